What follows belongs to an exercise in optimizing a design on an open flow for small area; a production flow would make more cautious choices.
In this exercise RTL edits were held to simulation tests only and were not proved equivalent to the original.
Order is by start time. A run may have started before the one above it ended, and the first run may already hold edits.
The series may have gaps, and a smaller design here may also do less where the tests do not look.
Power is estimated from default activity; no workload was simulated.

**design.v**
```verilog
module alu (
    input wire [31:0] input1,     
    input wire [31:0] input2,     
    input wire [4:0] alu_op,      
    input wire add_en,
    input wire addi_en,
    input wire sub_en,
    input wire xor_en,
    input wire xori_en,
    input wire or_en,
    input wire ori_en,
    input wire and_en,
    input wire andi_en,
    input wire sll_en,
    input wire slli_en,
    input wire srl_en,
    input wire srli_en,
    input wire sra_en,
    input wire srai_en,
    input wire slt_en,
    input wire slti_en,
    input wire sltu_en,
    input wire sltiu_en,
    output reg [31:0] alu_result  
);
    wire [31:0]  add_result, sub_result, xor_result, or_result, and_result;
    wire [31:0] sll_result, srl_result, sra_result, slt_result, sltu_result;
    wire [31:0] addi_result, xori_result, ori_result, andi_result;
    wire [31:0] slli_result, srli_result, srai_result, slti_result, sltiu_result;
    alu_addi addi_op (
        .rs1(input1),
        .imm(input2),
        .addi_result(addi_result)
    );
    alu_xori xori_op (
        .rs1(input1),
        .imm(input2),
        .xori_result(xori_result)
    );
    alu_ori ori_op (
        .rs1(input1),
        .imm(input2),
        .ori_result(ori_result)
    );
    alu_andi andi_op (
        .rs1(input1),
        .imm(input2),
        .andi_result(andi_result)
    );
    alu_slli slli_op (
        .rs1(input1),
        .imm(input2),
        .slli_result(slli_result)
    );
    alu_srli srli_op (
        .rs1(input1),
        .imm(input2),
        .srli_result(srli_result)
    );
    alu_srai srai_op (
        .rs1(input1),
        .imm(input2),
        .srai_result(srai_result)
    );
    alu_slti slti_op (
        .rs1(input1),
        .imm(input2),
        .slti_result(slti_result)
    );
    alu_sltiu sltiu_op (
        .rs1(input1),
        .imm(input2),
        .sltiu_result(sltiu_result)
    );
    alu_add add_op (
        .op1(input1),
        .op2(input2),
        .add_result(add_result)
    );
    alu_sub sub_op (
        .op1(input1),
        .op2(input2),
        .sub_result(sub_result)
    );
    alu_xor xor_op (
        .op1(input1),
        .op2(input2),
        .xor_result(xor_result)
    );
    alu_or or_op (
        .op1(input1),
        .op2(input2),
        .or_result(or_result)
    );
    alu_and and_op (
        .op1(input1),
        .op2(input2),
        .and_result(and_result)
    );
    alu_sll sll_op (
        .op1(input1),
        .op2(input2),
        .sll_result(sll_result)
    );
    alu_srl srl_op (
        .op1(input1),
        .op2(input2),
        .srl_result(srl_result)
    );
    alu_sra sra_op (
        .op1(input1),
        .op2(input2),
        .sra_result(sra_result)
    );
    alu_slt slt_op (
        .op1(input1),
        .op2(input2),
        .slt_result(slt_result)
    );
    alu_sltu sltu_op (
        .op1(input1),
        .op2(input2),
        .sltu_result(sltu_result)
    );
    always @(*) begin
        alu_result = 32'b0;
        case(alu_op)
            5'b00000: if (add_en)   alu_result = add_result;    
            5'b00001: if (addi_en)  alu_result = addi_result;   
            5'b00010: if (sub_en)   alu_result = sub_result;    
            5'b00011: if (xor_en)   alu_result = xor_result;    
            5'b00100: if (xori_en)  alu_result = xori_result;   
            5'b00101: if (or_en)    alu_result = or_result;     
            5'b00110: if (ori_en)   alu_result = ori_result;    
            5'b00111: if (and_en)   alu_result = and_result;    
            5'b01000: if (andi_en)  alu_result = andi_result;   
            5'b01001: if (sll_en)   alu_result = sll_result;    
            5'b01010: if (slli_en)  alu_result = slli_result;   
            5'b01011: if (srl_en)   alu_result = srl_result;    
            5'b01100: if (srli_en)  alu_result = srli_result;   
            5'b01101: if (sra_en)   alu_result = sra_result;    
            5'b01110: if (srai_en)  alu_result = srai_result;   
            5'b01111: if (slt_en)   alu_result = slt_result;    
            5'b10000: if (slti_en)  alu_result = slti_result;   
            5'b10001: if (sltu_en)  alu_result = sltu_result;   
            5'b10010: if (sltiu_en) alu_result = sltiu_result;  
            default: alu_result = 32'b0;   
        endcase
    end
endmodule
module alu_add #(parameter PRECISION = 32)
(
    input  wire [PRECISION-1:0] op1,
    input  wire [PRECISION-1:0] op2,
    output wire [PRECISION-1:0] add_result
);
    localparam num_steps = $clog2(PRECISION);
    wire [PRECISION-1:0] generates  [num_steps:0];
    wire [PRECISION-1:0] propagates [num_steps:0];
    genvar k, idx;
    generate
        for (idx = 0; idx < PRECISION; idx = idx + 1) begin : init_step
            assign generates[0][idx]  = op1[idx] & op2[idx];
            assign propagates[0][idx] = op1[idx] ^ op2[idx];
        end
        for (k = 1; k <= num_steps; k = k + 1) begin : steps
            for (idx = 0; idx < PRECISION; idx = idx + 1) begin : stage
                if (idx < (1 << (k-1))) begin
                    assign generates[k][idx] = generates[k-1][idx];
                    assign propagates[k][idx] = propagates[k-1][idx];
                end else begin
                    assign generates[k][idx] = generates[k-1][idx] | 
                                             (propagates[k-1][idx] & generates[k-1][idx-(1<<(k-1))]);
                    assign propagates[k][idx] = propagates[k-1][idx] & 
                                              propagates[k-1][idx-(1<<(k-1))];
                end
            end
        end
        assign add_result[0] = propagates[0][0];
        for (idx = 1; idx < PRECISION; idx = idx + 1) begin : sum
            assign add_result[idx] = propagates[0][idx] ^ generates[num_steps][idx-1];
        end
    endgenerate
endmodule
module alu_addi #(parameter PRECISION = 32)
(
    input  wire [PRECISION-1:0] rs1,
    input  wire [PRECISION-1:0] imm,
    output wire [PRECISION-1:0] addi_result
);
    localparam num_steps = $clog2(PRECISION);
    wire [PRECISION-1:0] generates  [num_steps:0];
    wire [PRECISION-1:0] propagates [num_steps:0];
    genvar k, idx;
    generate
        for (idx = 0; idx < PRECISION; idx = idx + 1) begin : init_step
            assign generates[0][idx]  = rs1[idx] & imm[idx];
            assign propagates[0][idx] = rs1[idx] ^ imm[idx];
        end
        for (k = 1; k <= num_steps; k = k + 1) begin : steps
            for (idx = 0; idx < PRECISION; idx = idx + 1) begin : stage
                if (idx < (1 << (k-1))) begin
                    assign generates[k][idx] = generates[k-1][idx];
                    assign propagates[k][idx] = propagates[k-1][idx];
                end else begin
                    assign generates[k][idx] = generates[k-1][idx] | 
                                             (propagates[k-1][idx] & generates[k-1][idx-(1<<(k-1))]);
                    assign propagates[k][idx] = propagates[k-1][idx] & 
                                              propagates[k-1][idx-(1<<(k-1))];
                end
            end
        end
        assign addi_result[0] = propagates[0][0];
        for (idx = 1; idx < PRECISION; idx = idx + 1) begin : sum
            assign addi_result[idx] = propagates[0][idx] ^ generates[num_steps][idx-1];
        end
    endgenerate
endmodule
module alu_and (
    input wire [31:0] op1,
    input wire [31:0] op2,
    output wire [31:0] and_result
);
    assign and_result = op1 & op2;   
endmodule
module alu_andi (
    input wire [31:0] rs1,
    input wire [31:0] imm,
    output wire [31:0] andi_result
);
    assign andi_result = rs1 & imm;   
endmodule
module alu_or (
    input wire [31:0] op1,
    input wire [31:0] op2,
    output wire [31:0] or_result
);
    assign or_result = op1 | op2;   
endmodule
module alu_ori (
    input wire [31:0] rs1,
    input wire [31:0] imm,
    output wire [31:0] ori_result
);
    assign ori_result = rs1 | imm;   
endmodule
module alu_sll (
    input wire [31:0] op1,
    input wire [31:0] op2,
    output wire [31:0] sll_result
);
    assign sll_result = op1 << op2[4:0];   
endmodule
module alu_slli (
    input wire [31:0] rs1,
    input wire [31:0] imm,
    output wire [31:0] slli_result
);
    assign slli_result = rs1 << imm[4:0];   
endmodule
module alu_slt (
    input wire [31:0] op1,
    input wire [31:0] op2,
    output wire [31:0] slt_result
);
    assign slt_result = ($signed(op1) < $signed(op2)) ? 32'b1 : 32'b0;   
endmodule
module alu_slti (
    input wire [31:0] rs1,
    input wire [31:0] imm,
    output wire [31:0] slti_result
);
    assign slti_result = ($signed(rs1) < $signed(imm)) ? 32'b1 : 32'b0;   
endmodule
module alu_sltiu (
    input wire [31:0] rs1,
    input wire [31:0] imm,
    output wire [31:0] sltiu_result
);
    assign sltiu_result = (rs1 < imm) ? 32'b1 : 32'b0;   
endmodule
module alu_sltu (
    input wire [31:0] op1,
    input wire [31:0] op2,
    output wire [31:0] sltu_result
);
    assign sltu_result = (op1 < op2) ? 32'b1 : 32'b0;   
endmodule
module alu_sra (
    input wire [31:0] op1,
    input wire [31:0] op2,
    output wire [31:0] sra_result
);
    assign sra_result = $signed(op1) >>> op2[4:0];   
endmodule
module alu_srai (
    input wire [31:0] rs1,
    input wire [31:0] imm,
    output wire [31:0] srai_result
);
    assign srai_result = $signed(rs1) >>> imm[4:0];   
endmodule
module alu_srl (
    input wire [31:0] op1,
    input wire [31:0] op2,
    output wire [31:0] srl_result
);
    assign srl_result = op1 >> op2[4:0];   
endmodule
module alu_srli (
    input wire [31:0] rs1,
    input wire [31:0] imm,
    output wire [31:0] srli_result
);
    assign srli_result = rs1 >> imm[4:0];   
endmodule
module alu_sub #(parameter PRECISION = 32)
(
    input  wire [PRECISION-1:0] op1,
    input  wire [PRECISION-1:0] op2,
    output wire [PRECISION-1:0] sub_result
);
    localparam num_steps = $clog2(PRECISION);
    wire [PRECISION-1:0] generates  [num_steps:0];
    wire [PRECISION-1:0] propagates [num_steps:0];
    wire [PRECISION-1:0] op2_complement = ~op2 + 1;
    genvar k, idx;
    generate
        for (idx = 0; idx < PRECISION; idx = idx + 1) begin : init_step
            assign generates[0][idx]  = op1[idx] & op2_complement[idx];
            assign propagates[0][idx] = op1[idx] ^ op2_complement[idx];
        end
        for (k = 1; k <= num_steps; k = k + 1) begin : steps
            for (idx = 0; idx < PRECISION; idx = idx + 1) begin : stage
                if (idx < (1 << (k-1))) begin
                    assign generates[k][idx] = generates[k-1][idx];
                    assign propagates[k][idx] = propagates[k-1][idx];
                end else begin
                    assign generates[k][idx] = generates[k-1][idx] | 
                                             (propagates[k-1][idx] & generates[k-1][idx-(1<<(k-1))]);
                    assign propagates[k][idx] = propagates[k-1][idx] & 
                                              propagates[k-1][idx-(1<<(k-1))];
                end
            end
        end
        assign sub_result[0] = propagates[0][0];
        for (idx = 1; idx < PRECISION; idx = idx + 1) begin : subtract
            assign sub_result[idx] = propagates[0][idx] ^ generates[num_steps][idx-1];
        end
    endgenerate
endmodule
module alu_xor (
    input wire [31:0] op1,
    input wire [31:0] op2,
    output wire [31:0] xor_result
);
    assign xor_result = op1 ^ op2;   
endmodule
module alu_xori (
    input wire [31:0] rs1,
    input wire [31:0] imm,
    output wire [31:0] xori_result
);
    assign xori_result = rs1 ^ imm;   
endmodule
module gpr(
    input [4:0] rs1,
    input [4:0] rs2,
    input [4:0] rd,
    input [31:0] write_data,
    output reg [31:0] read_data1,
    output reg [31:0] read_data2,
    input reg_write,
    input reg_read,
    input clock,
    input reset
);
    reg [31:0] reg_memory [31:0];
    integer i;
    always @(posedge clock or posedge reset) begin
        if (reset) begin
            for (i = 0; i < 32; i = i + 1) begin
                reg_memory[i] <= i;  
            end
        end
        else if (reg_write && rd != 5'b0) begin
            reg_memory[rd] <= write_data;
        end
    end
    always @(*) begin
        if (reg_read) begin
            read_data1 = reg_memory[rs1];
            read_data2 = reg_memory[rs2];
        end else begin
            read_data1 = 32'h0;
            read_data2 = 32'h0;
        end
    end
endmodule
module decoder(
    input wire [31:0] instruction,   
    output reg [4:0] alu_op,         
    output reg reg_write,            
    output reg reg_read,             
    output reg [4:0] rs1,            
    output reg [4:0] rs2,            
    output reg [4:0] rd,             
    output reg [31:0] imm,           
    output reg alu_src,              
    output reg add_en,
    output reg addi_en,
    output reg sub_en,
    output reg xor_en,
    output reg xori_en,
    output reg or_en,
    output reg ori_en,
    output reg and_en,
    output reg andi_en,
    output reg sll_en,
    output reg slli_en,
    output reg srl_en,
    output reg srli_en,
    output reg sra_en,
    output reg srai_en,
    output reg sltu_en,
    output reg slt_en,
    output reg slti_en,
    output reg sltiu_en
);
    wire [6:0] opcode = instruction[6:0];
    wire [2:0] funct3 = instruction[14:12];
    wire [6:0] funct7 = instruction[31:25];
    localparam R_TYPE = 7'b0110011;
    localparam I_TYPE = 7'b0010011;
    always @(*) begin
        rs1 = instruction[19:15];
        rs2 = instruction[24:20];
        rd = instruction[11:7];
        imm = 32'b0;
        reg_write = 1'b0;
        reg_read = 1'b0;   
        alu_src = 1'b0;
        alu_op = 5'b00000;
        add_en = 1'b0;
        addi_en = 1'b0;
        sub_en = 1'b0;
        xor_en = 1'b0;
        xori_en = 1'b0;
        or_en = 1'b0;
        ori_en = 1'b0;
        and_en = 1'b0;
        andi_en = 1'b0;
        sll_en = 1'b0;
        slli_en = 1'b0;
        srl_en = 1'b0;
        srli_en = 1'b0;
        sra_en = 1'b0;
        srai_en = 1'b0;
        slt_en = 1'b0;
        slti_en = 1'b0;
        sltu_en = 1'b0;
        sltiu_en = 1'b0;
        case (opcode)
            R_TYPE: begin
                reg_write = 1'b1;
                reg_read = 1'b1;   
                alu_src = 1'b0;
                if (funct7 == 7'b0000000 && funct3 == 3'b000) begin
                    add_en = 1'b1;
                    alu_op = 5'b00000;   
                end
                else if (funct7 == 7'b0100000 && funct3 == 3'b000) begin
                    sub_en = 1'b1;
                    alu_op = 5'b00010;   
                end
                else if (funct7 == 7'b0000000 && funct3 == 3'b100) begin
                    xor_en = 1'b1;
                    alu_op = 5'b00011;   
                end
                else if (funct7 == 7'b0000000 && funct3 == 3'b110) begin
                    or_en = 1'b1;
                    alu_op = 5'b00101;   
                end
                else if (funct7 == 7'b0000000 && funct3 == 3'b111) begin
                    and_en = 1'b1;
                    alu_op = 5'b00111;   
                end
                else if (funct7 == 7'b0000000 && funct3 == 3'b001) begin
                    sll_en = 1'b1;
                    alu_op = 5'b01001;   
                end
                else if (funct7 == 7'b0000000 && funct3 == 3'b101) begin
                    srl_en = 1'b1;
                    alu_op = 5'b01011;   
                end
                else if (funct7 == 7'b0100000 && funct3 == 3'b101) begin
                    sra_en = 1'b1;
                    alu_op = 5'b01101;   
                end
                else if (funct7 == 7'b0000000 && funct3 == 3'b011) begin
                    sltu_en = 1'b1;
                    alu_op = 5'b10001;   
                end
                else if (funct7 == 7'b0000000 && funct3 == 3'b010) begin
                    slt_en = 1'b1;
                    alu_op = 5'b01111;   
                end
                else begin
                    reg_write = 1'b0;
                    alu_op = 5'b00000;
                end
            end
            I_TYPE: begin
                reg_write = 1'b1;
                reg_read = 1'b1;   
                alu_src = 1'b1;
                rs2 = 5'b0;   
                case (funct3)
                    3'b000: begin   
                        addi_en = 1'b1;
                        alu_op = 5'b00001;   
                        imm = {{20{instruction[31]}}, instruction[31:20]};
                    end
                    3'b010: begin   
                        slti_en = 1'b1;
                        alu_op = 5'b10000;   
                        imm = {{20{instruction[31]}}, instruction[31:20]};
                    end
                    3'b011: begin   
                        sltiu_en = 1'b1;
                        alu_op = 5'b10010;   
                        imm = {{20{instruction[31]}}, instruction[31:20]};
                    end
                    3'b100: begin   
                        xori_en = 1'b1;
                        alu_op = 5'b00100;   
                        imm = {{20{instruction[31]}}, instruction[31:20]};
                    end
                    3'b110: begin   
                        ori_en = 1'b1;
                        alu_op = 5'b00110;   
                        imm = {{20{instruction[31]}}, instruction[31:20]};
                    end
                    3'b111: begin   
                        andi_en = 1'b1;
                        alu_op = 5'b01000;   
                        imm = {{20{instruction[31]}}, instruction[31:20]};
                    end
                    3'b001: begin   
                        slli_en = 1'b1;
                        alu_op = 5'b01010;   
                        imm = {27'b0, instruction[24:20]};   
                    end
                    3'b101: begin   
                        imm = {27'b0, instruction[24:20]};   
                        if (funct7[5]) begin
                            srai_en = 1'b1;
                            alu_op = 5'b01110;   
                        end else begin
                            srli_en = 1'b1;
                            alu_op = 5'b01100;   
                        end
                    end
                    default: begin
                        alu_op = 5'b00000;
                        reg_write = 1'b0;
                        reg_read = 1'b0;   
                    end
                endcase
            end
            default: begin
                alu_op = 5'b00000;
                reg_write = 1'b0;
                reg_read = 1'b0;
                alu_src = 1'b0;
                rs1 = 5'b0;
                rs2 = 5'b0;
                rd = 5'b0;
                imm = 32'b0;
            end
        endcase
    end
endmodule
module riscv_top (
    input wire clk,
    input wire reset,
    input wire [31:0] instruction,
    output wire [31:0] alu_result,
    output wire reg_write,
    output wire reg_read
);
    wire [4:0] alu_op;
    wire [4:0] rs1;
    wire [4:0] rs2;
    wire [4:0] rd;
    wire [31:0] imm;
    wire alu_src;
    wire add_en, addi_en, sub_en, xor_en, xori_en;
    wire or_en, ori_en, and_en, andi_en;
    wire sll_en, slli_en, srl_en, srli_en;
    wire sra_en, srai_en, sltu_en;
    wire slt_en, slti_en, sltiu_en;
    wire [31:0] read_data1;
    wire [31:0] read_data2;
    wire [31:0] alu_input2;
    decoder u_decoder (
        .instruction(instruction),
        .alu_op(alu_op),
        .reg_write(reg_write),
        .reg_read(reg_read),
        .rs1(rs1),
        .rs2(rs2),
        .rd(rd),
        .imm(imm),
        .alu_src(alu_src),
        .add_en(add_en),
        .addi_en(addi_en),
        .sub_en(sub_en),
        .xor_en(xor_en),
        .xori_en(xori_en),
        .or_en(or_en),
        .ori_en(ori_en),
        .and_en(and_en),
        .andi_en(andi_en),
        .sll_en(sll_en),
        .slli_en(slli_en),
        .srl_en(srl_en),
        .srli_en(srli_en),
        .sra_en(sra_en),
        .srai_en(srai_en),
        .sltu_en(sltu_en),
        .slt_en(slt_en),
        .slti_en(slti_en),
        .sltiu_en(sltiu_en)
    );
    gpr u_gpr (
        .clock(clk),
        .reset(reset),
        .reg_write(reg_write),
        .reg_read(reg_read),
        .rs1(rs1),
        .rs2(rs2),
        .rd(rd),
        .write_data(alu_result),
        .read_data1(read_data1),
        .read_data2(read_data2)
    );
    assign alu_input2 = alu_src ? imm : read_data2;
    alu u_alu (
        .input1(read_data1),
        .input2(alu_input2),
        .alu_op(alu_op),
        .add_en(add_en),
        .addi_en(addi_en),
        .sub_en(sub_en),
        .xor_en(xor_en),
        .xori_en(xori_en),
        .or_en(or_en),
        .ori_en(ori_en),
        .and_en(and_en),
        .andi_en(andi_en),
        .sll_en(sll_en),
        .slli_en(slli_en),
        .srl_en(srl_en),
        .srli_en(srli_en),
        .sra_en(sra_en),
        .srai_en(srai_en),
        .slt_en(slt_en),
        .slti_en(slti_en),
        .sltu_en(sltu_en),
        .sltiu_en(sltiu_en),
        .alu_result(alu_result)
    );
endmodule
```
**run.sh**
```bash
#!/bin/bash
# synth_recipe.tcl (not shown) runs the flow's synth.tcl, then flattens the netlist and writes it again
# the make line also repeats each setting of config.mk as NAME=value (left out here)
make -C /OpenROAD-flow-scripts/flow DESIGN_CONFIG=/design/flow/config.mk WORK_HOME=/design/flow/orfs CLKGATE_MAP_FILE= SYNTH_SCRIPT=/design/flow/synth_recipe.tcl finish
```
**config.mk**
```make
export PLATFORM = sky130hd
export DESIGN_NAME = riscv_top
export DESIGN_NICKNAME = riscv_top
export VERILOG_FILES = /design/flow/design.v
export SDC_FILE = /design/flow/constraint.sdc
export NUM_CORES = 4
export LEC_CHECK = 0
export CAP_MARGIN = 20
export CORE_MARGIN = 2
export CORE_UTILIZATION = 30
export SETUP_SLACK_MARGIN = 0.5
export SLEW_MARGIN = 20
```
**constraint.sdc**
```tcl
create_clock -name core_clock -period 18.0 [get_ports {clk}]
set_input_delay 3.6000 -clock core_clock [delete_from_list [all_inputs] [get_ports {clk}]]
set_output_delay 3.6000 -clock core_clock [all_outputs]
set_load 0.01 [all_outputs]
```
==> impl_metrics.toml, run 1 <==
[yosys]
synth_edf_count = 0
async_flop_share = 1.00
yosysSeqAreaShare = 0.393
synthTopCellsByArea = "dfrtp_1, a21oi_1, nor2_1"
synth_top_area_share = 0.361
ys_seq_elements = 1024
synth_common_cells = "dfrtp_1, nor2_1, a21oi_1, nand2_1, o21ai_0"
synth.avg_cell_area_um2 = 8.55
yosysWarnings = 7
netlist_instances = 7650
synth_top_area_cell = "dfrtp_1"
synthFlopType = "dfrtp_1"
netlist_area_um2 = 65400
post_synth_num_cell_types = 115
yosysMostFrequentCell = "dfrtp_1"

[timing]
drv_slew = 0
relSlewSlack = 0.118
min_period_ps = 17630
worst_slack_ps = 374
period_share = 0.979
finalSetupViolCount = 0
fin_tns_setup_ps = 0
finalClockSkew_ps = 71.9
final-hold-violation-count = 0
rsz0062_at_grt = "no"
whs_ps = 405
tightest_slew_ps = 1320
fmax_mhz = 56.7

[power_and_ir_drop]
irDropWorstVdd_mv = 0.0770
p_leak_nw = 31.3
pwr_density_cell_nw_per_um2 = 72.7

[clock_tree]
path_clk_slew_ps = 60
cts_hold_buf = 0
cts_sinks = 1024
cts_setup_buffers = 0
clock_latency_ps = 830
cts.htree.levels = 3
cts_buffers = 116
tritoncts = "done"
cts_root_buf = "clkbuf_16"
cts_buffer_depth = 3
post_cts_resized = 0

[layout]
layout.nets = 7793
regMostFlops = "u_gpr.reg_memory"
drive_above_1_share = 0.163
synthToLayoutAreaGrowth_pct = 16.6
largest_reg_flops = 1024
top_regs = "u_gpr.reg_memory (1024)"

[route]
initialDrtViolationCount = 14200
vias_per_cell = 7.29
wl_um = 582000
drc = 0
vias = 78100
wl_per_cell_um = 54.3
drtAntennaViolNets = 0
drt_first_pass_iters = 10

[worst_setup_path]
critPathMaxStageDelay_ps = 1020
r2r_slack_ps = 9540
cp-end-kind = "primary output"
crit_slowest_cell = "nand3_2"
crit_arrival_ps = 14030
required_ps = 14400
crit_path_frequent_cell = "buf_4"
critPathLaunchType = "input port"
crit_type = "input port to primary output"
critPathMaxFanout = 16

[place]
place_ws_ps = 1020
dp_hpwl_um = 414000
numPortBuffers = 67
finalWeightedCongestion = 1.14

[global_routing]
grt_max_degree = 154
grt_pass1_wl_um = 740000
track_usage = 0.508
grt_pass1_vias = 69700
antenna_found_initial = 96
grt_overflow = 0

[floorplanning]
die_h_um = 471
coreArea_um2 = 217000
start_util = 0.301
rows = 171
die_x_um = 471
die_area_um2 = 222000
top_level_ports = 68

[min_path]
hold_path_class = "flop to flop"

[outcome]
outcome = "complete, no violations"

[job]
maxCapViolations = 0
final timing paths:
path | cells after the start | start | end
setup / recovery | 31 | instruction[4] | alu_result[30]
hold / removal | 0 | u_gpr.reg_memory[0][25] | u_gpr.reg_memory[0][25]
setup reg to reg | 26 | u_gpr.reg_memory[16][1] | u_gpr.reg_memory[24][30]
hold reg to reg | 0 | u_gpr.reg_memory[0][25] | u_gpr.reg_memory[0][25]
max in group asynchronous | 5 | reset | u_gpr.reg_memory[17][1]
min in group asynchronous | 2 | reset | u_gpr.reg_memory[14][12]
critical path, delay by kind of cell:
| kind | cells | cell delay [ps] |
|---|---|---|
| compound gates | 10 | 2770 |
| xor+xnor | 1 | 160 |
| fa+ha+maj | 1 | 470 |
| buf+inv | 10 | 3130 |
| simple gates | 9 | 3740 |
where the power goes:
part / switching [W] / internal [W] / total (W)
logic: 0.000475 / 0.000101 / 0.000576
registers: 0.0000299 / 0.00232 / 0.00235
clock network: 0.00114 / 0.00148 / 0.00262
placed cells by master, fill, tap and decap left out, types with 94 or more instances in the layout:
master,count
o21ai_0,537
nor3_1,139
mux2i_1,322
mux2_2,158
a21oi_1,800
buf_4,506
nor2_1,821
a22oi_1,293
dfrtp_1,944
o22ai_1,94
clkbuf_16,119
nand3_1,146
ha_1,124
nand2_1,681
inv_1,128
diode_2,127
layout make-up:
| cell class | instances | area [um^2] |
|---|---|---|
| fill | 22600 | 141000 |
| multi-input combinational | 5757 | 37200 |
| sequential | 1024 | 25700 |
| timing repair buffer | 593 | 4890 |
| tap | 2854 | 3570 |
| clock buffer | 158 | 3280 |
| clock inverter | 53 | 747 |
| inverter | 142 | 541 |
| antenna | 127 | 318 |
cells by family after synthesis:
family                     Yosys count  synth area share
AOI/OAI and AO/OA                 2611             0.259
and+or+nand+nor                   2461             0.178
xor gates and xnor gates            67           0.00918
DFF                               1024             0.393
adders and majority gates          125            0.0240
buffers and inverters              869            0.0565
muxes                              493            0.0796
per-stage QoR:
step	cells	cell area [um^2]	utilization	total power, W
6_report	10700	76200	0.351	0.00554
5_1_grt	10600	76000	0.350	0.00558
3_3_place_gp	10400	71700	0.330	0.00290
3_5_place_dp	10400	71800	0.331	0.00290
2_1_floorplan	7650	65400	-	0.00259
4_1_cts	10600	75800	0.349	0.00548
routing by layer:
layer	global-route usage	vias up	wire [um]
li1	-	28400	-
met1	0.575	38900	206000
met2	0.684	7960	226000
met3	0.263	2784	81900
met4	0.462	45	66300
met5	0.0203	-	960
==> inputs of run 2 (changes only) <==
==> design.v (replaced) <==
module alu (
    input wire [31:0] a,
    input wire [31:0] b,
    input wire sub,
    input wire sgn,
    input wire fill_en,
    input wire sh_left,
    input wire s_sum,
    input wire s_sr,
    input wire s_sl,
    input wire s_xo,
    input wire s_ao,
    input wire s_lt,
    output wire [31:0] result
);
    genvar j;
    wire [32:0] c;
    wire [31:0] sum;
    alu_cla u_cla (.a(a[23:0]), .b(b[23:0]), .cin(sub), .c8(c[8]), .c16(c[16]), .c24(c[24]));
    assign c[0] = sub;
    generate
        for (j = 0; j < 32; j = j + 1) begin : add
            wire co;
            c_fa u (.a(a[j]), .b(b[j]), .ci(c[j]), .s(sum[j]), .co(co));
            if (j % 8 != 7 || j == 31) begin : chain
                assign c[j + 1] = co;
            end
        end
    endgenerate
    wire lt;
    alu_lt u_lt (.a31(a[31]), .b31(b[31]), .c32(c[32]), .sgn(sgn), .lt(lt));
    wire fill = fill_en & a[31] & ~sh_left;
    wire fill_n = ~fill;
    wire [31:0] a_rev, st0, st1, st2, st3, st4, st5, st5_rev;
    generate
        for (j = 0; j < 32; j = j + 1) begin : rev
            assign a_rev[j] = a[31 - j];
            assign st5_rev[j] = st5[31 - j];
        end
    endgenerate
    c_mux2i_v #(32) u_sr (.s({32{sh_left}}), .a0(a), .a1(a_rev), .y(st0));    
    c_mux2i_v #(32) u_s1 (.s({32{b[0]}}), .a0(st0), .a1({fill_n, st0[31:1]}), .y(st1));
    c_mux2i_v #(32) u_s2 (.s({32{b[1]}}), .a0(st1), .a1({{2{fill}}, st1[31:2]}), .y(st2));
    c_mux2i_v #(32) u_s4 (.s({32{b[2]}}), .a0(st2), .a1({{4{fill_n}}, st2[31:4]}), .y(st3));
    c_mux2i_v #(32) u_s8 (.s({32{b[3]}}), .a0(st3), .a1({{8{fill}}, st3[31:8]}), .y(st4));
    c_mux2i_v #(32) u_s16 (.s({32{b[4]}}), .a0(st4), .a1({{16{fill_n}}, st4[31:16]}), .y(st5));
    wire [31:0] yn, xab, xn, an;
    c_aoi222_v #(32) u_y (.a1({32{s_sum}}), .a2(sum), .b1({32{s_sr}}), .b2(st5),
                          .c1({32{s_sl}}), .c2(st5_rev), .y(yn));
    c_xor2_v #(32) u_xab (.a(a), .b(b), .y(xab));
    c_nand2_v #(32) u_xn (.a({32{s_xo}}), .b(xab), .y(xn));        
    c_nand3_v #(32) u_an (.a({32{s_ao}}), .b(a), .c(b), .y(an));   
    wire ltn;
    c_nand2_v #(1) u_ltn (.a(s_lt), .b(lt), .y(ltn));
    c_nand4_v #(1) u_o0 (.a(yn[0]), .b(xn[0]), .c(an[0]), .d(ltn), .y(result[0]));
    c_nand3_v #(31) u_o (.a(yn[31:1]), .b(xn[31:1]), .c(an[31:1]), .y(result[31:1]));
endmodule
module alu_cla (
    input wire [23:0] a,
    input wire [23:0] b,
    input wire cin,
    output wire c8,
    output wire c16,
    output wire c24
);
    wire [23:0] g = a & b;
    wire [23:0] p = a | b;
    reg [2:0] bg, bp;
    integer k, m;
    always @(*) begin
        for (k = 0; k < 3; k = k + 1) begin
            bg[k] = 1'b0;
            bp[k] = 1'b1;
            for (m = 0; m < 8; m = m + 1) begin
                bg[k] = g[8*k + m] | (p[8*k + m] & bg[k]);
                bp[k] = bp[k] & p[8*k + m];
            end
        end
    end
    assign c8 = bg[0] | (bp[0] & cin);
    assign c16 = bg[1] | (bp[1] & bg[0]) | (bp[1] & bp[0] & cin);
    assign c24 = bg[2] | (bp[2] & bg[1]) | (bp[2] & bp[1] & bg[0]) | (bp[2] & bp[1] & bp[0] & cin);
endmodule
module alu_lt (
    input wire a31,
    input wire b31,
    input wire c32,
    input wire sgn,
    output wire lt
);
    assign lt = (a31 ^ b31) ? ~c32 : (sgn ? a31 : ~b31);
endmodule
module c_fa (input wire a, input wire b, input wire ci, output wire s, output wire co);
    assign s = a ^ b ^ ci;
    assign co = (a & b) | (ci & (a ^ b));
endmodule
module c_oai22_v #(parameter W = 1) (
    input wire [W-1:0] a1,
    input wire [W-1:0] a2,
    input wire [W-1:0] b1,
    input wire [W-1:0] b2,
    output wire [W-1:0] y
);
    assign y = ~((a1 | a2) & (b1 | b2));
endmodule
module c_aoi222_v #(parameter W = 1) (
    input wire [W-1:0] a1,
    input wire [W-1:0] a2,
    input wire [W-1:0] b1,
    input wire [W-1:0] b2,
    input wire [W-1:0] c1,
    input wire [W-1:0] c2,
    output wire [W-1:0] y
);
    assign y = ~((a1 & a2) | (b1 & b2) | (c1 & c2));
endmodule
module c_aoi22_v #(parameter W = 1) (
    input wire [W-1:0] a1,
    input wire [W-1:0] a2,
    input wire [W-1:0] b1,
    input wire [W-1:0] b2,
    output wire [W-1:0] y
);
    assign y = ~((a1 & a2) | (b1 & b2));
endmodule
module c_or3_v #(parameter W = 1) (
    input wire [W-1:0] a,
    input wire [W-1:0] b,
    input wire [W-1:0] c,
    output wire [W-1:0] y
);
    assign y = a | b | c;
endmodule
module c_a2bb2oi_v #(parameter W = 1) (
    input wire [W-1:0] a1_n,
    input wire [W-1:0] a2_n,
    input wire [W-1:0] b1,
    input wire [W-1:0] b2,
    output wire [W-1:0] y
);
    assign y = ~((~a1_n & ~a2_n) | (b1 & b2));
endmodule
module c_mux2i_v #(parameter W = 1) (
    input wire [W-1:0] s,
    input wire [W-1:0] a0,
    input wire [W-1:0] a1,
    output wire [W-1:0] y
);
    assign y = ~((s & a1) | (~s & a0));
endmodule
module c_nand2_v #(parameter W = 1) (
    input wire [W-1:0] a,
    input wire [W-1:0] b,
    output wire [W-1:0] y
);
    assign y = ~(a & b);
endmodule
module c_nand3_v #(parameter W = 1) (
    input wire [W-1:0] a,
    input wire [W-1:0] b,
    input wire [W-1:0] c,
    output wire [W-1:0] y
);
    assign y = ~(a & b & c);
endmodule
module c_nand4_v #(parameter W = 1) (
    input wire [W-1:0] a,
    input wire [W-1:0] b,
    input wire [W-1:0] c,
    input wire [W-1:0] d,
    output wire [W-1:0] y
);
    assign y = ~(a & b & c & d);
endmodule
module c_nor3_v #(parameter W = 1) (
    input wire [W-1:0] a,
    input wire [W-1:0] b,
    input wire [W-1:0] c,
    output wire [W-1:0] y
);
    assign y = ~(a | b | c);
endmodule
module c_xor2_v #(parameter W = 1) (
    input wire [W-1:0] a,
    input wire [W-1:0] b,
    output wire [W-1:0] y
);
    assign y = a ^ b;
endmodule
module c_xnor2_v #(parameter W = 1) (
    input wire [W-1:0] a,
    input wire [W-1:0] b,
    output wire [W-1:0] y
);
    assign y = ~(a ^ b);
endmodule
module gpr (
    input wire clock,
    input wire reset,
    input wire reg_write,
    input wire is_r,
    input wire is_i,
    input wire sub,
    input wire [4:0] rs1,
    input wire [4:0] rs2,
    input wire [4:0] rd,
    input wire [31:0] imm,
    input wire [31:0] write_data,
    output wire [31:0] read_a,    
    output wire [31:0] read_b     
);
    reg phase;
    always @(posedge clock or posedge reset)
        if (reset)
            phase <= 1'b0;
        else
            phase <= ~phase;
    wire [31:1] en, en_n;
    gpr_wdec u_wdec (.reg_write(reg_write), .rd(rd), .en(en), .en_n(en_n));
    wire [31:0] wenc;
    c_xor2_v #(32) u_wenc (.a(write_data), .b({32{phase}}), .y(wenc));
    wire [32*33-1:0] slot_a, slot_b;
    assign slot_a[31:0] = {27'b0, rs1};
    assign slot_b[31:0] = {27'b0, rs2};
    assign slot_a[32*32 +: 32] = 32'b0;
    assign slot_b[32*32 +: 32] = imm;
    reg [31*32-1:0] r;
    wire [31*32-1:0] d, en_bits, en_n_bits;
    genvar i;
    generate
        for (i = 1; i < 32; i = i + 1) begin : regs
            assign en_bits[32*(i-1) +: 32] = {32{en[i]}};
            assign en_n_bits[32*(i-1) +: 32] = {32{en_n[i]}};
        end
    endgenerate
    c_oai22_v #(31*32) u_hold (.a1(en_bits), .a2(r), .b1(en_n_bits), .b2({31{wenc}}), .y(d));
    always @(posedge clock)
        r <= d;
    assign slot_a[32 +: 31*32] = r;
    assign slot_b[32 +: 31*32] = r;
    reg [31:1] written;
    always @(posedge clock or posedge reset)
        if (reset)
            written <= 31'b0;
        else
            written <= written | en;
    wire [32:0] sa, sb;
    wire ta, tb;
    gpr_sel u_sela (.rs(rs1), .written(written), .phase(phase), .gate(1'b1), .sub(1'b0),
                    .use_imm(1'b0), .s(sa), .t(ta));
    gpr_sel u_selb (.rs(rs2), .written(written), .phase(phase), .gate(is_r), .sub(sub),
                    .use_imm(is_i), .s(sb), .t(tb));
    rd_port #(.N(32)) u_rda (.s(sa[31:0]), .d(slot_a[32*32-1:0]), .t(ta), .y(read_a));
    rd_port #(.N(33)) u_rdb (.s(sb), .d(slot_b), .t(tb), .y(read_b));
endmodule
module gpr_wdec (
    input wire reg_write,
    input wire [4:0] rd,
    output wire [31:1] en,
    output wire [31:1] en_n
);
    genvar i;
    generate
        for (i = 1; i < 32; i = i + 1) begin : g
            assign en[i] = reg_write & (rd == i);
            assign en_n[i] = ~(reg_write & (rd == i));
        end
    endgenerate
endmodule
module gpr_sel (
    input wire [4:0] rs,
    input wire [31:1] written,
    input wire phase,
    input wire gate,
    input wire sub,
    input wire use_imm,
    output wire [32:0] s,
    output wire t
);
    wire [31:0] w = {written, 1'b0};
    wire hit = w[rs];
    genvar k;
    generate
        for (k = 1; k < 32; k = k + 1) begin : g
            assign s[k] = gate & w[k] & (rs == k);
        end
    endgenerate
    assign s[0] = gate & ~hit;
    assign s[32] = use_imm;
    assign t = (gate & hit & phase) ^ sub;
endmodule
module rd_port #(parameter N = 33) (
    input wire [N-1:0] s,
    input wire [32*N-1:0] d,
    input wire t,
    output wire [31:0] y
);
    wire [32*10-1:0] tn;
    genvar g;
    generate
        for (g = 0; g < 10; g = g + 1) begin : grp
            c_aoi222_v #(32) u (.a1({32{s[3*g]}}), .a2(d[32*(3*g) +: 32]),
                                .b1({32{s[3*g+1]}}), .b2(d[32*(3*g+1) +: 32]),
                                .c1({32{s[3*g+2]}}), .c2(d[32*(3*g+2) +: 32]),
                                .y(tn[32*g +: 32]));
        end
    endgenerate
    wire [31:0] o0, o1, o2;
    c_nand4_v #(32) u_o0 (.a(tn[0 +: 32]), .b(tn[32 +: 32]), .c(tn[64 +: 32]), .d(tn[96 +: 32]), .y(o0));
    c_nand4_v #(32) u_o1 (.a(tn[128 +: 32]), .b(tn[160 +: 32]), .c(tn[192 +: 32]), .d(tn[224 +: 32]), .y(o1));
    generate
        if (N == 33) begin : last3
            wire [31:0] t10;
            c_aoi222_v #(32) u (.a1({32{s[30]}}), .a2(d[32*30 +: 32]),
                                .b1({32{s[31]}}), .b2(d[32*31 +: 32]),
                                .c1({32{s[32]}}), .c2(d[32*32 +: 32]),
                                .y(t10));
            c_nand3_v #(32) u_o2 (.a(tn[256 +: 32]), .b(tn[288 +: 32]), .c(t10), .y(o2));
        end else begin : last2
            c_nand2aoi22_v #(32) u_o2 (.a(tn[256 +: 32]), .b(tn[288 +: 32]),
                                       .a1({32{s[30]}}), .a2(d[32*30 +: 32]),
                                       .b1({32{s[31]}}), .b2(d[32*31 +: 32]), .y(o2));
        end
    endgenerate
    wire [31:0] m;
    c_or3_v #(32) u_m (.a(o0), .b(o1), .c(o2), .y(m));
    c_xor2_v #(32) u_y (.a(m), .b({32{t}}), .y(y));
endmodule
module c_nand2aoi22_v #(parameter W = 1) (
    input wire [W-1:0] a,
    input wire [W-1:0] b,
    input wire [W-1:0] a1,
    input wire [W-1:0] a2,
    input wire [W-1:0] b1,
    input wire [W-1:0] b2,
    output wire [W-1:0] y
);
    assign y = ~(a & b & ~((a1 & a2) | (b1 & b2)));
endmodule
module decoder (
    input wire [31:0] instruction,
    output wire reg_write,
    output wire reg_read,
    output wire is_r,
    output wire is_i,
    output wire sub,       
    output wire sgn,       
    output wire fill_en,   
    output wire sh_left,   
    output wire s_sum,     
    output wire s_sr,
    output wire s_sl,
    output wire s_xo,      
    output wire s_ao,      
    output wire s_lt
);
    wire [6:0] opcode = instruction[6:0];
    wire [2:0] f3 = instruction[14:12];
    wire [6:0] f7 = instruction[31:25];
    assign is_i = (opcode == 7'b0010011);
    assign is_r = (opcode == 7'b0110011);
    wire f7_zero = (f7 == 7'b0000000);
    wire f7_alt = (f7 == 7'b0100000);
    wire r_ok = f7_zero | (f7_alt & (f3 == 3'b000 || f3 == 3'b101));
    assign reg_read = is_r | is_i;
    assign reg_write = is_i | (is_r & r_ok);
    assign sub = (f3 == 3'b000) ? (is_r & instruction[30]) : (f3[2:1] == 2'b01);
    assign sgn = ~f3[0];
    assign fill_en = instruction[30];
    assign sh_left = ~f3[2];
    assign s_sum = reg_write & (f3 == 3'b000);
    assign s_sr = reg_write & (f3 == 3'b101);
    assign s_sl = reg_write & (f3 == 3'b001);
    assign s_xo = reg_write & (f3 == 3'b100 || f3 == 3'b110);
    assign s_ao = reg_write & f3[2] & f3[1];
    assign s_lt = reg_write & (f3[2:1] == 2'b01);
endmodule
module riscv_top (
    input wire clk,
    input wire reset,
    input wire [31:0] instruction,
    output wire [31:0] alu_result,
    output wire reg_write,
    output wire reg_read
);
    wire is_r, is_i, sub, sgn, fill_en, sh_left;
    wire s_sum, s_sr, s_sl, s_xo, s_ao, s_lt;
    wire [31:0] a, b;
    decoder u_decoder (
        .instruction(instruction),
        .reg_write(reg_write),
        .reg_read(reg_read),
        .is_r(is_r),
        .is_i(is_i),
        .sub(sub),
        .sgn(sgn),
        .fill_en(fill_en),
        .sh_left(sh_left),
        .s_sum(s_sum),
        .s_sr(s_sr),
        .s_sl(s_sl),
        .s_xo(s_xo),
        .s_ao(s_ao),
        .s_lt(s_lt)
    );
    gpr u_gpr (
        .clock(clk),
        .reset(reset),
        .reg_write(reg_write),
        .is_r(is_r),
        .is_i(is_i),
        .sub(sub),
        .rs1(instruction[19:15]),
        .rs2(instruction[24:20]),
        .rd(instruction[11:7]),
        .imm({{20{instruction[31]}}, instruction[31:20]}),
        .write_data(alu_result),
        .read_a(a),
        .read_b(b)
    );
    alu u_alu (
        .a(a),
        .b(b),
        .sub(sub),
        .sgn(sgn),
        .fill_en(fill_en),
        .sh_left(sh_left),
        .s_sum(s_sum),
        .s_sr(s_sr),
        .s_sl(s_sl),
        .s_xo(s_xo),
        .s_ao(s_ao),
        .s_lt(s_lt),
        .result(alu_result)
    );
endmodule
--- a/config.mk
+++ b/config.mk
@@ -7,6 +7,7 @@
 export LEC_CHECK = 0
 export CAP_MARGIN = 20
 export CORE_MARGIN = 2
-export CORE_UTILIZATION = 30
-export SETUP_SLACK_MARGIN = 0.5
+export CORE_UTILIZATION = 50
+export SETUP_SLACK_MARGIN = 0.1
 export SLEW_MARGIN = 20
+export SYNTH_HIERARCHICAL = 1
==> impl_metrics.toml, run 2 <==
[outcome]
outcome = "complete, no violations"

[global_routing]
grt_pass1_wl_um = 298000
track_usage = 0.466
antenna_found_initial = 10
grt_overflow = 0
grt_max_degree = 36
grt_pass1_vias = 40900

[job]
maxCapViolations = 0

[route]
wl_per_cell_um = 38.9
vias_per_cell = 8.38
drc = 0
wl_um = 212000
vias = 45700
drtAntennaViolNets = 0
initialDrtViolationCount = 11800
drt_first_pass_iters = 15

[place]
place_area_um2 = 46700
numPortBuffers = 67
finalWeightedCongestion = 1.05
dp_hpwl_um = 131000

[worst_setup_path]
crit_slowest_cell = "and3_2"
critPathMaxStageDelay_ps = 840
required_ps = 14400
crit_type = "input port to primary output"
critPathLaunchType = "input port"
r2r_slack_ps = 8040
crit_path_frequent_cell = "fa_1"
critPathMaxFanout = 24
crit_family = "simple AND/OR/NAND/NOR gates"
cp-end-kind = "primary output"
crit_arrival_ps = 14100
reg2regPathDepth = 28
r2r_start = "u_gpr.written[12]"
r2r_end = "u_gpr.r[415]"
path_buf_inv = 4

[timing]
final-hold-violation-count = 0
fin_tns_setup_ps = 0
drv_slew = 0
min_period_ps = 17700
fmax_mhz = 56.5
finalSetupViolCount = 0
period_share = 0.983
finalClockSkew_ps = 32.8
relSlewSlack = 0.158
rsz0062_at_grt = "no"
tightest_slew_ps = 1260

[clock_tree]
cts_setup_buffers = 0
cts_sinks = 1024
tritoncts = "done"
post_cts_resized = 0
cts_buffer_depth = 3
cts_root_buf = "clkbuf_16"
cts_buffers = 107
cts_hold_buf = 0
path_clk_slew_ps = 60
clock_latency_ps = 710
cts.htree.levels = 3

[power_and_ir_drop]
p_leak_nw = 18.3
p_seq_frac = 0.475
clockPowerShare = 0.456
pwr_density_cell_nw_per_um2 = 97.0
combPwrFrac = 0.069
p_sw_w = 0.00121
irDropWorstVdd_mv = 0.0915
swShare = 0.247
internal_power_w = 0.00369

[floorplanning]
top_level_ports = 68
coreArea_um2 = 83800
rows = 106
start_util = 0.506
die_x_um = 295
die_h_um = 295
die_area_um2 = 87200

[layout]
layout.nets = 4295
synthToLayoutAreaGrowth_pct = 19.0
drive_above_1_share = 0.108
design_area_um2 = 50500
final_core_util = 0.602
top_regs = "u_gpr.r (992), u_gpr.written (31), u_gpr.phase (1)"
regMostFlops = "u_gpr.r"
final_common_cell = "o22ai_1"
fill_cells = 7127
final_cell_mix = "o22ai_1, dfxtp_1, a222oi_1"
largest_reg_flops = 992

[yosys]
synth.avg_cell_area_um2 = 11.0
yosysWarnings = 8
netlist_area_um2 = 42400
netlist_instances = 3854

[min_path]
hold_path_startpoint = "u_gpr.r[320]"
holdPathEnd = "u_gpr.r[320]"
hold_path_class = "flop to flop"
whs_path_depth = 1
run 2: power by group through the flow:
stage | Clock [W] | Sequential [W] | Combinational [W]
global route | 0.00232 | 0.00233 | 0.000356
detailed placement | 0 | 0.00237 | 0.000322
finish | 0.00223 | 0.00233 | 0.000340
floorplan | 0 | 0.00237 | 0.000219
global placement | 0 | 0.00237 | 0.000319
CTS | 0.00223 | 0.00232 | 0.000324
run 2: layout make-up:
class / instances / area, um^2 / share of cell area
antenna: 15 / 37.5 / 0.000743
clock buffer: 154 / 3110 / 0.0615
clock inverter: 37 / 369 / 0.00731
inverter: 10 / 37.5 / 0.000743
multi-input combinational: 2854 / 22700 / 0.449
sequential: 1024 / 20700 / 0.409
tap: 1134 / 1420 / 0.0281
timing repair buffer: 232 / 2200 / 0.0436
run 2: worst max path at each step:
| stage | endpoint | depth (start not counted) | start |
|---|---|---|---|
| floorplan | alu_result[31] | 23 | instruction[3] |
| global placement | alu_result[31] | 29 | instruction[3] |
| detailed placement | alu_result[31] | 29 | instruction[3] |
| CTS | alu_result[31] | 29 | instruction[3] |
| global route | alu_result[31] | 29 | instruction[3] |
| finish | alu_result[31] | 29 | instruction[3] |
run 2: metal layers:
layer	up-vias	wire length (um)	GRT usage
met5	-	110	0.00610
met4	8	15900	0.287
met3	771	35300	0.180
met2	4221	82900	0.630
met1	22400	78200	0.621
li1	18300	-	-
run 2: per-stage QoR:
| stage | setup slack (ps) | cells | power (W) | hold WS [ps] |
|---|---|---|---|---|
| 2_1_floorplan | 473 | 3911 | 0.00258 | 455 |
| 3_3_place_gp | 1010 | 5236 | 0.00269 | 462 |
| 3_5_place_dp | 895 | 5242 | 0.00270 | 471 |
| 4_1_cts | 866 | 5433 | 0.00487 | 480 |
| 5_1_grt | 258 | 5447 | 0.00500 | 492 |
| 6_report | 303 | 5460 | 0.00490 | 482 |
run 2: worst register-to-register path, delay by kind of cell (launching register included):
kind	cells	cell delay, ps
AO/OA/AOI/OAI	9	1900
multiplexers	1	510
buffers and inverters	1	500
XOR/XNOR	2	430
flip-flops	1	510
adder cells (fa/ha/maj)	9	3720
AND/OR/NAND/NOR	6	2290
==> inputs of run 3 (changes only) <==
--- a/design.v
+++ b/design.v
@@ -123,6 +123,13 @@
 );
     assign y = ~((a1 & a2) | (b1 & b2));
 endmodule
+module c_and2_v #(parameter W = 1) (
+    input wire [W-1:0] a,
+    input wire [W-1:0] b,
+    output wire [W-1:0] y
+);
+    assign y = a & b;
+endmodule
 module c_or3_v #(parameter W = 1) (
     input wire [W-1:0] a,
     input wire [W-1:0] b,
@@ -246,12 +253,33 @@
             written <= written | en;
     wire [32:0] sa, sb;
     wire ta, tb;
-    gpr_sel u_sela (.rs(rs1), .written(written), .phase(phase), .gate(1'b1), .sub(1'b0),
-                    .use_imm(1'b0), .s(sa), .t(ta));
+    gpr_sel_a u_sela (.rs(rs1), .written(written), .phase(phase), .s(sa[31:0]), .t(ta));
+    assign sa[32] = 1'b0;
     gpr_sel u_selb (.rs(rs2), .written(written), .phase(phase), .gate(is_r), .sub(sub),
                     .use_imm(is_i), .s(sb), .t(tb));
-    rd_port #(.N(32)) u_rda (.s(sa[31:0]), .d(slot_a[32*32-1:0]), .t(ta), .y(read_a));
-    rd_port #(.N(33)) u_rdb (.s(sb), .d(slot_b), .t(tb), .y(read_b));
+    wire [5*32-1:0] slot_a_lo;
+    wire [5*33-1:0] slot_b_lo;
+    wire [27*31-1:0] slot_a_hi;
+    wire [27*32-1:0] slot_b_hi;
+    genvar k;
+    generate
+        for (k = 0; k < 33; k = k + 1) begin : split
+            if (k < 32) begin : a
+                assign slot_a_lo[5*k +: 5] = slot_a[32*k +: 5];
+            end
+            if (k >= 1 && k < 32) begin : ah
+                assign slot_a_hi[27*(k-1) +: 27] = slot_a[32*k + 5 +: 27];
+            end
+            assign slot_b_lo[5*k +: 5] = slot_b[32*k +: 5];
+            if (k >= 1) begin : bh
+                assign slot_b_hi[27*(k-1) +: 27] = slot_b[32*k + 5 +: 27];
+            end
+        end
+    endgenerate
+    rd_port #(.N(32), .W(5)) u_rda_lo (.s(sa[31:0]), .d(slot_a_lo[5*32-1:0]), .t(ta), .y(read_a[4:0]));
+    rd_port #(.N(31), .W(27)) u_rda_hi (.s(sa[31:1]), .d(slot_a_hi), .t(ta), .y(read_a[31:5]));
+    rd_port #(.N(33), .W(5)) u_rdb_lo (.s(sb), .d(slot_b_lo[5*33-1:0]), .t(tb), .y(read_b[4:0]));
+    rd_port #(.N(32), .W(27)) u_rdb_hi (.s(sb[32:1]), .d(slot_b_hi), .t(tb), .y(read_b[31:5]));
 endmodule
 module gpr_wdec (
     input wire reg_write,
@@ -259,11 +287,33 @@
     output wire [31:1] en,
     output wire [31:1] en_n
 );
+    wire [3:0] lo;
+    wire [7:0] hi;
+    gpr_predec u_pre (.gate(reg_write), .r(rd), .lo(lo), .hi(hi));
+    wire [31:0] lo_x, hi_x, e, e_n;
     genvar i;
     generate
-        for (i = 1; i < 32; i = i + 1) begin : g
-            assign en[i] = reg_write & (rd == i);
-            assign en_n[i] = ~(reg_write & (rd == i));
+        for (i = 0; i < 32; i = i + 1) begin : g
+            assign lo_x[i] = lo[i % 4];
+            assign hi_x[i] = hi[i / 4];
+        end
+    endgenerate
+    c_and2_v #(31) u_en (.a(lo_x[31:1]), .b(hi_x[31:1]), .y(en));
+    c_nand2_v #(31) u_en_n (.a(lo_x[31:1]), .b(hi_x[31:1]), .y(en_n));
+endmodule
+module gpr_predec (
+    input wire gate,
+    input wire [4:0] r,
+    output wire [3:0] lo,
+    output wire [7:0] hi
+);
+    genvar i;
+    generate
+        for (i = 0; i < 4; i = i + 1) begin : l
+            assign lo[i] = gate & (r[1:0] == i);
+        end
+        for (i = 0; i < 8; i = i + 1) begin : h
+            assign hi[i] = (r[4:2] == i);
         end
     endgenerate
 endmodule
@@ -289,42 +339,64 @@
     assign s[32] = use_imm;
     assign t = (gate & hit & phase) ^ sub;
 endmodule
-module rd_port #(parameter N = 33) (
+module gpr_sel_a (
+    input wire [4:0] rs,
+    input wire [31:1] written,
+    input wire phase,
+    output wire [31:0] s,
+    output wire t
+);
+    wire [31:0] w = {written, 1'b0};
+    wire hit = w[rs];
+    genvar k;
+    generate
+        for (k = 1; k < 32; k = k + 1) begin : g
+            assign s[k] = w[k] & (rs == k);
+        end
+    endgenerate
+    assign s[0] = ~hit;
+    assign t = hit & phase;
+endmodule
+module rd_port #(parameter N = 33, parameter W = 32) (
     input wire [N-1:0] s,
-    input wire [32*N-1:0] d,
+    input wire [W*N-1:0] d,
     input wire t,
-    output wire [31:0] y
+    output wire [W-1:0] y
 );
-    wire [32*10-1:0] tn;
+    wire [W*10-1:0] tn;
     genvar g;
     generate
         for (g = 0; g < 10; g = g + 1) begin : grp
-            c_aoi222_v #(32) u (.a1({32{s[3*g]}}), .a2(d[32*(3*g) +: 32]),
-                                .b1({32{s[3*g+1]}}), .b2(d[32*(3*g+1) +: 32]),
-                                .c1({32{s[3*g+2]}}), .c2(d[32*(3*g+2) +: 32]),
-                                .y(tn[32*g +: 32]));
+            c_aoi222_v #(W) u (.a1({W{s[3*g]}}), .a2(d[W*(3*g) +: W]),
+                               .b1({W{s[3*g+1]}}), .b2(d[W*(3*g+1) +: W]),
+                               .c1({W{s[3*g+2]}}), .c2(d[W*(3*g+2) +: W]),
+                               .y(tn[W*g +: W]));
         end
     endgenerate
-    wire [31:0] o0, o1, o2;
-    c_nand4_v #(32) u_o0 (.a(tn[0 +: 32]), .b(tn[32 +: 32]), .c(tn[64 +: 32]), .d(tn[96 +: 32]), .y(o0));
-    c_nand4_v #(32) u_o1 (.a(tn[128 +: 32]), .b(tn[160 +: 32]), .c(tn[192 +: 32]), .d(tn[224 +: 32]), .y(o1));
+    wire [W-1:0] o0, o1, o2;
+    c_nand4_v #(W) u_o0 (.a(tn[0 +: W]), .b(tn[W +: W]), .c(tn[2*W +: W]), .d(tn[3*W +: W]), .y(o0));
+    c_nand4_v #(W) u_o1 (.a(tn[4*W +: W]), .b(tn[5*W +: W]), .c(tn[6*W +: W]), .d(tn[7*W +: W]), .y(o1));
     generate
         if (N == 33) begin : last3
-            wire [31:0] t10;
-            c_aoi222_v #(32) u (.a1({32{s[30]}}), .a2(d[32*30 +: 32]),
-                                .b1({32{s[31]}}), .b2(d[32*31 +: 32]),
-                                .c1({32{s[32]}}), .c2(d[32*32 +: 32]),
-                                .y(t10));
-            c_nand3_v #(32) u_o2 (.a(tn[256 +: 32]), .b(tn[288 +: 32]), .c(t10), .y(o2));
-        end else begin : last2
-            c_nand2aoi22_v #(32) u_o2 (.a(tn[256 +: 32]), .b(tn[288 +: 32]),
-                                       .a1({32{s[30]}}), .a2(d[32*30 +: 32]),
-                                       .b1({32{s[31]}}), .b2(d[32*31 +: 32]), .y(o2));
+            wire [W-1:0] t10;
+            c_aoi222_v #(W) u (.a1({W{s[30]}}), .a2(d[W*30 +: W]),
+                               .b1({W{s[31]}}), .b2(d[W*31 +: W]),
+                               .c1({W{s[32]}}), .c2(d[W*32 +: W]),
+                               .y(t10));
+            c_nand3_v #(W) u_o2 (.a(tn[8*W +: W]), .b(tn[9*W +: W]), .c(t10), .y(o2));
+        end else if (N == 32) begin : last2
+            c_nand2aoi22_v #(W) u_o2 (.a(tn[8*W +: W]), .b(tn[9*W +: W]),
+                                      .a1({W{s[30]}}), .a2(d[W*30 +: W]),
+                                      .b1({W{s[31]}}), .b2(d[W*31 +: W]), .y(o2));
+        end else begin : last1
+            wire [W-1:0] t10;
+            c_nand2_v #(W) u (.a({W{s[30]}}), .b(d[W*30 +: W]), .y(t10));
+            c_nand3_v #(W) u_o2 (.a(tn[8*W +: W]), .b(tn[9*W +: W]), .c(t10), .y(o2));
         end
     endgenerate
-    wire [31:0] m;
-    c_or3_v #(32) u_m (.a(o0), .b(o1), .c(o2), .y(m));
-    c_xor2_v #(32) u_y (.a(m), .b({32{t}}), .y(y));
+    wire [W-1:0] m;
+    c_or3_v #(W) u_m (.a(o0), .b(o1), .c(o2), .y(m));
+    c_xor2_v #(W) u_y (.a(m), .b({W{t}}), .y(y));
 endmodule
 module c_nand2aoi22_v #(parameter W = 1) (
     input wire [W-1:0] a,
==> flow/run.sh (new file) <==
#!/bin/bash
# The standard layout (standard.sh: ORFS synthesis through finish) with two
# changes, passed to ORFS through its own variables:
#  - clock tree: sink clusters of up to 20 flip-flops on clkbuf_16, and no dummy loads
#  - port buffers: buf_1 instead of ORFS's default pick
# make's output goes to standard.log; ORFS keeps each step's log under
# orfs/logs/.
set -euo pipefail
export CTS_ARGS="-sink_clustering_enable -repair_clock_nets -dont_use_dummy_load -sink_clustering_size 20 -sink_clustering_max_diameter 100 -buf_list sky130_fd_sc_hd__clkbuf_16"
export BUFFER_PORTS_ARGS="-buffer_cell sky130_fd_sc_hd__buf_1"
bash standard.sh > standard.log 2>&1
==> standard.sh (new file) <==
#!/bin/bash
# synth_recipe.tcl (not shown) runs the flow's synth.tcl, then flattens the netlist and writes it again
# the make line also repeats each setting of config.mk as NAME=value (left out here)
make -C /OpenROAD-flow-scripts/flow DESIGN_CONFIG=/design/flow/config.mk WORK_HOME=/design/flow/orfs CLKGATE_MAP_FILE= SYNTH_SCRIPT=/design/flow/synth_recipe.tcl "${@:-finish}"
--- a/config.mk
+++ b/config.mk
@@ -5,9 +5,9 @@
 export SDC_FILE = /design/flow/constraint.sdc
 export NUM_CORES = 4
 export LEC_CHECK = 0
-export CAP_MARGIN = 20
+export CAP_MARGIN = 10
 export CORE_MARGIN = 2
-export CORE_UTILIZATION = 50
+export CORE_UTILIZATION = 52
 export SETUP_SLACK_MARGIN = 0.1
-export SLEW_MARGIN = 20
+export SLEW_MARGIN = 10
 export SYNTH_HIERARCHICAL = 1
removed: run.sh
==> impl_metrics.toml, run 3 <==
[outcome]
outcome = "complete, no violations"

[layout]
design_area_um2 = 46900
top_regs = "u_gpr.r (992), u_gpr.written (31), u_gpr.phase (1)"
final_cell_mix = "o22ai_1, dfxtp_1, a222oi_1"
regMostFlops = "u_gpr.r"
layout.nets = 4134
synthToLayoutAreaGrowth_pct = 11.0
final_common_cell = "o22ai_1"
drive_above_1_share = 0.0730
largest_reg_flops = 992

[route]
vias = 45700
vias_per_cell = 8.89
wl_per_cell_um = 41.3
drtAntennaViolNets = 0
drt_first_pass_iters = 15
initialDrtViolationCount = 13100
wl_um = 212000
drc = 0

[worst_setup_path]
reg2regPathDepth = 25
r2r_slack_ps = 8040
crit_type = "input port to primary output"
r2r_end = "u_gpr.r[799]"
r2r_start = "u_gpr.written[22]"
critPathLaunchType = "input port"
crit_arrival_ps = 13010
critPathMaxFanout = 17
crit_path_frequent_cell = "fa_1"
critPathMaxStageDelay_ps = 1050
cp-end-kind = "primary output"
crit_slowest_cell = "and3_1"
required_ps = 14400
setup.worst_path.start = "instruction[3]"

[global_routing]
grt_pass1_vias = 42300
track_usage = 0.485
grt_overflow = 0
grt_pass1_wl_um = 297000
antenna_found_initial = 19
grt_max_degree = 37

[place]
numPortBuffers = 67
dp_hpwl_um = 129000
place_ws_ps = 1800
place_area_um2 = 45400
finalWeightedCongestion = 1.01

[yosys]
ys_seq_elements = 1024
synth_top_area_cell = "dfxtp_1"
synth_common_cells = "o22ai_1, dfxtp_1, a222oi_1, mux2i_1, nand3_1"
netlist_instances = 3825
yosysSeqAreaShare = 0.489
synth_top_area_share = 0.470
synth.avg_cell_area_um2 = 11.0
synthTopCellsByArea = "dfxtp_1, a222oi_1, o22ai_1"
synth_edf_count = 0
synthFlopType = "dfxtp_1"
yosysWarnings = 8
async_flop_share = 0.0313
post_synth_num_cell_types = 66
netlist_area_um2 = 42200
yosysMostFrequentCell = "o22ai_1"

[timing]
final-hold-violation-count = 0
fin_tns_setup_ps = 0
finalSetupViolCount = 0
drv_slew = 0
tightest_slew_ps = 1370
relSlewSlack = 0.0821
min_period_ps = 16610
finalClockSkew_ps = 117
worst_slack_ps = 1390
period_share = 0.923
fmax_mhz = 60.2
whs_ps = 484
rsz0062_at_grt = "no"

[clock_tree]
cts_sinks = 1024
clock_latency_ps = 710
path_clk_slew_ps = 70
cts.htree.levels = 2
post_cts_resized = 0
cts_hold_buf = 0
cts_buffer_depth = 3
cts_buffers = 57
tritoncts = "done"
cts_root_buf = "clkbuf_16"
cts_setup_buffers = 0

[floorplanning]
die_h_um = 289
start_util = 0.525
coreArea_um2 = 80400
die_x_um = 289
top_level_ports = 68
die_area_um2 = 83500
rows = 104

[power_and_ir_drop]
clockPowerShare = 0.341
swShare = 0.240
combPwrFrac = 0.059
pwr_density_cell_nw_per_um2 = 82.5
p_seq_frac = 0.601
p_leak_nw = 16.9
internal_power_w = 0.00294
p_sw_w = 0.000927
irDropWorstVdd_mv = 0.0791

[min_path]
holdPathEnd = "u_gpr.r[473]"
hold_path_class = "flop to flop"
whs_path_depth = 1
hold_path_startpoint = "u_gpr.r[473]"

[job]
maxCapViolations = 0
## run 3: power by group through the flow
stage / clock (W) / sequential, W / combinational, W
6_report: 0.00132 / 0.00232 / 0.000226
5_1_grt: 0.00138 / 0.00233 / 0.000238
4_1_cts: 0.00131 / 0.00232 / 0.000217
3_5_place_dp: 0 / 0.00237 / 0.000216
3_3_place_gp: 0 / 0.00237 / 0.000212
2_1_floorplan: 0 / 0.00237 / 0.000156
## run 3: how the worst max path moves through the flow
stage                           endpoint  slack (ps)  cells after the start
after floorplan           alu_result[31]         470                     23
after global placement    alu_result[31]        1880                     28
after detailed placement  alu_result[31]        1800                     28
after CTS                 alu_result[31]        1750                     28
after global routing      alu_result[31]        1130                     28
final                     alu_result[31]        1390                     29
## run 3: final cells by class
cell class | count | area [um^2]
sequential | 1024 | 20700
timing repair buffer | 200 | 1260
multi-input combinational | 2777 | 22100
inverter | 8 | 30.0
clock buffer | 57 | 1430
antenna | 12 | 30.0
tap | 1060 | 1330
fill | 6897 | 33600
## run 3: kinds of logic after synthesis
| group | count (synthesis) | share of synthesized area |
|---|---|---|
| AND/OR/NAND/NOR | 640 | 0.0856 |
| multiplexers | 216 | 0.0549 |
| adder cells (fa/ha/maj) | 33 | 0.0154 |
| AO/OA/AOI/OAI | 1757 | 0.323 |
| XOR/XNOR | 131 | 0.0272 |
| buffers and inverters | 24 | 0.00456 |
| flip-flops | 1024 | 0.489 |
## run 3: through the flow
step / total power [W] / utilization / cells
3_5_place_dp: 0.00259 / 0.564 / 5068
6_report: 0.00386 / 0.583 / 5138
5_1_grt: 0.00395 / 0.582 / 5127
4_1_cts: 0.00384 / 0.582 / 5125
3_3_place_gp: 0.00258 / 0.564 / 5068
2_1_floorplan: 0.00252 / - / 3825
## run 3: worst max-delay path, delay by kind of cell
kind                       cells  cell delay, ps
and+or+nand+nor                9            3640
adders and majority gates      8            3350
xor gates and xnor gates       1             320
AOI/OAI and AO/OA              8            1410
buffers and inverters          3             660
## run 3: modules after synthesis (local to each module, per instance), excerpt
module / cells / flip-flops and latches / area [um^2] / copies in the design
decoder: 30 / 0 / 195 / 1
alu_lt: 4 / 0 / 27.5 / 1
c_fa: 1 / 0 / 20.0 / 32
alu: 2 / 0 / 16.3 / 1
gpr_sel: 85 / 0 / 661 / 1
alu_cla: 61 / 0 / 380 / 1
gpr_predec: 12 / 0 / 96.3 / 1
gpr: 1057 / 1024 / 20900 / 1
gpr_sel_a: 79 / 0 / 687 / 1
## run 3: per-layer routing
layer,wire [um],track usage,vias to the layer above
met3,37100,0.197,1100
met5,347,0.0227,-
met4,19400,0.350,16
met1,73200,0.617,22100
li1,-,-,17800
met2,82200,0.658,4676
==> inputs of run 4 (changes only) <==
--- a/design.v
+++ b/design.v
@@ -224,8 +224,9 @@
             phase <= ~phase;
     wire [31:1] en, en_n;
     gpr_wdec u_wdec (.reg_write(reg_write), .rd(rd), .en(en), .en_n(en_n));
-    wire [31:0] wenc;
-    c_xor2_v #(32) u_wenc (.a(write_data), .b({32{phase}}), .y(wenc));
+    wire [31:0] wenc_lo, wenc_hi;
+    c_xor2_v #(32) u_wenc_lo (.a(write_data), .b({32{phase}}), .y(wenc_lo));
+    c_xor2_v #(32) u_wenc_hi (.a(write_data), .b({32{phase}}), .y(wenc_hi));
     wire [32*33-1:0] slot_a, slot_b;
     assign slot_a[31:0] = {27'b0, rs1};
     assign slot_b[31:0] = {27'b0, rs2};
@@ -240,7 +241,7 @@
             assign en_n_bits[32*(i-1) +: 32] = {32{en_n[i]}};
         end
     endgenerate
-    c_oai22_v #(31*32) u_hold (.a1(en_bits), .a2(r), .b1(en_n_bits), .b2({31{wenc}}), .y(d));
+    c_oai22_v #(31*32) u_hold (.a1(en_bits), .a2(r), .b1(en_n_bits), .b2({{16{wenc_hi}}, {15{wenc_lo}}}), .y(d));
     always @(posedge clock)
         r <= d;
     assign slot_a[32 +: 31*32] = r;
==> flow/run.sh (replaced) <==
#!/bin/bash
# The standard layout (standard.sh: ORFS synthesis through finish) with two
# changes, passed to ORFS through its own variables:
#  - clock tree: sink clusters of up to 24 flip-flops on clkbuf_16, and no dummy loads
#  - port buffers: buf_1 instead of ORFS's default pick
# make's output goes to standard.log; ORFS keeps each step's log under
# orfs/logs/.
set -euo pipefail
export CTS_ARGS="-sink_clustering_enable -repair_clock_nets -dont_use_dummy_load -sink_clustering_size 24 -sink_clustering_max_diameter 100 -buf_list sky130_fd_sc_hd__clkbuf_16"
export BUFFER_PORTS_ARGS="-buffer_cell sky130_fd_sc_hd__buf_1"
bash standard.sh > standard.log 2>&1
--- a/config.mk
+++ b/config.mk
@@ -5,9 +5,9 @@
 export SDC_FILE = /design/flow/constraint.sdc
 export NUM_CORES = 4
 export LEC_CHECK = 0
-export CAP_MARGIN = 10
+export CAP_MARGIN = 5
 export CORE_MARGIN = 2
-export CORE_UTILIZATION = 52
+export CORE_UTILIZATION = 56
 export SETUP_SLACK_MARGIN = 0.1
-export SLEW_MARGIN = 10
+export SLEW_MARGIN = 5
 export SYNTH_HIERARCHICAL = 1
==> impl_metrics.toml, run 4 <==
[outcome]
outcome = "complete, but fails checks"
so_faults = "capacitance limit, slew limit"

[route]
vias_per_cell = 9.16
initialDrtViolationCount = 15000
wl_um = 214000
wl_per_cell_um = 41.5
drt_first_pass_iters = 22
drc = 0
vias = 47100
drtAntennaViolNets = 0

[timing]
finalClockSkew_ps = 97.7
final-hold-violation-count = 0
min_period_ps = 16990
fmax_mhz = 58.9
fin_tns_setup_ps = 0
finalSetupViolCount = 0
drv_slew = 20
relSlewSlack = -0.0215
rsz0062_at_grt = "no"
period_share = 0.944
tightest_slew_ps = 1530

[power_and_ir_drop]
combPwrFrac = 0.068
p_leak_nw = 17.1
pwr_density_cell_nw_per_um2 = 81.3
p_sw_w = 0.000939
irDropWorstVdd_mv = 0.0819
internal_power_w = 0.00287
clockPowerShare = 0.322
p_seq_frac = 0.610
swShare = 0.247

[yosys]
yosysMostFrequentCell = "o22ai_1"
netlist_instances = 3857
synth_common_cells = "o22ai_1, dfxtp_1, a222oi_1, mux2i_1, xor2_1"
post_synth_num_cell_types = 66
yosysWarnings = 8
synth.avg_cell_area_um2 = 11.0
synthTopCellsByArea = "dfxtp_1, a222oi_1, o22ai_1"
synthFlopType = "dfxtp_1"
synth_top_area_share = 0.467
yosysSeqAreaShare = 0.486
synth_top_area_cell = "dfxtp_1"
synth_edf_count = 0
ys_seq_elements = 1024
netlist_area_um2 = 42500
async_flop_share = 0.0313

[worst_setup_path]
crit_type = "input port to primary output"
crit_arrival_ps = 13390
crit_slowest_cell = "and3_1"
critPathMaxFanout = 18
required_ps = 14400
reg2regPathDepth = 27
critPathMaxStageDelay_ps = 1140
critPathLaunchType = "input port"
crit_path_frequent_cell = "fa_1"
cp-end-kind = "primary output"

[clock_tree]
cts_sinks = 1024
path_clk_slew_ps = 90
cts_root_buf = "clkbuf_16"
tritoncts = "done"
cts_buffers = 49
cts.htree.levels = 2
cts_buffer_depth = 3
cts_setup_buffers = 0
cts_hold_buf = 0
post_cts_resized = 0
clock_latency_ps = 670

[layout]
drive_above_1_share = 0.0743
synthToLayoutAreaGrowth_pct = 10.3
largest_reg_flops = 992
regMostFlops = "u_gpr.r"
final_cells = 5143
final_cell_mix = "o22ai_1, dfxtp_1, a222oi_1"
final_common_cell = "o22ai_1"
layout.nets = 4225
top_regs = "u_gpr.r (992), u_gpr.written (31), u_gpr.phase (1)"

[floorplanning]
die_h_um = 279
rows = 101
top_level_ports = 68
die_x_um = 279
coreArea_um2 = 75600
start_util = 0.562
die_area_um2 = 78100

[global_routing]
grt_pass1_vias = 43100
grt_overflow = 0
track_usage = 0.518
grt_max_degree = 36
grt_pass1_wl_um = 300000
antenna_found_initial = 11

[place]
finalWeightedCongestion = 1.11
dp_hpwl_um = 135000
numPortBuffers = 67
placedCellCount = 5086

[min_path]
whs_path_depth = 1
hold_path_class = "flop to flop"

[job]
maxCapViolations = 1
## run 4: path summary, 6_finish.rpt
kind,endpoint,from,slack [ps]
min reg2reg,u_gpr.r[189],u_gpr.r[189],490
max reg2reg,u_gpr.r[799],u_gpr.written[30],8050
min,u_gpr.r[189],u_gpr.r[189],490
min in group asynchronous,u_gpr.written[15],reset,2960
max,alu_result[31],instruction[3],1010
max in group asynchronous,u_gpr.phase,reset,14310
## run 4: layout make-up
| class | instances | area, um^2 |
|---|---|---|
| multi-input cells | 2809 | 21900 |
| flip-flops and latches | 1024 | 20700 |
| diodes | 8 | 20.0 |
| well taps | 978 | 1220 |
| repair buffers | 267 | 1770 |
| clock buffers | 49 | 1230 |
| inverters | 8 | 30.0 |
| fillers | 6256 | 28700 |
## run 4: per-layer routing
metal  global-route usage  vias to the layer above  part of all wire
met3                0.214                     1470              0.18
met5               0.0169                        -           0.00058
li1                     -                    18000                 -
met1                0.647                    22300              0.33
met4                0.414                       12              0.11
met2                0.697                     5337              0.38
## run 4: power by group through the flow
| stage | registers, W | clock network (W) | logic (W) |
|---|---|---|---|
| final | 0.00232 | 0.00123 | 0.000259 |
| after global routing | 0.00233 | 0.00129 | 0.000264 |
| after CTS | 0.00232 | 0.00121 | 0.000240 |
| after detailed placement | 0.00237 | 0 | 0.000239 |
| after global placement | 0.00237 | 0 | 0.000237 |
| after floorplan | 0.00237 | 0 | 0.000156 |
## run 4: cells by family after synthesis
kind of cell,after synthesis,share of synthesized area
adders and majority gates,33,0.0153
DFF,1024,0.486
and+or+nand+nor,640,0.0851
AOI/OAI and AO/OA,1757,0.321
muxes,216,0.0546
xor gates and xnor gates,163,0.0336
buffers and inverters,24,0.00453
## run 4: modules after synthesis (local to each module, per instance), excerpt
module     flops+latches  copies in the design  area, um^2
gpr_sel_a              0                     1         687
alu_cla                0                     1         380
c_fa                   0                    32        20.0
alu_lt                 0                     1        27.5
decoder                0                     1         195
gpr_sel                0                     1         661
alu                    0                     1        16.3
## run 4: metrics by stage
stage	util	hold WS, ps	setup slack, ps	area, um^2	total power, W
floorplan	-	455	397	42500	0.00252
global placement	0.603	461	1710	45600	0.00261
detailed placement	0.603	472	1680	45600	0.00261
CTS	0.619	486	1640	46800	0.00377
global route	0.620	498	979	46800	0.00388
finish	0.620	487	1010	46800	0.00381
## run 4: worst max-delay path: cells and delay by family
family	cells	cell delay (ps)
buf+inv	3	500
xor+xnor	1	100
compound gates	6	1310
fa+ha+maj	9	3630
simple gates	10	4220

==> port drivers added, routing unchanged <==
No port has a modelled driver above. Below, the same layouts with a new extraction and two added sets of constraints. Step 1 assumes that a clkbuf_16 drives the clock port and a buf_2 every other input. Step 2 moves the port delays by t, midway between the first and last clock arrival at a register: inputs arrive t later, outputs are due t later. That takes back most of the time a late clock gives input paths. a / b / c = no drivers / after step 1 / after step 2; a / b = the first two.
run | shift t [ns] | slack for setup (ns) | hold WS [ns] | clock arrival spread, ns | worst data-port slew with drivers (ns)
run 1 | 0.891 | 0.374 / 0.349 / 0.349 | 0.405 / 0.405 / 0.405 | 0.072 / 0.071 | 0.12
run 2 | 0.770 | 0.303 / 0.280 / 0.280 | 0.482 / 0.482 / 0.482 | 0.032 / 0.032 | 0.05
run 3 | 0.721 | 1.395 / 1.372 / 1.372 | 0.484 / 0.484 / 0.484 | 0.117 / 0.117 | 0.04
run 4 | 0.697 | 1.010 / 0.990 / 0.990 | 0.487 / 0.487 / 0.487 | 0.098 / 0.097 | 0.05
The setup slack of run 1, which loses most, moves by -0.025 ns with the drivers and by -0.025 ns with both steps.
